This is an optimization exercise on Yosys and OpenROAD, whose aim is small area, not a production implementation.
The RTL was checked by simulation tests, not by an equivalence proof against the original design.
The runs stand in the order in which they began. Some may have run side by side, so a run need not build on the results above it, and the first need not be the original design.
Some runs may be left out. An edit can pass the tests and still lose a function that they never use.
Power is estimated from default activity; no workload was simulated.

==> flow/design.v <==
module alu(
    input logic [4-1:0] alu_op,
    input logic [32-1:0] A, B,
    output logic [32-1:0] alu_out
);
    always_comb begin
        case (alu_op)
            0:   alu_out = A + B;
            1:   alu_out = A - B;
            2:   alu_out = A << B[4:0];
            3:   alu_out = $signed(A) < $signed(B);
            4:  alu_out = A < B;
            5:   alu_out = A ^ B;
            6:   alu_out = A >> B[4:0];
            7:   alu_out = A >>> B[4:0];
            9:   alu_out = A & B;
            8:    alu_out = A | B;
            10:     alu_out = A;
            11:     alu_out = B;
            12:  alu_out = (A + B) & ~(1'b1);
            default:        alu_out = '0;
        endcase
    end
endmodule
module branch_condition(
    input logic [3-1:0] br_op,
    input logic [32-1:0] a, b,
    output logic br_taken
);
    always_comb begin
        case (br_op)
            0:         br_taken = (a == b);
            1:         br_taken = (a != b);
            2:         br_taken = ($signed(a) < $signed(b));
            3:         br_taken = ($signed(a) >= $signed(b));
            4:        br_taken = (a < b);
            5:        br_taken = (a >= b);
            6:     br_taken = 1;
            default:            br_taken = 0;
        endcase
    end
endmodule
module controller(
    input clk, rst, valid,
    input logic [32-1:0] inst_de, inst_mw,
    output logic reg_wr, sel_a, sel_b, rd_en, wr_en, fwd_a, fwd_b, stall, csr_rd, csr_wr, is_mret,
    output logic [4-1:0] alu_op,
    output logic [4-1:0] rd_op, wr_op,
    output logic [3-1:0] br_op,
    output logic [1:0] wb_sel
);
    logic [6:0] opcode, funct7;
    logic [2:0] funct3;
    logic reg_wr_de, rd_en_de, wr_en_de, csr_rd_de, csr_wr_de, is_mret_de;
    logic [1:0] wb_sel_de;
    logic [4-1:0] rd_op_de, wr_op_de;
    assign opcode = inst_de[6:0];
    assign funct3 = inst_de[14:12];
    assign funct7 = inst_de[31:25];
    always_comb begin
        is_mret_de = 0;
        if (inst_de == 32'h30200073) begin
            is_mret_de = 1;
        end
        if (opcode == 7'b0110011) begin
            csr_rd_de = 0;
            csr_wr_de = 0;
            reg_wr_de = 1;
            sel_a = 0;
            sel_b = 0;
            rd_op_de = 8;
            rd_en_de = 0;
            wr_op_de = 8;
            wr_en_de = 0;
            wb_sel_de = 0;
            br_op = 7;
            case (funct3)
                3'b000: begin
                    case (funct7)
                        7'b0000000: alu_op = 0;
                        7'b0100000: alu_op = 1; 
                        default:    alu_op = 13;
                    endcase
                end
                3'b001: alu_op = 2;
                3'b010: alu_op = 3;
                3'b011: alu_op = 4;
                3'b100: alu_op = 5;
                3'b101: begin
                    case (funct7)
                        7'b0000000: alu_op = 6;
                        7'b0100000: alu_op = 7; 
                        default:    alu_op = 13;
                    endcase
                end
                3'b110: alu_op = 8;
                3'b111: alu_op = 9;
                default: alu_op = 13;
            endcase
        end else if (opcode == 7'b0010011) begin
            csr_rd_de = 0;
            csr_wr_de = 0;
            reg_wr_de = 1;
            sel_a = 0;
            sel_b = 1;
            rd_op_de = 8;
            rd_en_de = 0;
            wr_op_de = 8;
            wr_en_de = 0;
            wb_sel_de = 0;
            br_op = 7;
            case (funct3)
                3'b000: alu_op = 0;
                3'b001: alu_op = 2;
                3'b010: alu_op = 3;
                3'b011: alu_op = 4;
                3'b100: alu_op = 5;
                3'b101: begin
                    case (funct7)
                        7'b0000000: alu_op = 6;
                        7'b0100000: alu_op = 7; 
                        default:    alu_op = 13;
                    endcase
                end
                3'b110: alu_op = 8;
                3'b111: alu_op = 9;
                default: alu_op = 13;
            endcase
        end else if (opcode == 7'b0000011) begin 
            csr_rd_de = 0;
            csr_wr_de = 0;
            alu_op = 0;
            reg_wr_de = 1;
            sel_a = 0;
            sel_b = 1;
            rd_en_de = 1;
            wb_sel_de = 1;
            wr_op_de = 8;
            wr_en_de = 0;
            br_op = 7;
            case (funct3)
                3'b000: rd_op_de = 0;
                3'b001: rd_op_de = 2;
                3'b010: rd_op_de = 4;
                3'b100: rd_op_de = 1;
                3'b101: rd_op_de = 3; 
                default: rd_op_de = 8;
            endcase
        end else if (opcode == 7'b0100011) begin
            alu_op = 0;
            csr_rd_de = 0;
            csr_wr_de = 0;
            reg_wr_de = 0;
            sel_a = 0;
            sel_b = 1;
            rd_op_de = 8;
            rd_en_de = 0;
            wb_sel_de = 0;
            wr_en_de = 1;
            br_op = 7;
            case (funct3)
                3'b000: wr_op_de = 5;
                3'b001: wr_op_de = 6;
                3'b010: wr_op_de = 7;
                default: wr_op_de = 8;
            endcase
        end else if (opcode == 7'b0110111) begin
            csr_rd_de = 0;
            csr_wr_de = 0;
            alu_op = 11;
            reg_wr_de = 1;
            sel_a = 0;
            sel_b = 1;
            rd_op_de = 8;
            rd_en_de = 0;
            wb_sel_de = 0;
            wr_en_de = 0;
            wr_op_de = 8;
            br_op = 7;
        end else if (opcode == 7'b0010111) begin
            csr_rd_de = 0;
            csr_wr_de = 0;
            alu_op = 0;
            reg_wr_de = 1;
            sel_a = 1;
            sel_b = 1;
            rd_op_de = 8;
            rd_en_de = 0;
            wb_sel_de = 0;
            wr_en_de = 0;
            wr_op_de = 8;
            br_op = 7;
        end else if (opcode == 7'b1100011) begin
            csr_rd_de = 0;
            csr_wr_de = 0;
            alu_op = 0;
            reg_wr_de = 0;
            sel_a = 1;
            sel_b = 1;
            rd_op_de = 8;
            rd_en_de = 0;
            wb_sel_de = 0;
            wr_en_de = 0;
            wr_op_de = 8;
            case (funct3)
                3'b000: br_op = 0;
                3'b001: br_op = 1;
                3'b100: br_op = 2;
                3'b101: br_op = 3;
                3'b110: br_op = 4;
                3'b111: br_op = 5;
                default: br_op = 7;
            endcase
        end else if (opcode == 7'b1101111) begin
            csr_rd_de = 0;
            csr_wr_de = 0;
            alu_op = 0;
            reg_wr_de = 1;
            sel_a = 1;
            sel_b = 1;
            rd_op_de = 8;
            rd_en_de = 0;
            wr_op_de = 8;
            wr_en_de = 0;
            wb_sel_de = 2;
            br_op = 6;
        end else if (opcode == 7'b1100111) begin
            csr_rd_de = 0;
            csr_wr_de = 0;
            alu_op = 0;
            reg_wr_de = 1;
            sel_a = 0;
            sel_b = 1;
            rd_op_de = 8;
            rd_en_de = 0;
            wr_op_de = 8;
            wr_en_de = 0;
            wb_sel_de = 2;
            br_op = 6;
        end else if (opcode == 7'b1110011) begin
            csr_rd_de = 1;
            csr_wr_de = 1;
            alu_op = 0;
            reg_wr_de = 1;
            sel_a = 0;
            sel_b = 0;
            rd_op_de = 8;
            rd_en_de = 0;
            wr_op_de = 8;
            wr_en_de = 0;
            wb_sel_de = 3;
            br_op = 7;
        end else begin
            csr_rd_de = 0;
            csr_wr_de = 0;
            alu_op = 13;
            reg_wr_de = 0;
            sel_a = 0;
            sel_b = 0;
            rd_op_de = 8;
            rd_en_de = 0;
            wr_op_de = 8;
            wr_en_de = 0;
            wb_sel_de = 0;
            br_op = 7;
        end
    end
    de_mw_control_registers DE_MW_CTRL_REG(
        .clk(clk),
        .rst(rst),
        .reg_wr_in(reg_wr_de),
        .rd_en_in(rd_en_de),
        .wr_en_in(wr_en_de),
        .wb_sel_in(wb_sel_de),
        .rd_op_in(rd_op_de),
        .wr_op_in(wr_op_de),
        .reg_wr_out(reg_wr),
        .rd_en_out(rd_en),
        .wr_en_out(wr_en),
        .wb_sel_out(wb_sel),
        .rd_op_out(rd_op),
        .wr_op_out(wr_op),
        .csr_rd_in(csr_rd_de),
        .csr_wr_in(csr_wr_de),
        .csr_rd_out(csr_rd),
        .csr_wr_out(csr_wr),
        .is_mret_in(is_mret_de),
        .is_mret_out(is_mret)
    );
    forwarding_unit FWD_UNIT(
        .reg_wr(reg_wr),
        .valid(valid),
        .inst_de(inst_de),
        .inst_mw(inst_mw),
        .fwd_a(fwd_a),
        .fwd_b(fwd_b),
        .stall(stall)
    );
endmodule
module csr_encoder(
    input logic interrupt, exception,
    output logic [31:0] cause
);
    always_comb begin
        if (interrupt) cause = 32'h80000001;
        else cause = 32'h00000002;
    end
endmodule
module csr(
    input logic clk, rst, reg_rd, reg_wr, is_mret, interrupt, exception,
    input logic [32-1:0] addr, wdata, pc,
    output logic [32-1:0] rdata,
    output logic [32-1:0] epc_evec,
    output logic epc_taken
);
    logic [32-1:0] mie, mip, mstatus, mcause, mtvec, mepc, csr_mux_out, cause;
    always_comb begin
        rdata = 0;
        epc_taken = 0;
        if (((mip[7] == 1) & (mie[7]==1) & (mstatus[7] == 1)) | ((mip[11]==1) & (mie[11]==1) & (mstatus[11]==1)) | is_mret) epc_taken = 1;
        if (reg_rd) begin
            case (addr)
                12'h304:      rdata = mie;
                12'h344:      rdata = mip;
                12'h300:  rdata = mstatus;
                12'h342:   rdata = mcause;
                12'h305:    rdata = mtvec;
                12'h341:     rdata = mepc;
            endcase
        end
    end
    always_ff @(posedge clk) begin
        if (rst) begin
            mip <= 0; mie <= 0;
            mstatus <= 0;
            mtvec <= 0; mepc <= 16;
            mcause <= 0;
        end else begin
            if (interrupt | exception) mcause <= cause;
            mip[7] <= interrupt;
            mip[11] <= exception;
            if (epc_taken) begin
                mepc <= pc-4;
            end
            if (reg_wr) begin
                case (addr)
                    12'h304:      mie <= wdata;
                    12'h344:      mip <= wdata;
                    12'h300:  mstatus <= wdata;
                    12'h305:    mtvec <= wdata;
                    12'h341:     mepc <= wdata;
                endcase
            end
        end
    end
    csr_encoder CSR_ENC(
        .interrupt(interrupt),
        .exception(exception),
        .cause(cause)
    );
    mux2x1_32bit CSR_MUX(
        .ctrl(mtvec[0]),
        .a({mtvec[31:2], 2'b00}),
        .b({mtvec[31:2], 2'b00} + ((mcause[30:0])<<2)),
        .out(csr_mux_out)
    );
    mux2x1_32bit MRET_MUX(
        .ctrl(is_mret),
        .a(csr_mux_out),
        .b(mepc),
        .out(epc_evec)
    );
endmodule
module data_memory(
    input logic rd_en, wr_en,
    input logic [4-1:0] rd_op, wr_op,
    input logic [32-1:0] addr, wdata,
    output logic [32-1:0] rdata,
    output logic valid,
    output logic dmem_re, dmem_we,
    output logic [1:0] dmem_wsize,
    output logic [32-1:0] dmem_addr, dmem_wdata,
    input logic [32-1:0] dmem_rdata
);
    logic [32-1:0] read_data;
    assign dmem_re = rd_en;
    assign dmem_we = wr_en;
    assign dmem_addr = addr;
    assign dmem_wdata = wdata;
    always_comb begin
        case (wr_op)
            5: dmem_wsize = 2'd0;
            6: dmem_wsize = 2'd1;
            7: dmem_wsize = 2'd2;
            default:    dmem_wsize = 2'd3;
        endcase
    end
    always_comb begin
        valid = 0;
        rdata = '0;
        read_data = dmem_rdata;
        if (rd_en) begin
            valid = 1;
            case (rd_op)
                0:     rdata = {{24{read_data[7]}}, read_data[7:0]};
                1:    rdata = {24'b0, read_data[7:0]};
                2:     rdata = {{16{read_data[15]}}, read_data[15:0]};
                3:    rdata = {16'b0, read_data[15:0]};
                4:     rdata = read_data;
                default:        rdata = '0;
            endcase
        end
    end
endmodule
module de_mw_control_registers(
    input logic clk, rst, reg_wr_in, rd_en_in, wr_en_in, csr_rd_in, csr_wr_in, is_mret_in,
    input logic [1:0] wb_sel_in,
    input logic [4-1:0] rd_op_in, wr_op_in,
    output logic reg_wr_out, rd_en_out, wr_en_out, csr_rd_out, csr_wr_out, is_mret_out,
    output logic [1:0] wb_sel_out,
    output logic [4-1:0] rd_op_out, wr_op_out
);
    logic [31:0] cregs_out;
    register CTRL_REG(
        .clk(clk),
        .rst(rst),
        .stall(1'b0),
        .in({16'b0, is_mret_in, csr_rd_in, csr_wr_in, rd_op_in, wr_op_in, wb_sel_in, rd_en_in, wr_en_in, reg_wr_in}),
        .out(cregs_out)
    );
    assign reg_wr_out = cregs_out[0];
    assign wr_en_out = cregs_out[1];
    assign rd_en_out = cregs_out[2];
    assign wb_sel_out = cregs_out[4:3];
    assign wr_op_out = cregs_out[8:5];
    assign rd_op_out = cregs_out[12:9];
    assign csr_wr_out = cregs_out[13];
    assign csr_rd_out = cregs_out[14];
    assign is_mret_out = cregs_out[15];
endmodule
module de_mw_registers(
    input logic clk, rst, stall,
    input logic [31:0] pc_in, ir_in, alu_in, wd_in, csr_data_in, csr_addr_in,
    output logic [31:0] pc_out, ir_out, alu_out, wd_out, csr_data_out, csr_addr_out
);
    register PC_REG(
        .clk(clk),
        .rst(rst),
        .stall(stall),
        .in(pc_in),
        .out(pc_out)
    );
    register IR_REG(
        .clk(clk),
        .rst(rst),
        .stall(stall),
        .in(ir_in),
        .out(ir_out)
    );
    register ALU_REG(
        .clk(clk),
        .rst(rst),
        .stall(stall),
        .in(alu_in),
        .out(alu_out)
    );
    register WD_REG(
        .clk(clk),
        .rst(rst),
        .stall(stall),
        .in(wd_in),
        .out(wd_out)
    );
    register CSR_DATA_REG(
        .clk(clk),
        .rst(rst),
        .stall(stall),
        .in(csr_data_in),
        .out(csr_data_out)
    );
    register CSR_ADDR_REG(
        .clk(clk),
        .rst(rst),
        .stall(stall),
        .in(csr_addr_in),
        .out(csr_addr_out)
    );
endmodule
module f_de_registers(
    input logic clk, rst, stall,
    input logic [31:0] pc_in, ir_in,
    output logic [31:0] pc_out, ir_out
);
    register PC_REG(
        .clk(clk),
        .rst(rst),
        .stall(stall),
        .in(pc_in),
        .out(pc_out)
    );
    register IR_REG(
        .clk(clk),
        .rst(rst),
        .stall(stall),
        .in(ir_in),
        .out(ir_out)
    );
endmodule
module forwarding_unit(
    input logic reg_wr, valid,
    input logic [32-1:0] inst_de, inst_mw,
    output logic fwd_a, fwd_b, stall
);
    assign fwd_a = (inst_de[19:15] == inst_mw[11:7]) & (|inst_mw[11:7]) & reg_wr & (inst_mw[6:0] != 7'b0000011);
    assign fwd_b = (inst_de[24:20] == inst_mw[11:7]) & (|inst_mw[11:7]) & reg_wr & (inst_mw[6:0] != 7'b0000011);
    assign stall = (!valid) & (fwd_a | fwd_b) & (inst_mw[6:0] == 7'b0000011);
endmodule
module imm_generator(
    input logic [32-1:0] inst,
    output logic [32-1:0] imm
);
    logic [11:0] unextended_imm;
    logic [19:0] unextended_uimm;
    logic [6:0] opcode, funct7;
    logic [2:0] funct3;
    assign opcode = inst[6:0];
    assign funct3 = inst[14:12];
    assign funct7 = inst[31:25];
    always_comb begin
        unextended_imm = '0;
        unextended_uimm = '0;
        case (opcode)
            7'b0010011, 7'b0000011, 7'b1100111, 7'b1110011:
                unextended_imm = inst[31:20];
            7'b0100011:
                unextended_imm = {inst[31:25], inst[11:7]};
            7'b0110111, 7'b0010111:
                unextended_uimm = inst[31:12];
            7'b1100011:
                unextended_imm = {inst[31], inst[7], inst[30:25], inst[11:8]};
            7'b1101111:
                unextended_uimm = {inst[31], inst[19:12], inst[20], inst[30:21]};
        endcase
    end
    always_comb begin
        imm = '0;
        case (opcode)
            7'b0010011, 7'b1100111: begin
                if (funct3 == 3'b101 && funct7 == 7'b0100000) 
                    imm = {27'b0, unextended_imm[4:0]};
                else 
                    imm = {{20{unextended_imm[11]}}, unextended_imm};
            end
            7'b0000011, 7'b0100011: imm = {{20{unextended_imm[11]}}, unextended_imm};
            7'b0110111, 7'b0010111: imm = {unextended_uimm, 12'b0};
            7'b1100011: imm = {{19{unextended_imm[11]}}, unextended_imm, 1'b0};
            7'b1101111: imm = {{11{unextended_uimm[19]}}, unextended_uimm, 1'b0};
            7'b1110011: imm = {20'b0, unextended_imm};
        endcase
    end
endmodule
module mux2x1_32bit(
    input logic ctrl,
    input logic [31:0] a, b,
    output logic [31:0] out
);
    assign out = (ctrl)? b : a;
endmodule
module mux4x1_32bit(
    input logic [1:0] ctrl,
    input logic [31:0] a, b, c, d,
    output logic [31:0] out
);
    always_comb begin
        case (ctrl)
            2'b00: out = a;
            2'b01: out = b;
            2'b10: out = c;
            2'b11: out = d;
        endcase
    end
endmodule
module pc_increment(
    input logic [32-1:0] pci_i,
    output logic [32-1:0] pci_o
);
    assign pci_o = pci_i + 4;
endmodule
module register(
    input logic clk, rst, stall,
    input logic [31:0] in,
    output logic [31:0] out
);
    always_ff @(posedge clk) begin
        if (rst) out <= 0;
        else if (!stall) out <= in;
    end
endmodule
module register_file(
    input logic clk, rst, reg_wr,
    input logic [5-1:0] raddr1, raddr2, waddr,
    input logic [32-1:0] wdata,
    output logic [32-1:0] rdata1, rdata2
);
    logic [32-1:0] registers[32];
    always_ff @(posedge clk) begin
        if (reg_wr & ~(waddr == 0)) begin
            registers[waddr] <= wdata;
        end
    end
    assign rdata1 = (|raddr1)? registers[raddr1]: '0;
    assign rdata2 = (|raddr2)? registers[raddr2]: '0;
endmodule
module datapath(
    input logic clk, rst, reg_wr, sel_a, sel_b, rd_en, wr_en, fwd_a, fwd_b, stall, csr_rd, csr_wr, is_mret, interrupt, exception,
    input logic [4-1:0] alu_op,
    input logic [4-1:0] rd_op, wr_op,
    input logic [3-1:0] br_op,
    input logic [1:0] wb_sel,
    output logic [32-1:0] inst_de, inst_mw,
    output logic valid,
    output logic [32-1:0] imem_addr,
    input logic [32-1:0] imem_rdata,
    output logic dmem_re, dmem_we,
    output logic [1:0] dmem_wsize,
    output logic [32-1:0] dmem_addr, dmem_wdata,
    input logic [32-1:0] dmem_rdata
);
    logic [32-1:0] inst_f;
    logic [32-1:0] pc_f, pc_de, pc_mw, pci_o, pc_i, pci_o_wb, epc_evec, pc_br;
    logic [32-1:0] alu_out, alu_out_mw, rdata1, rdata2, imm, fwd_a_out, fwd_b_out;
    logic [32-1:0] alu_a, alu_b, wb_data, dm_rdata, csr_data, csr_addr, csr_rdata;
    logic [32-1:0] wdata_mw;
    logic br_taken, epc_taken, reg_wr_ie, wr_en_ie;
    always_comb begin
        if (interrupt) begin
            reg_wr_ie = 0; wr_en_ie = 0;
        end else if (exception) begin
            reg_wr_ie = 0; wr_en_ie = 0;
        end else begin
            reg_wr_ie = reg_wr; wr_en_ie = wr_en;
        end
    end
    assign imem_addr = pc_f;
    assign inst_f = imem_rdata;
    pc_increment PC_INC(
        .pci_i(pc_f),
        .pci_o(pci_o)
    );
    register PC(
        .clk(clk),
        .rst(rst),
        .stall(1'b0),
        .in(pc_i),
        .out(pc_f)
    );
    mux2x1_32bit PC_MUX(
        .ctrl(br_taken),
        .a(pci_o),
        .b(alu_out),
        .out(pc_br)
    );
    mux2x1_32bit CSR_PC_MUX(
        .ctrl(epc_taken),
        .a(pc_br),
        .b(epc_evec),
        .out(pc_i)
    );
    f_de_registers F_DE_REG(
        .clk(clk),
        .rst(rst|br_taken|epc_taken),
        .stall(stall),
        .pc_in(pc_f),
        .ir_in(inst_f),
        .pc_out(pc_de),
        .ir_out(inst_de)
    );
    register_file RF(
        .clk(clk),
        .rst(rst),
        .reg_wr(reg_wr_ie),
        .raddr1(inst_de[19:15]),
        .raddr2(inst_de[24:20]),
        .waddr(inst_mw[11:7]),
        .wdata(wb_data),
        .rdata1(rdata1),
        .rdata2(rdata2)
    );
    imm_generator IMM_GEN(
        .inst(inst_de),
        .imm(imm)
    );
    mux2x1_32bit FWD_A_MUX(
        .ctrl(fwd_a),
        .a(rdata1),
        .b(alu_out_mw),
        .out(fwd_a_out)
    );
    mux2x1_32bit FWD_B_MUX(
        .ctrl(fwd_b),
        .a(rdata2),
        .b(alu_out_mw),
        .out(fwd_b_out)
    );
    mux2x1_32bit IMM_MUX(
        .ctrl(sel_b),
        .a(fwd_b_out),
        .b(imm),
        .out(alu_b)
    );
    mux2x1_32bit SEL_A_MUX(
        .ctrl(sel_a),
        .a(fwd_a_out),
        .b(pc_de),
        .out(alu_a)
    );
    alu ALU(
        .alu_op(alu_op),
        .A(alu_a),
        .B(alu_b),
        .alu_out(alu_out)
    );
    branch_condition BR_COND(
        .br_op(br_op),
        .a(rdata1),
        .b(rdata2),
        .br_taken(br_taken)
    );
    de_mw_registers DE_MW_REG(
        .clk(clk),
        .rst(rst|epc_taken),
        .stall(stall),
        .pc_in(pc_de),
        .ir_in(inst_de),
        .alu_in(alu_out),
        .wd_in(rdata2),
        .csr_data_in(fwd_a_out),
        .csr_addr_in(imm),
        .pc_out(pc_mw),
        .ir_out(inst_mw),
        .alu_out(alu_out_mw),
        .wd_out(wdata_mw),
        .csr_data_out(csr_data),
        .csr_addr_out(csr_addr)
    );
    data_memory DM(
        .rd_en(rd_en),
        .wr_en(wr_en_ie),
        .rd_op(rd_op),
        .wr_op(wr_op),
        .addr(alu_out_mw),
        .wdata(wdata_mw),
        .rdata(dm_rdata),
        .valid(valid),
        .dmem_re(dmem_re),
        .dmem_we(dmem_we),
        .dmem_wsize(dmem_wsize),
        .dmem_addr(dmem_addr),
        .dmem_wdata(dmem_wdata),
        .dmem_rdata(dmem_rdata)
    );
    csr CSR(
        .clk(clk),
        .rst(rst),
        .pc(pc_mw),
        .interrupt(interrupt),
        .exception(exception),
        .reg_rd(csr_rd),
        .reg_wr(csr_wr),
        .addr(csr_addr),
        .wdata(csr_data),
        .rdata(csr_rdata),
        .is_mret(is_mret),
        .epc_evec(epc_evec),
        .epc_taken(epc_taken)
    );
    pc_increment PC_INC_WB(
        .pci_i(pc_mw),
        .pci_o(pci_o_wb)
    );
    mux4x1_32bit WB_MUX(
        .ctrl(wb_sel),
        .a(alu_out_mw),
        .b(dm_rdata),
        .c(pci_o_wb),
        .d(csr_rdata),
        .out(wb_data)
    );    
endmodule
module riscv(
    input logic rst, clk, interrupt, exception,
    output logic [32-1:0] imem_addr,
    input logic [32-1:0] imem_rdata,
    output logic dmem_re, dmem_we,
    output logic [1:0] dmem_wsize,
    output logic [32-1:0] dmem_addr, dmem_wdata,
    input logic [32-1:0] dmem_rdata
);
    logic reg_wr, sel_a, sel_b, rd_en, wr_en, fwd_a, fwd_b, stall, valid, csr_rd, csr_wr, is_mret;
    logic [4-1:0] alu_op;
    logic [4-1:0] rd_op, wr_op;
    logic [3-1:0] br_op;
    logic [32-1:0] inst_de, inst_mw;
    logic [1:0] wb_sel;
    datapath DATAPATH(
        .clk(clk),
        .rst(rst),
        .reg_wr(reg_wr),
        .sel_a(sel_a),
        .sel_b(sel_b),
        .rd_en(rd_en),
        .wr_en(wr_en),
        .fwd_a(fwd_a),
        .fwd_b(fwd_b),
        .stall(stall),
        .wb_sel(wb_sel),
        .alu_op(alu_op),
        .rd_op(rd_op),
        .wr_op(wr_op),
        .br_op(br_op),
        .inst_de(inst_de),
        .inst_mw(inst_mw),
        .valid(valid),
        .csr_rd(csr_rd),
        .csr_wr(csr_wr),
        .is_mret(is_mret),
        .interrupt(interrupt),
        .exception(exception),
        .imem_addr(imem_addr),
        .imem_rdata(imem_rdata),
        .dmem_re(dmem_re),
        .dmem_we(dmem_we),
        .dmem_wsize(dmem_wsize),
        .dmem_addr(dmem_addr),
        .dmem_wdata(dmem_wdata),
        .dmem_rdata(dmem_rdata)
    );
    controller CONTROLLER(
        .clk(clk),
        .rst(rst),
        .inst_de(inst_de),
        .inst_mw(inst_mw),
        .reg_wr(reg_wr),
        .valid(valid),
        .sel_a(sel_a),
        .sel_b(sel_b),
        .rd_en(rd_en),
        .wr_en(wr_en),
        .fwd_a(fwd_a),
        .fwd_b(fwd_b),
        .wb_sel(wb_sel),
        .alu_op(alu_op),
        .rd_op(rd_op),
        .wr_op(wr_op),
        .br_op(br_op),
        .stall(stall),
        .csr_rd(csr_rd),
        .csr_wr(csr_wr),
        .is_mret(is_mret)
    );
endmodule
==> flow/run.sh <==
#!/bin/bash
# synth_recipe.tcl (not shown) runs the flow's synth.tcl, then flattens the netlist and writes it again
# the make line also repeats each setting of config.mk as NAME=value (left out here)
make -C /OpenROAD-flow-scripts/flow DESIGN_CONFIG=/design/flow/config.mk WORK_HOME=/design/flow/orfs CLKGATE_MAP_FILE= SYNTH_SCRIPT=/design/flow/synth_recipe.tcl finish
==> flow/config.mk <==
export PLATFORM = sky130hd
export DESIGN_NAME = riscv
export DESIGN_NICKNAME = riscv
export VERILOG_FILES = /design/flow/design.v
export SDC_FILE = /design/flow/constraint.sdc
export NUM_CORES = 4
export LEC_CHECK = 0
export CAP_MARGIN = 20
export CORE_MARGIN = 2
export CORE_UTILIZATION = 40
export SLEW_MARGIN = 20
==> flow/constraint.sdc <==
create_clock -name core_clock -period 9.0 [get_ports {clk}]
set_input_delay 1.8000 -clock core_clock [delete_from_list [all_inputs] [get_ports {clk}]]
set_output_delay 1.8000 -clock core_clock [all_outputs]
set_load 0.01 [all_outputs]
==> notes.md, run 1 <==
* Estimated wirelength of the detail-placed design at 215 mm
* IO Count at 168
* Pwr Density at roughly 190 nW/um2
* Hold Path End: DATAPATH.CSR.mie[8]
* WL met2 at about 140 mm
* Yosys warns at 11
* Via count at 59200
* Area Growth Syn to Fin at 13.6%
* Total wire length at 316 mm
* Cts repair resizes at 0
* CTS root buffer: clkbuf_16
* Setup_tns at 0 ns
* Placer congestion estimate at 1.03
* Netlist cell types at around 100
* Final setup viols at 0
* Top-area cell type share of the netlist area at 0.398
* Worst slew margin at 0.180
* Leakage at 29.2 nW
* GRT Overall Usage at 0.314
* DR vias/cell at approximately 6.5
* Synthesized area per cell at 12.3 um2
* Die Area at 196000 um2
* Post-synth ARST share at 0
* Clock slew at reported path FFs at 0.06 ns
* Post-CTS Setup Bufs at 0
* Worst EP arrival at 8.80 ns
* Max-Cap Viols at 0
* Initial Utilization at 0.402
* F_max at 123 MHz
* DP Cell Count at 8764
* Die W at 443 um
* Hold Vio Cnt, Final at 0
* Synthesized flop and latch total at about 1500
* Iteration-0 DRC Markers at 8254
* Number of flip-flops in the largest register at 1024
* Commonest cells in the netlist: edfxtp_1, nand2_1, mux4_2
* Top sig layer: met5
* Top FF cell, synth: edfxtp_1
* Number of synthesized flops with an enable pin at 1024
* RSZ-0062 raised after global routing: no
* CP endpoint kind: flip-flop
* Run status: finished clean
* Antenna viol nets, final at 0
* Mapped Cells at 6261
* Worst hold path class: reg -> reg
* Clock period minus worst slack at 8.12 ns
* Hold-fix buffers, CTS at 0
* Drt first pass iters at 8
* Final Non-Filler Cells at 9060
* Core area at 192000 um2
* Critical Path Source Type: flip-flop
* Top cells by area, synth: edfxtp_1, mux4_2, dfxtp_1, mux2i_1, nand2_1
* Pin count of the biggest net entering global routing at 100
* Max-slew violations at 0
* Seq/Total Area, Yosys at 0.517
* Post-synth top area cell: edfxtp_1
* Top reg by flops: DATAPATH.RF.registers
* CP Class: reg -> reg
* Fin crit share at 0.902
* Worst Hold Launch: DATAPATH.CSR.mie[8]
* Vias in the first global route at 57000
* Post-Syn Area at 77200 um2
* Hold depth at 2
* # port buffers at 167
* WP data required at 9.68 ns
* Avg WL per Cell at approximately 35 um
* Nets at 6602
* Initial antenna violation count at 26
* Ratio of cells with drive above 1 in the final layout at 0.182
* Std cell rows at between 150 and 200
* First-pass GRT wire length at 439 mm
* Grt total ovfl at 0
* Worst-skew pair later-pin latency at 0.82 ns
* Least-Margin Pin Slew at between 1 and 1.5 ns
* Met1 wire length at 118 mm
* R2R Setup Slk at about 0.88 ns
* Most common cell in the netlist: edfxtp_1
* Power, Total at 16.7 mW
* Metal3 WL at 34.8 mm
* Reg2reg end: DATAPATH.DE_MW_REG.ALU_REG.out[31]
* CP Max Fanout at 48
* CTS max path bufs at 3
* Max H-tree Level at 4
* Remaining DRCs at 0
* Peak supply drop at around 190 uV
* Die Ht at 443 um
* CTS tree: yes
* Sink Count at 1479
* Number of buffers created by CTS at 157
* Reg2reg path depth at 20
* Clk_skew at 0.0460 ns
## layer usage
layer | track usage | vias to the layer above
li1 | - | 24500
met1 | 0.402 | 30000
met2 | 0.476 | 3838
met3 | 0.0827 | 903
met4 | 0.195 | 14
met5 | 0 | -
## cells in the final DEF (no fill, tap or decap), drive strengths merged, types with 22 or more instances in the layout
master and n:
conb 32, a21o 34, a211oi 57, mux4 473, xnor2 84, o22ai 74
buf 247, nand4 58, o21a 23, o211ai 43, and3 107, mux2i 353
clkbuf 205, inv 127, clkinv 60, mux2 91, and2 102, a31oi 27
a221o 24, nand3 136, dfxtp 455, or3 26, nor2b 53, nor4 31
clkdlybuf4s50 166, nand2 597, xor2 49, nand2b 32, a221oi 51, a22oi 214
ha 134, nor2 404, or2 22, edfxtp 1024, a21oi 396, o21ai 169
nor3 82
## worst max path at each step
stage | startpoint | endpoint | slack, ns | depth (start not counted)
detailed placement | flip-flop | DATAPATH.DE_MW_REG.ALU_REG.out[31] | 1.42 | 19
finish | flip-flop | DATAPATH.DE_MW_REG.ALU_REG.out[31] | 0.88 | 20
floorplan | flip-flop | DATAPATH.PC.out[0] | 2.19 | 27
CTS | flip-flop | DATAPATH.DE_MW_REG.ALU_REG.out[31] | 1.36 | 19
global placement | flip-flop | DATAPATH.DE_MW_REG.ALU_REG.out[31] | 1.47 | 19
global route | flip-flop | DATAPATH.DE_MW_REG.ALU_REG.out[31] | 0.76 | 20
## stage by stage
stage | util | hold slack, ns | area, um2 | setup WS [ns]
global placement | 0.430 | 0.438 | 82600 | 1.47
floorplan | - | 0.433 | 77300 | 2.19
detailed placement | 0.430 | 0.445 | 82600 | 1.42
global route | 0.456 | 0.471 | 87700 | 0.758
finish | 0.456 | 0.451 | 87700 | 0.880
CTS | 0.456 | 0.454 | 87600 | 1.36
## area by class of cell
class	instances	area [um2]
fill	17400	104000
sequential	1479	39900
multi-input combinational	4224	35500
clock buffer	205	4270
timing repair buffer	413	3680
tap	2526	3160
clock inverter	78	722
inverter	122	465
antenna	13	32.5
## cell families after synthesis
family                     Yosys count  synth area share
adders and majority gates          137            0.0225
muxes                              917             0.197
DFF                               1479             0.517
and+or+nand+nor                   1718             0.106
xor gates and xnor gates           133            0.0151
other                                1         0.0000486
AOI/OAI and AO/OA                 1287             0.111
buffers and inverters              589            0.0323
## where the power goes
group	switching, mW	internal, mW
Sequential	0.123	7.30
Combinational	1.91	0.995
Clock	2.81	3.59
Total	4.84	11.9
## worst max-delay path: stages, from the launching register on
cell	delay [ns]
dfxtp_4	0.87
buf_12	0.37
mux4_2	0.36
mux4_2	0.50
mux2i_1	0.24
or2_2	0.34
nor2_1	0.08
a21oi_1	0.76
o21ai_0	0.44
inv_1	0.21
ha_1	0.39
nand2_1	0.17
nor3b_1	0.42
and4_1	0.35
o2111ai_1	0.23
a2111oi_0	0.78
o31ai_1	0.19
mux2i_1	0.15
a31oi_1	0.41
o221ai_1	0.22
o31a_1	0.33
==> inputs of run 2 (changes only) <==
==> flow/design.v (replaced) <==
module riscv(
    input logic rst, clk, interrupt, exception,
    output logic [31:0] imem_addr,
    input logic [31:0] imem_rdata,
    output logic dmem_re, dmem_we,
    output logic [1:0] dmem_wsize,
    output logic [31:0] dmem_addr, dmem_wdata,
    input logic [31:0] dmem_rdata
);
    logic [31:0] pc_f, ir;
    logic        v_de;                      
    logic        fwa, fwb;                  
    logic [31:0] pc4_mw, alu_mw, wd_mw;     
    logic [4:0]  rd_mw;                     
    logic [1:0]  wb_mw;                     
    logic [2:0]  sub_mw;                    
    logic        epc_taken;
    logic        re_mw, we_mw, mret_mw;
    logic [1:0]  ws_mw;
    logic [31:0] regs [1:31];
    logic [31:1] sel1, sel2;                
    logic [31:0] mie, mip, mstatus, mtvec, mepc;
    logic [31:0] mip_r;                     
    logic        mip7, mip11;
    assign mip = {mip_r[31:12], mip11, mip_r[10:8], mip7, mip_r[6:0]};
    logic        mc31, mc1;                 
    logic [6:0] op;
    logic [2:0] f3;
    logic [6:0] f7;
    logic [4:0] rs1, rs2, rd;
    assign op  = ir[6:0];
    assign f3  = ir[14:12];
    assign f7  = ir[31:25];
    assign rs1 = ir[19:15];
    assign rs2 = ir[24:20];
    assign rd  = ir[11:7];
    logic op_r, op_i, op_ld, op_st, op_lui, op_auipc, op_br, op_jal, op_jalr, op_sys;
    assign op_r     = v_de & (op == 7'b0110011);
    assign op_i     = v_de & (op == 7'b0010011);
    assign op_ld    = v_de & (op == 7'b0000011);
    assign op_st    = v_de & (op == 7'b0100011);
    assign op_lui   = v_de & (op == 7'b0110111);
    assign op_auipc = v_de & (op == 7'b0010111);
    assign op_br    = v_de & (op == 7'b1100011);
    assign op_jal   = v_de & (op == 7'b1101111);
    assign op_jalr  = v_de & (op == 7'b1100111);
    assign op_sys   = v_de & (op == 7'b1110011);
    logic reg_wr_de;
    assign reg_wr_de = op_r | op_i | op_ld | op_lui | op_auipc | op_jal | op_jalr | op_sys;
    logic f7_sra;
    assign f7_sra = f7 == 7'b0100000;
    logic [31:0] imm;
    always_comb begin
        imm = {{20{ir[31]}}, ir[31:20]};
        if (op_st)               imm = {{20{ir[31]}}, ir[31:25], ir[11:7]};
        if (op_lui | op_auipc)   imm = {ir[31:12], 12'b0};
        if (op_br)               imm = {{19{ir[31]}}, ir[31], ir[7], ir[30:25], ir[11:8], 1'b0};
        if (op_jal)              imm = {{11{ir[31]}}, ir[31], ir[19:12], ir[20], ir[30:21], 1'b0};
        if (op_jalr & (f3 == 3'b101) & f7_sra) imm = {27'b0, ir[24:20]};
    end
    logic [31:0] rdata1, rdata2;
    always_comb begin
        rdata1 = {32{fwa}} & alu_mw;
        rdata2 = {32{fwb}} & alu_mw;
        for (int i = 1; i < 32; i++) begin
            rdata1 = rdata1 | ({32{sel1[i]}} & regs[i]);
            rdata2 = rdata2 | ({32{sel2[i]}} & regs[i]);
        end
    end
    logic [31:0] fa, fb, pc_de;
    assign fa = rdata1;
    assign fb = rdata2;
    assign pc_de = pc_f - 32'd4;
    logic sel_a, sel_b;
    assign sel_a = op_auipc | op_br | op_jal;
    assign sel_b = ~(op_r | op_sys);
    logic [31:0] A, B;
    assign A = sel_a ? pc_de : fa;
    assign B = sel_b ? imm : fb;
    logic ri, f7_bad, is_sub, is_cmp;
    assign ri       = op_r | op_i;
    assign f7_bad   = (f7 != 7'b0000000) & ~f7_sra;
    assign is_cmp   = ri & (f3[2:1] == 2'b01);
    assign is_sub   = (op_r & (f3 == 3'b000) & f7_sra) | is_cmp;
    logic [33:0] sum_w;
    logic [31:0] sum;
    assign sum_w = {1'b0, A, 1'b1} + {1'b0, B ^ {32{is_sub}}, is_sub};
    assign sum = sum_w[32:1];
    logic ltu, lts;
    assign ltu = ~sum_w[33];
    assign lts = (A[31] ^ B[31]) ? A[31] : sum[31];
    logic shl;
    assign shl = ~f3[2];
    logic [31:0] sh_in, sh_out;
    always_comb for (int i = 0; i < 32; i++) sh_in[i] = shl ? A[31-i] : A[i];
    assign sh_out = sh_in >> B[4:0];
    logic kill;
    assign kill = rst | epc_taken;
    logic s_add, s_sll, s_srl, s_logic, s_cmp;
    assign s_add   = ~kill & ~op_lui & ~(ri & (f3 != 3'b000)) & ~(op_r & (f3 == 3'b000) & f7_bad);
    assign s_sll   = ~kill & ri & (f3 == 3'b001);
    assign s_srl   = ~kill & ri & (f3 == 3'b101) & ~f7_bad;
    assign s_logic = ~kill & (op_lui | (ri & f3[2] & (f3[1:0] != 2'b01)));
    assign s_cmp   = ~kill & is_cmp;
    logic [3:0] tt;
    always_comb begin
        if (op_lui) tt = 4'b1010;
        else case (f3[1:0])
            2'b00:   tt = 4'b0110;
            2'b10:   tt = 4'b1110;
            default: tt = 4'b1000;
        endcase
    end
    logic [31:0] alu_out;
    always_comb begin
        for (int i = 0; i < 32; i++)
            alu_out[i] = (s_add & sum[i]) | (s_sll & sh_out[31-i]) | (s_srl & sh_out[i])
                       | (s_logic & tt[{A[i], B[i]}]);
        alu_out[0] = alu_out[0] | (s_cmp & (f3[0] ? ltu : lts));
    end
    logic br_eq, br_lt, br_ltu, br_cond, br_taken;
    logic br_sgn;
    assign br_sgn = ~f3[1];
    assign br_eq  = rdata1 == rdata2;
    assign br_ltu = {rdata1[31] ^ br_sgn, rdata1[30:0]} < {rdata2[31] ^ br_sgn, rdata2[30:0]};
    assign br_lt  = br_ltu;
    always_comb begin
        case (f3)
            3'b000: br_cond = br_eq;
            3'b001: br_cond = ~br_eq;
            3'b100: br_cond = br_lt;
            3'b101: br_cond = ~br_lt;
            3'b110: br_cond = br_ltu;
            3'b111: br_cond = ~br_ltu;
            default: br_cond = 1'b0;
        endcase
    end
    assign br_taken = (op_br & br_cond) | op_jal | op_jalr;
    logic [2:0] csr_sel;
    always_comb begin
        case (ir[31:20])
            12'h300: csr_sel = 3'd1;
            12'h304: csr_sel = 3'd2;
            12'h305: csr_sel = 3'd3;
            12'h341: csr_sel = 3'd4;
            12'h342: csr_sel = 3'd5;
            12'h344: csr_sel = 3'd6;
            default: csr_sel = 3'd0;
        endcase
    end
    logic trap;
    assign trap = (mip[7] & mie[7] & mstatus[7]) | (mip[11] & mie[11] & mstatus[11]);
    assign epc_taken = trap | mret_mw;
    logic block;
    assign block = interrupt | exception;
    assign dmem_re    = re_mw;
    assign dmem_we    = we_mw & ~block;
    assign dmem_wsize = ws_mw;
    assign dmem_addr  = alu_mw;
    assign dmem_wdata = wd_mw;
    logic [31:0] ld_data;
    always_comb begin
        case (sub_mw)
            3'b000: ld_data = {{24{dmem_rdata[7]}}, dmem_rdata[7:0]};
            3'b001: ld_data = {{16{dmem_rdata[15]}}, dmem_rdata[15:0]};
            3'b010: ld_data = dmem_rdata;
            3'b100: ld_data = {24'b0, dmem_rdata[7:0]};
            3'b101: ld_data = {16'b0, dmem_rdata[15:0]};
            default: ld_data = 32'd0;
        endcase
    end
    logic is_csr;
    assign is_csr = wb_mw == 2'd3;
    logic [31:0] wb_data;
    assign wb_data = ({32{wb_mw == 2'd0}} & alu_mw)
                   | ({32{wb_mw == 2'd1}} & ld_data)
                   | ({32{wb_mw == 2'd2}} & pc4_mw)
                   | ({32{is_csr & (sub_mw == 3'd1)}} & mstatus)
                   | ({32{is_csr & (sub_mw == 3'd2)}} & mie)
                   | ({32{is_csr & (sub_mw == 3'd3)}} & mtvec)
                   | ({32{is_csr & (sub_mw == 3'd4)}} & mepc)
                   | ({32{is_csr & (sub_mw == 3'd5)}} & {mc31, 29'b0, mc1, mc31})
                   | ({32{is_csr & (sub_mw == 3'd6)}} & mip);
    logic csr_we;
    assign csr_we = wb_mw == 2'd3;
    logic [31:0] tvec, epc_evec;
    assign tvec = {mtvec[31:2] + (mtvec[0] ? {28'b0, mc1, mc31} : 30'd0), 2'b00};
    assign epc_evec = mret_mw ? mepc : tvec;
    assign imem_addr = pc_f;
    always_ff @(posedge clk) begin
        if (rst) pc_f <= 32'd0;
        else if (epc_taken) pc_f <= epc_evec;
        else if (br_taken) pc_f <= alu_out;
        else pc_f <= pc_f + 32'd4;
    end
    logic [6:0] op_f;
    logic fw_rd, nfa, nfb;
    assign op_f  = imem_rdata[6:0];
    assign fw_rd = ~kill & reg_wr_de & ~op_ld & (rd != 5'd0);
    assign nfa   = fw_rd & (imem_rdata[19:15] == rd) & (op_f != 7'b1100011);
    assign nfb   = fw_rd & (imem_rdata[24:20] == rd) & ((op_f == 7'b0110011) | (op_f == 7'b1110011));
    always_ff @(posedge clk) begin
        if (rst | br_taken | epc_taken) begin
            v_de <= 1'b0;
        end else begin
            v_de <= 1'b1;
        end
    end
    always_ff @(posedge clk) begin
        ir <= imem_rdata;
        fwa <= nfa;
        fwb <= nfb;
        for (int i = 1; i < 32; i++) begin
            sel1[i] <= (imem_rdata[19:15] == i) & ~nfa;
            sel2[i] <= (imem_rdata[24:20] == i) & ~nfb;
        end
    end
    always_ff @(posedge clk) begin
        alu_mw <= alu_out;
        wd_mw <= ({32{~kill & op_sys}} & fa) | ({32{~kill & op_st}} & rdata2);
        if (kill) begin
            pc4_mw <= 32'd4;
            rd_mw <= 5'd0;
            wb_mw <= 2'd0;
        end else begin
            pc4_mw <= v_de ? pc_f : 32'd4;      
            rd_mw <= reg_wr_de ? rd : 5'd0;
            wb_mw <= op_ld ? 2'd1 : (op_jal | op_jalr) ? 2'd2 : op_sys ? 2'd3 : 2'd0;
        end
    end
    always_ff @(posedge clk) begin
        sub_mw <= op_sys ? csr_sel : f3;
    end
    always_ff @(posedge clk) begin
        if (rst) begin
            re_mw <= 1'b0;
            we_mw <= 1'b0;
            ws_mw <= 2'd0;
            mret_mw <= 1'b0;
        end else begin
            re_mw <= op_ld;
            we_mw <= op_st;
            ws_mw <= (f3[2] | (f3[1:0] == 2'b11)) ? 2'd3 : f3[1:0];
            mret_mw <= v_de & (ir == 32'h30200073);
        end
    end
    always_ff @(posedge clk) begin
        if ((rd_mw != 5'd0) & ~block) regs[rd_mw] <= wb_data;
    end
    logic [31:0] csr_d, mepc_d;
    logic en_mstatus, en_mie, en_mtvec, en_mepc, en_mip, wr_mepc;
    assign csr_d      = wd_mw & {32{~rst}};
    assign en_mstatus = rst | (csr_we & (sub_mw == 3'd1));
    assign en_mie     = rst | (csr_we & (sub_mw == 3'd2));
    assign en_mtvec   = rst | (csr_we & (sub_mw == 3'd3));
    assign wr_mepc    = csr_we & (sub_mw == 3'd4);
    assign en_mepc    = rst | wr_mepc | epc_taken;
    assign en_mip     = rst | (csr_we & (sub_mw == 3'd6));
    assign mepc_d     = rst ? 32'd16 : wr_mepc ? wd_mw : pc4_mw - 32'd8;
    always_ff @(posedge clk) begin
        if (en_mstatus) mstatus <= csr_d;
        if (en_mie) mie <= csr_d;
        if (en_mtvec) mtvec <= csr_d;
        if (en_mepc) mepc <= mepc_d;
        if (en_mip) mip_r <= csr_d;
    end
    always_ff @(posedge clk) begin
        if (rst) begin
            mip7 <= 1'b0;
            mip11 <= 1'b0;
            mc31 <= 1'b0;
            mc1 <= 1'b0;
        end else begin
            if (block) begin
                mc31 <= interrupt;
                mc1 <= ~interrupt;
            end
            mip7 <= (csr_we & (sub_mw == 3'd6)) ? wd_mw[7] : interrupt;
            mip11 <= (csr_we & (sub_mw == 3'd6)) ? wd_mw[11] : exception;
        end
    end
endmodule
==> flow/flow/run.sh (new file) <==
#!/bin/bash
# Layout flow: the standard synthesis unchanged, then the standard ORFS layout with
# a lighter clock tree (clkbuf_8 buffers, no dummy loads) and small port buffers.
# Each step's full output goes to a log in the work folder.
set -euo pipefail
bash standard.sh synth > flow_synth.log 2>&1
bash standard.sh \
  "CTS_ARGS=-sink_clustering_enable -repair_clock_nets -buf_list sky130_fd_sc_hd__clkbuf_8 -dont_use_dummy_load" \
  "BUFFER_PORTS_ARGS=-buffer_cell sky130_fd_sc_hd__buf_1" \
  finish > flow_layout.log 2>&1
==> flow/standard.sh (new file) <==
#!/bin/bash
# synth_recipe.tcl (not shown) runs the flow's synth.tcl, then flattens the netlist and writes it again
# the make line also repeats each setting of config.mk as NAME=value (left out here)
make -C /OpenROAD-flow-scripts/flow DESIGN_CONFIG=/design/flow/config.mk WORK_HOME=/design/flow/orfs CLKGATE_MAP_FILE= SYNTH_SCRIPT=/design/flow/synth_recipe.tcl "${@:-finish}"
--- a/flow/config.mk
+++ b/flow/config.mk
@@ -8,2 +8,4 @@
 export CAP_MARGIN = 20
+export CELL_PAD_IN_SITES_DETAIL_PLACEMENT = 1
+export CELL_PAD_IN_SITES_GLOBAL_PLACEMENT = 1
 export CORE_MARGIN = 2
removed: flow/run.sh
==> run 2 against run 1 <==
  * Largest power group unchanged
  * Clock power decreased by 27%
  * Power down 9.7%
  * Clock skew increased by 0.082 ns
  * Largest cell class unchanged
  * Setup slack better by 0.54 ns
  * Die area fell by 14%
  * Register-to-register slack better by 0.54 ns
  * Via count grew 2.6%
  * Hold slack improved by 0.11 ns
  * Highest routed layer unchanged
==> notes.md, run 2 <==
* Yosys warns at 1 (-10)
* Post-route cell area at 73800 um2 (-16%)
* Top reg by flops: regs
* Ratio of cells with drive above 1 in the final layout at 0.126 (-0.0559)
* Initial Utilization at 0.402 (about the same)
* Clock slew at reported path FFs at 0.06 ns (about the same)
* GRT Overall Usage at 0.460 (+0.146)
* Most common cell after layout, fill and taps aside: edfxtp_1
* First-pass GRT wire length at 523 mm (+19%)
* Top cells by area, synth: edfxtp_1, a22oi_1, dfxtp_1, nand4_1, clkbuf_1
* Least-Margin Pin Slew at 1.29 ns (+0.0577 ns)
* WP depth at 21 (+5.0%)
* Hold-fix buffers, CTS at 0 (unchanged)
* Iteration-0 DRC Markers at 10500 (+27%)
* RSZ-0062 raised after global routing: no
* Reg2reg path depth at 21 (+5.0%)
* Via count at 60800 (+2.6%)
* CP Class: reg -> reg
* IO Count at 168 (unchanged)
* Commonest non-fill, non-tap cells in the layout: edfxtp_1, a22oi_1, nand2_1
* Leakage at 24.4 nW (-17%)
* Initial antenna violation count at 26 (unchanged)
* Synthesized flop and latch total at 1394 (-5.7%)
* Final setup viols at 0 (unchanged)
* Clock period minus worst slack at 7.58 ns (-0.542 ns)
* Reg2reg end: pc_f[24]
* Drt first pass iters at 9 (+1)
* Number of synthesized flops with an enable pin at 1150 (+12%)
* Post-CTS Setup Bufs at 0 (unchanged)
* Crit path to: pc_f[24]
* Netlist cell types at 104 (+2.0%)
* DR vias/cell at 7.59 (+16%)
* F_max at 132 MHz (+7.2%)
* CP Max Fanout at 22 (-54%)
* Remaining DRCs at 0 (unchanged)
* WP data required at 9.86 ns (+0.18 ns)
* Run status: finished clean
* Max H-tree Level at 4 (unchanged)
* DP Area at 70500 um2 (-15%)
* CP Cell Sequence: buf_4 -> a22oi_1 -> nand4_1 -> nor2_1 -> a21oi_1 -> nor2_2 -> buf_4 -> xnor2_1 -> ha_1 -> nand4_1 -> o211ai_1 -> nand4_1 -> a2111oi_0 -> buf_4 -> o21ai_0 -> nor2b_1 -> and3_1 -> o21ai_0 -> nand4_1 -> a211o_1 -> a221o_1
* Std cell rows at 149 (-7.5%)
* Hold Vio Cnt, Final at 0 (unchanged)
* Critical Path Source Type: flip-flop
* Number of flip-flops in the largest register at 992 (-3.1%)
* Bufs and invs on worst path at 3 (+1)
* Post-Syn Area at 66100 um2 (-14%)
* Worst-skew pair later-pin latency at 1.09 ns (+0.27 ns)
* CP endpoint kind: flip-flop
* Pwr Density at 205 nW/um2 (+7.3%)
* Commonest cells in the netlist: edfxtp_1, a22oi_1, clkbuf_1
* # port buffers at 167 (unchanged)
* Die Area at 168000 um2 (-14%)
* Number of buffers created by CTS at 232 (+48%)
* Total wire length at 397 mm (+26%)
* Worst hold path class: reg -> reg
* Die W at 410 um (-7.4%)
* Avg WL per Cell at 49.6 um (+42%)
* R2R Setup Slk at 1.42 ns (+0.54 ns)
* Worst slew margin at 0.142 (-0.0385)
* Cts repair resizes at 0 (unchanged)
* Peak supply drop at 169 uV (-8.9%)
* Placer congestion estimate at 0.993 (-3.4%)
* Seq/Total Area, Yosys at 0.597 (+0.0801)
* Sink Count at 1394 (-5.7%)
* CTS max path bufs at 3 (unchanged)
* Worst EP arrival at 8.43 ns (-0.37 ns)
* Estimated wirelength of the detail-placed design at 253 mm (+18%)
* Most common cell in the netlist: edfxtp_1
* Die Ht at 410 um (-7.4%)
* Area Growth Syn to Fin at 11.7%
* CTS tree: yes
* CP Launch Point: sel2[26]
* Clk_skew at 0.128 ns (+0.0820 ns)
* Pin count of the biggest net entering global routing at 62 (-38%)
* Vias in the first global route at 58500 (+2.5%)
* Top-area cell type share of the netlist area at 0.523 (+0.124)
* CP max-delay cell: dfxtp_2
* Grt total ovfl at 0 (unchanged)
* Max-Cap Viols at 0 (unchanged)
* Post-synth ARST share at 0 (unchanged)
* Core area at 164000 um2 (-14%)
* Synthesized area per cell at 11.9 um2 (-3.4%)
* Antenna viol nets, final at 0 (unchanged)
* Top FF cell, synth: edfxtp_1
* CTS root buffer: clkbuf_8
* Setup_tns at 0 ns (unchanged)
* Crit path largest cell delay at 0.97 ns (+0.10 ns)
* Fin crit share at 0.842 (-0.0603)
* Worst r2r src: sel2[26]
* Mapped Cells at 5552 (-11%)
* CP most frequent cell: nand4_1
* Nets at 5932 (-10%)
* Max-slew violations at 0 (unchanged)
* Post-synth top area cell: edfxtp_1
* Top delay family on crit path: compound AO/OA/AOI/OAI gates
run 2: cell count changes in the layout (fill, tap and decap cells not counted), sizes merged, moves of 172 or more:
cell and change:
buf +172, nand2 -301, dfxtp -211, mux4 -452
a22oi +791, nand4 +208, mux2i -286, a21oi -229
run 2: final cells by class:
type | instances | area [um2]
Timing Repair Buffer | 420 | 2620
Fill cell | 17200 | 90700
Multi-Input combinational cell | 3646 | 25300
Tap cell | 2189 | 2740
Sequential cell | 1394 | 39500
Antenna cell | 22 | 55.1
Inverter | 105 | 394
Clock buffer | 232 | 3190
run 2: routing by layer:
metal,share of wire,vias to the layer above,track usage
met5,0.00016,-,0
li1,-,22800,-
met2,0.43,5496,0.683
met1,0.35,30800,0.556
met4,0.090,10,0.341
met3,0.13,1696,0.150
run 2: metrics by stage:
stage / setup slack [ns] / cells / util / hold WS, ns / power, mW
after floorplan: 3.74 / 5552 / - / 0.465 / 8.85
after global placement: 1.67 / 7752 / 0.429 / 0.530 / 10.4
after detailed placement: 1.73 / 7752 / 0.429 / 0.552 / 10.4
after CTS: 1.77 / 7984 / 0.448 / 0.563 / 15.0
after global routing: 1.22 / 7991 / 0.448 / 0.588 / 15.4
final: 1.42 / 8008 / 0.449 / 0.562 / 15.1
run 2: report_power, final:
| group | switching [mW] | internal [mW] |
|---|---|---|
| Clock | 2.43 | 2.24 |
| Sequential | 0.334 | 7.39 |
| Combinational | 2.01 | 0.695 |
run 2: cells by family (layout without fill, tap and decap cells):
| family | Yosys count | count (layout) | synth area share |
|---|---|---|---|
| AND/OR/NAND/NOR | 1467 | 1467 | 0.114 |
| multiplexers | 110 | 110 | 0.0219 |
| flip-flops | 1394 | 1394 | 0.597 |
| buffers and inverters | 512 | 757 | 0.0298 |
| XOR/XNOR | 169 | 169 | 0.0224 |
| adder cells (fa/ha/maj) | 66 | 66 | 0.0126 |
| AO/OA/AOI/OAI | 1834 | 1834 | 0.202 |
| other | 0 | 22 | 0 |
run 2: worst register-to-register path: stages, from the launching register on:
cell and delay [ns]:
dfxtp_2 0.97, buf_4 0.60, a22oi_1 0.18, nand4_1 0.18, nor2_1 0.17, a21oi_1 0.62, nor2_2 0.09, buf_4 0.27
xnor2_1 0.18, ha_1 0.55, nand4_1 0.43, o211ai_1 0.38, nand4_1 0.30, a2111oi_0 0.68, buf_4 0.22, o21ai_0 0.15
nor2b_1 0.21, and3_1 0.18, o21ai_0 0.18, nand4_1 0.14, a211o_1 0.40, a221o_1 0.34
run 2: worst min-delay path by stage:
stage / from / to / slack (ns) / cells after the start
6_report: mc31 / mc31 / 0.56 / 2
5_1_grt: mc1 / mc1 / 0.59 / 2
4_1_cts: mc31 / mc31 / 0.56 / 2
3_5_place_dp: mc31 / mc31 / 0.55 / 2
3_3_place_gp: mc1 / mc1 / 0.53 / 2
2_1_floorplan: mc31 / mc31 / 0.46 / 2
==> inputs of run 3 (changes only) <==
==> flow/run.sh (new file) <==
#!/bin/bash
# synth_recipe.tcl (not shown) runs the flow's synth.tcl, then flattens the netlist and writes it again
# the make line also repeats each setting of config.mk as NAME=value (left out here)
make -C /OpenROAD-flow-scripts/flow DESIGN_CONFIG=/design/flow/config.mk WORK_HOME=/design/flow/orfs CLKGATE_MAP_FILE= SYNTH_SCRIPT=/design/flow/synth_recipe.tcl finish
--- a/flow/config.mk
+++ b/flow/config.mk
@@ -12,2 +12,3 @@
 export CORE_UTILIZATION = 40
+export CTS_BUF_LIST = sky130_fd_sc_hd__clkbuf_8
 export SLEW_MARGIN = 20
removed: flow/flow/run.sh
removed: flow/standard.sh
==> run 3 against run 2 <==
  * Still clean
  * Sequential cell count did not move
  * Wire length is 0.72% lower
  * Cell area is 3.4% higher
  * Count of clock-buffer cells in the layout increased by 18
  * Global-route usage is 0.46 points lower
  * Non-clock buffer count rose by 18
  * Combinational power grew 6%
  * Fmax grew 6.3%
  * Setup slack gained 0.45 ns
  * Critical path depth down 3
  * Utilization grew 1.5 points
  * Largest power group unchanged
==> notes.md, run 3 <==
* Run status: finished clean
* Critical Path Source Type: flip-flop
* Top reg by flops: regs
* Ratio of cells with drive above 1 in the final layout at 0.137 (+0.0108)
* Die Area at 168000 um2 (unchanged)
* Worst EP arrival at 8.07 ns (-0.36 ns)
* CTS tree: yes
* Initial antenna violation count at 33 (+27%)
* Number of synthesized flops with an enable pin at 1150 (unchanged)
* Max H-tree Level at 4 (unchanged)
* CP Max Fanout at 33 (+50%)
* Top-area cell type share of the netlist area at 0.523 (unchanged)
* Top cells by area, synth: edfxtp_1, a22oi_1, dfxtp_1, nand4_1, clkbuf_1
* Post-synth top area cell: edfxtp_1
* Final Non-Filler Cells at 8223 (+2.7%)
* Remaining DRCs at 0 (unchanged)
* Synthesized area per cell at 11.9 um2 (unchanged)
* Leakage at 25.8 nW (+5.7%)
* CTS root buffer: clkbuf_8
* CP Class: reg -> reg
* Max-slew violations at 0 (unchanged)
* Worst slew margin at 0.145 (+0.00367)
* Seq/Total Area, Yosys at 0.597 (unchanged)
* Final setup viols at 0 (unchanged)
* Total wire length at 395 mm (-0.72%)
* Post-synth ARST share at 0 (unchanged)
* Post-CTS Setup Bufs at 0 (unchanged)
* CP endpoint kind: flip-flop
* Yosys warns at 1 (unchanged)
* First-pass GRT wire length at 520 mm (-0.74%)
* Clk_skew at 0.0849 ns (-0.0431 ns)
* Least-Margin Pin Slew at 1.25 ns (-0.0378 ns)
* Grt total ovfl at 0 (unchanged)
* Most common cell after layout, fill and taps aside: edfxtp_1
* Post-Syn Area at 66100 um2 (unchanged)
* Mapped Cells at 5552 (unchanged)
* Vias in the first global route at 58600 (+0.24%)
* Pin count of the biggest net entering global routing at 62 (unchanged)
* IO Count at 168 (unchanged)
* WP data required at 9.94 ns (+0.08 ns)
* Placer congestion estimate at 1.01 (+1.7%)
* Antenna viol nets, final at 0 (unchanged)
* Die W at 410 um (unchanged)
* Drt first pass iters at 10 (+1)
* Netlist cell types at 104 (unchanged)
* Worst-skew pair later-pin latency at 1.05 ns (-0.04 ns)
* # port buffers at 167 (unchanged)
* WHS at 0.543 ns (-0.0191 ns)
* Core area at 164000 um2 (unchanged)
* Hold-fix buffers, CTS at 0 (unchanged)
* Cts repair resizes at 0 (unchanged)
* GRT Overall Usage at 0.455 (-0.00463)
* Synthesized flop and latch total at 1394 (unchanged)
* DR vias/cell at 7.54 (-0.62%)
* Max-Cap Viols at 0 (unchanged)
* Initial Utilization at 0.402 (unchanged)
* Std cell rows at 149 (unchanged)
* Commonest non-fill, non-tap cells in the layout: edfxtp_1, a22oi_1, nand2_1
* Area Growth Syn to Fin at 15.4%
* Via count at 62000 (+2.1%)
* Fin crit share at 0.792 (-0.0496)
* Avg WL per Cell at 48.0 um (-3.3%)
* Setup_tns at 0 ns (unchanged)
* Nets at 5949 (+0.29%)
* Peak supply drop at 166 uV (-1.8%)
* Hold Vio Cnt, Final at 0 (unchanged)
* Pwr Density at 211 nW/um2 (+3.0%)
* Estimated wirelength of the detail-placed design at 251 mm (-1.1%)
* Worst hold path class: reg -> reg
* DP Cell Count at 7772 (+0.26%)
* Commonest cells in the netlist: edfxtp_1, a22oi_1, clkbuf_1
* RSZ-0062 raised after global routing: no
* Iteration-0 DRC Markers at 12100 (+15%)
* Sink Count at 1394 (unchanged)
* Most common cell in the netlist: edfxtp_1
* Top FF cell, synth: edfxtp_1
* Clock period minus worst slack at 7.13 ns (-0.447 ns)
* F_max at 140 MHz (+6.3%)
* Number of buffers created by CTS at 231 (-0.43%)
* Clock slew at reported path FFs at 0.07 ns (about the same)
* Number of flip-flops in the largest register at 992 (unchanged)
* Die Ht at 410 um (unchanged)
* CTS max path bufs at 3 (unchanged)
## run 3: cell counts after synthesis
Identical to the previous run, type by type.
## run 3: logic make-up after synthesis
logic type	share of synthesized area
adder cells (fa/ha/maj)	0.0126
AND/OR/NAND/NOR	0.114
XOR/XNOR	0.0224
multiplexers	0.0219
flip-flops	0.597
AO/OA/AOI/OAI	0.202
buffers and inverters	0.0298
## run 3: layer usage
metal	vias up	share of wire	GRT usage
li1	23000	-	-
met1	31000	0.35	0.550
met2	6122	0.42	0.653
met3	1854	0.15	0.177
met4	20	0.091	0.340
met5	-	0.0013	0.0178
## run 3: worst paths after layout
check         start        to  slack [ns]  cells after the start
min            mc31      mc31        0.54                      2
max          ir[14]  pc_f[29]        1.87                     18
max reg2reg  ir[14]  pc_f[29]        1.87                     18
min reg2reg    mc31      mc31        0.54                      2
## run 3: report_power, final
group,switching (mW),internal (mW)
combinational,2.08,0.778
clock,2.81,2.75
sequential,0.269,7.38
## run 3: through the flow
step	area, um2	total power, mW	setup slack (ns)	utilization
final	76300	16.1	1.87	0.464
after global routing	76200	16.4	1.45	0.463
after CTS	76200	15.9	1.95	0.463
after detailed placement	71700	10.4	2.03	0.436
after global placement	71600	10.4	2.16	0.435
after floorplan	66100	8.85	3.74	-
## run 3: cell type report
type | instances | area (um2)
Fill cell | 17100 | 88200
Sequential cell | 1394 | 39500
Multi-Input combinational cell | 3646 | 25300
Timing Repair Buffer | 438 | 3850
Clock buffer | 250 | 3440
Tap cell | 2189 | 2740
Clock inverter | 172 | 1010
Inverter | 105 | 394
Antenna cell | 29 | 72.6
## run 3: worst max-delay path, cell delays in order (launching register included)
cell and delay [ns]:
dfxtp_2 0.31, buf_4 0.28, nor3_1 0.92, a41oi_1 0.34, nand2b_1 0.48, inv_2 0.69
xnor2_1 0.16, ha_1 0.45, and4_1 0.31, a221oi_1 0.13, nand2b_1 0.16, a211oi_1 0.59
a21oi_1 0.21, a31oi_1 0.48, a31oi_1 0.22, o41ai_1 0.42, xor2_1 0.50, nand2_1 0.16
o221ai_1 0.21
==> inputs of run 4 (changes only) <==
==> flow/flow/run.sh (new file) <==
#!/bin/bash
# Layout flow: the standard synthesis unchanged, then the standard ORFS layout with
# a lighter clock tree (clkbuf_8 buffers in sink clusters of up to 12, no dummy loads) and small port buffers.
# Each step's full output goes to a log in the work folder.
set -euo pipefail
bash standard.sh synth > flow_synth.log 2>&1
bash standard.sh \
  "CTS_ARGS=-sink_clustering_enable -repair_clock_nets -buf_list sky130_fd_sc_hd__clkbuf_8 -sink_clustering_size 12 -sink_clustering_max_diameter 45 -dont_use_dummy_load" \
  "BUFFER_PORTS_ARGS=-buffer_cell sky130_fd_sc_hd__buf_1" \
  finish > flow_layout.log 2>&1
==> flow/standard.sh (new file) <==
#!/bin/bash
# synth_recipe.tcl (not shown) runs the flow's synth.tcl, then flattens the netlist and writes it again
# the make line also repeats each setting of config.mk as NAME=value (left out here)
make -C /OpenROAD-flow-scripts/flow DESIGN_CONFIG=/design/flow/config.mk WORK_HOME=/design/flow/orfs CLKGATE_MAP_FILE= SYNTH_SCRIPT=/design/flow/synth_recipe.tcl "${@:-finish}"
--- a/flow/config.mk
+++ b/flow/config.mk
@@ -12,3 +12,2 @@
 export CORE_UTILIZATION = 40
-export CTS_BUF_LIST = sky130_fd_sc_hd__clkbuf_8
 export SLEW_MARGIN = 20
removed: flow/run.sh
==> run 4 against run 3 <==
  * Sequential share of layout area grew 2.3 points
  * Sequential cell count unchanged
  * Sequential power rose by 0.8%
  * Fmax fell by 5.7%
  * Global-route usage grew 0.42 points
  * Synthesized cell count unchanged
  * Clock skew grew 0.032 ns
  * Non-clock buffer count decreased by 17
  * Wire length rose by 0.65%
  * Count of clock-buffer cells in the layout decreased by 70
  * Highest routed layer unchanged
==> notes.md, run 4 <==
* DP Cell Count at 7752 (-0.26%)
* Synthesized area per cell at 11.9 um2 (unchanged)
* Clock period minus worst slack at 7.56 ns (+0.428 ns)
* Vias in the first global route at 58000 (-1.0%)
* Main combinational cell family by area after synthesis: compound AO/OA/AOI/OAI gates
* Top cells by area, synth: edfxtp_1, a22oi_1, dfxtp_1, nand4_1, clkbuf_1
* XOR/XNOR Fraction of Synth Area at 0.0224 (unchanged)
* Worst hold path class: reg -> reg
* Hold Vio Cnt, Final at 0 (unchanged)
* Ratio of cells with drive above 1 in the final layout at 0.118 (-0.0185)
* CP Class: reg -> reg
* Peak supply drop at 172 uV (+3.3%)
* Max-Cap Viols at 0 (unchanged)
* Final Non-Filler Cells at 7956 (-3.2%)
* Via count at 60600 (-2.3%)
* Pin count of the biggest net entering global routing at 62 (unchanged)
* Netlist cell types at 104 (unchanged)
* GRT Overall Usage at 0.459 (+0.00417)
* Estimated wirelength of the detail-placed design at 253 mm (+1.1%)
* Post-synth ARST share at 0 (unchanged)
* Initial Utilization at 0.402 (unchanged)
* Seq/Total Area, Yosys at 0.597 (unchanged)
* Cts repair resizes at 0 (unchanged)
* Leakage at 24.0 nW (-6.8%)
* R2R Setup Slk at 1.44 ns (-0.43 ns)
* Worst EP arrival at 8.42 ns (+0.35 ns)
* Synthesized flop and latch total at 1394 (unchanged)
* Run status: finished clean
* Clk_skew at 0.116 ns (+0.0316 ns)
* Sink Count at 1394 (unchanged)
* Pwr Density at 198 nW/um2 (-5.9%)
* Nets at 5881 (-1.1%)
* Hold-fix buffers, CTS at 0 (unchanged)
* Max H-tree Level at 4 (unchanged)
* Post-CTS Setup Bufs at 0 (unchanged)
* Compound-cell area share of the yosys netlist at 0.202 (unchanged)
* Antenna viol nets, final at 0 (unchanged)
* CTS max path bufs at 3 (unchanged)
* IO Count at 168 (unchanged)
* Fin crit share at 0.840 (+0.0475)
* Number of flip-flops in the largest register at 992 (unchanged)
* Die W at 410 um (unchanged)
* Final Util at 0.444 (-0.0194)
* DP Area at 70500 um2 (-1.8%)
* Remaining DRCs at 0 (unchanged)
* Std cell rows at 149 (unchanged)
* Most common cell after layout, fill and taps aside: edfxtp_1
* Top FF cell, synth: edfxtp_1
* Die Ht at 410 um (unchanged)
* Most common cell in the netlist: edfxtp_1
* Initial antenna violation count at 27 (-18%)
* Final setup viols at 0 (unchanged)
* WP data required at 9.86 ns (-0.08 ns)
* Mux cell area share after synthesis at 0.0219 (unchanged)
* Drt first pass iters at 7 (-3)
* Worst slew margin at 0.121 (-0.0245)
* Least-Margin Pin Slew at 1.32 ns (+0.0673 ns)
* Simple logic cell fraction of the synthesized area at 0.114 (unchanged)
* Area Growth Syn to Fin at 10.6%
* DR vias/cell at 7.62 (+1.0%)
* Post-synthesis adder-cell area fraction at 0.0126 (unchanged)
* Power, Total at 14.5 mW (-9.8%)
* Commonest non-fill, non-tap cells in the layout: edfxtp_1, a22oi_1, nand2_1
* Number of buffers created by CTS at 180 (-22%)
* Post-route cell area at 73100 um2 (-4.2%)
* Setup_tns at 0 ns (unchanged)
* Total wire length at 397 mm (+0.65%)
* Die Area at 168000 um2 (unchanged)
* Yosys warns at 1 (unchanged)
* Top reg by flops: regs
* Avg WL per Cell at 49.9 um (+4.0%)
* Clock slew at reported path FFs at 0.08 ns (about the same)
* CP Max Fanout at 22 (-33%)
* Top-area cell type share of the netlist area at 0.523 (unchanged)
* Grt total ovfl at 0 (unchanged)
* Number of synthesized flops with an enable pin at 1150 (unchanged)
* Critical Path Source Type: flip-flop
* Post-synth top area cell: edfxtp_1
* Core area at 164000 um2 (unchanged)
* Placer congestion estimate at 0.993 (-1.6%)
* CTS tree: yes
* Commonest cells in the netlist: edfxtp_1, a22oi_1, clkbuf_1
* Post-Syn Area at 66100 um2 (unchanged)
* # port buffers at 167 (unchanged)
* Max-slew violations at 0 (unchanged)
* Worst-skew pair later-pin latency at 1.05 ns (about the same)
* CTS root buffer: clkbuf_8
* RSZ-0062 raised after global routing: no
* First-pass GRT wire length at 522 mm (+0.49%)
* Mapped Cells at 5552 (unchanged)
* Iteration-0 DRC Markers at 10600 (-12%)
* CP endpoint kind: flip-flop
* F_max at 132 MHz (-5.7%)
run 4: changes by cell type in the layout (fill, tap and decap cells not counted), moves of 35 or more:
cell	before	now
buf_1	0	166
clkdlybuf4s50_1	166	0
inv_1	174	102
clkinv_1	42	0
clkbuf_8	250	180
clkinv_2	35	0
run 4: final timing paths:
path                 start        to  cells past startpoint
setup reg to reg  sel2[26]  pc_f[24]                     21
hold / removal        mc31      mc31                      2
hold reg to reg       mc31      mc31                      2
setup / recovery  sel2[26]  pc_f[24]                     21
run 4: logic make-up after synthesis:
kind of cell    Yosys count
simple gates           1467
xor+xnor                169
flops                  1394
fa+ha+maj                66
buf+inv                 512
mux                     110
compound gates         1834
run 4: cell type report:
cell class / instances / area, um2
fillers: 17200 / 91400
flip-flops and latches: 1394 / 39500
multi-input cells: 3646 / 25300
well taps: 2189 / 2740
repair buffers: 421 / 2640
clock buffers: 180 / 2480
inverters: 105 / 394
diodes: 21 / 52.6
run 4: metal layers:
| layer | vias to the layer above | share of wire | GRT usage |
|---|---|---|---|
| li1 | 22700 | - | - |
| met3 | 1660 | 0.13 | 0.150 |
| met2 | 5455 | 0.43 | 0.681 |
| met4 | 10 | 0.090 | 0.341 |
| met1 | 30800 | 0.35 | 0.558 |
| met5 | - | 0.00017 | 0 |
run 4: power breakdown:
| group | leakage (nW) | switching [mW] | internal [mW] |
|---|---|---|---|
| clock network | 1.29 | 2.32 | 1.76 |
| registers | 12.7 | 0.336 | 7.38 |
| logic | 10.0 | 2.01 | 0.696 |
run 4: per-stage QoR:
stage	hold slack, ns	setup WS [ns]
after floorplan	0.465	3.74
final	0.563	1.44
after global placement	0.530	1.67
after CTS	0.563	1.78
after detailed placement	0.552	1.73
after global routing	0.587	1.25
run 4: critical path, cell delays in order (launching register included):
cell,delay [ns]
dfxtp_2,1.01
buf_4,0.58
a22oi_1,0.17
nand4_1,0.18
nor2_1,0.18
a21oi_1,0.61
nor2_2,0.08
buf_4,0.26
xnor2_1,0.17
ha_1,0.56
nand4_1,0.43
o211ai_1,0.38
nand4_1,0.30
a2111oi_0,0.62
buf_4,0.21
o21ai_0,0.15
nor2b_1,0.21
and3_1,0.18
o21ai_0,0.19
nand4_1,0.13
a211o_1,0.40
a221o_1,0.34
==> inputs of run 5 (changes only) <==
==> flow/flow/run.sh (replaced) <==
#!/bin/bash
# Layout flow: the standard synthesis unchanged, then the standard ORFS layout with
# a lighter clock tree (clkbuf_8 buffers in sink clusters of up to 16, no dummy loads) and small port buffers.
# Each step's full output goes to a log in the work folder.
set -euo pipefail
bash standard.sh synth > flow_synth.log 2>&1
bash standard.sh \
  "CTS_ARGS=-sink_clustering_enable -repair_clock_nets -buf_list sky130_fd_sc_hd__clkbuf_8 -sink_clustering_size 16 -sink_clustering_max_diameter 55 -dont_use_dummy_load" \
  "BUFFER_PORTS_ARGS=-buffer_cell sky130_fd_sc_hd__buf_1" \
  finish > flow_layout.log 2>&1
==> run 5 against run 4 <==
  * Cell count is 0.55% lower
  * Sequential share of layout area rose by 0.41 points
  * Synthesized cell count stayed put
  * Count of clock-buffer cells in the layout shrank 36
  * Sequential power about the same
  * Non-clock buffer count decreased by 2
  * Cell area fell by 0.74%
  * Sequential cell count unchanged
  * Clock skew increased by 0.011 ns
  * Clock power down 11%
==> notes.md, run 5 <==
* Vias in the first global route at 57700 (-0.50%)
* GRT Overall Usage at 0.458 (-0.00134)
* Most common cell in the netlist: edfxtp_1
* Cts repair resizes at 0 (unchanged)
* Commonest non-fill, non-tap cells in the layout: edfxtp_1, a22oi_1, nand2_1
* CTS root buffer: clkbuf_8
* CTS max path bufs at 3 (unchanged)
* Post-Syn Area at 66100 um2 (unchanged)
* Power, Total at 14.0 mW (-3.1%)
* Std cell rows at 149 (unchanged)
* Initial Utilization at 0.402 (unchanged)
* # port buffers at 167 (unchanged)
* CP Cell Sequence: buf_4 -> a22oi_1 -> nand4_1 -> nor2_1 -> a21oi_1 -> nor2_2 -> buf_4 -> xnor2_1 -> ha_1 -> nand4_1 -> o211ai_1 -> nand4_1 -> a2111oi_0 -> buf_4 -> o21ai_0 -> nor2b_1 -> and3_1 -> o21ai_0 -> nand4_1 -> a211o_1 -> a221o_1
* CP endpoint kind: flip-flop
* Clock slew at reported path FFs at 0.10 ns (+0.02 ns)
* CP max-delay cell: dfxtp_2
* Total wire length at 396 mm (-0.34%)
* Pwr Density at 194 nW/um2 (-2.3%)
* Grt total ovfl at 0 (unchanged)
* Setup_tns at 0 ns (unchanged)
* Core area at 164000 um2 (unchanged)
* Worst-skew pair later-pin latency at 0.99 ns (-0.06 ns)
* WP data required at 9.81 ns (-0.05 ns)
* CP Max Fanout at 22 (unchanged)
* Hold-fix buffers, CTS at 0 (unchanged)
* Fillers at 17200 (+0.046%)
* Fin crit share at 0.834 (-0.00607)
* IO Count at 168 (unchanged)
* DP Cell Count at 7752 (unchanged)
* Antenna viol nets, final at 0 (unchanged)
* Via count at 60400 (-0.28%)
* Number of flip-flops in the largest register at 992 (unchanged)
* Crit path largest cell delay at 0.97 ns (-0.04 ns)
* Iteration-0 DRC Markers at 10400 (-2.2%)
* Top-area cell type share of the netlist area at 0.523 (unchanged)
* Sink Count at 1394 (unchanged)
* Clk_skew at 0.128 ns (+0.0115 ns)
* Least-Margin Pin Slew at 1.29 ns (-0.0265 ns)
* Nets at 5843 (-0.65%)
* Worst slew margin at 0.140 (+0.0189)
* Die Ht at 410 um (unchanged)
* Netlist cell types at 104 (unchanged)
* Area Growth Syn to Fin at 9.78%
* Synthesized flop and latch total at 1394 (unchanged)
* First-pass GRT wire length at 521 mm (-0.29%)
* Yosys warns at 1 (unchanged)
* Drt first pass iters at 8 (+1)
* Run status: finished clean
* Die W at 410 um (unchanged)
* CP Class: reg -> reg
* Avg WL per Cell at 50.0 um (+0.21%)
* Peak supply drop at 165 uV (-4.0%)
* Reg2reg path depth at 21 (unchanged)
* Worst hold path class: reg -> reg
* DR vias/cell at 7.64 (+0.27%)
* Number of buffers created by CTS at 144 (-20%)
* Critical Path Source Type: flip-flop
* Die Area at 168000 um2 (unchanged)
* Remaining DRCs at 0 (unchanged)
* CP most frequent cell: nand4_1
* Seq/Total Area, Yosys at 0.597 (unchanged)
* Top cells by area, synth: edfxtp_1, a22oi_1, dfxtp_1, nand4_1, clkbuf_1
* Post-CTS Setup Bufs at 0 (unchanged)
* Number of synthesized flops with an enable pin at 1150 (unchanged)
* Pin count of the biggest net entering global routing at 62 (unchanged)
* Leakage at 23.7 nW (-1.1%)
* F_max at 133 MHz (+0.73%)
* Ratio of cells with drive above 1 in the final layout at 0.113 (-0.00569)
* Worst EP arrival at 8.31 ns (-0.11 ns)
* Most common cell after layout, fill and taps aside: edfxtp_1
* Placer congestion estimate at 0.993 (unchanged)
* Final setup viols at 0 (unchanged)
* Max-Cap Viols at 0 (unchanged)
* Max H-tree Level at 4 (unchanged)
* Final Non-Filler Cells at 7912 (-0.55%)
* Top reg by flops: regs
* RSZ-0062 raised after global routing: no
* Hold Vio Cnt, Final at 0 (unchanged)
* Commonest cells in the netlist: edfxtp_1, a22oi_1, clkbuf_1
* Clock period minus worst slack at 7.50 ns (-0.0546 ns)
* Hold depth at 2 (unchanged)
* Estimated wirelength of the detail-placed design at 253 mm (unchanged)
* Max-slew violations at 0 (unchanged)
* Post-synth top area cell: edfxtp_1
* Post-synth ARST share at 0 (unchanged)
* Synthesized area per cell at 11.9 um2 (unchanged)
* Initial antenna violation count at 28 (+3.7%)
* Mapped Cells at 5552 (unchanged)
* WHS at 0.564 ns (+0.000758 ns)
* Top FF cell, synth: edfxtp_1
* CTS tree: yes
-- run 5: cell counts after synthesis --
No cell type changed its count.
-- run 5: worst paths after layout --
path	from	end	slack, ns
max	sel2[26]	pc_f[24]	1.50
min reg2reg	mc31	mc31	0.56
min	mc31	mc31	0.56
max reg2reg	sel2[26]	pc_f[24]	1.50
-- run 5: routing by layer --
layer  share of wire  vias to the layer above  track usage  wire, um
li1                -                    22600            -         -
met1            0.35                    30800        0.554    140000
met2            0.43                     5401        0.680    170000
met3            0.13                     1608        0.151     50600
met4           0.090                       14        0.338     35700
met5         0.00048                        -      0.00172       191
-- run 5: power breakdown --
part           internal [mW]  total, mW  switching (mW)
sequential              7.37       7.71           0.334
combinational          0.691       2.69            2.00
clock                   1.42       3.64            2.22
-- run 5: area by class of cell --
| cell class | instances | area [um2] | area share |
|---|---|---|---|
| multi-input combinational | 3646 | 25300 | 0.348 |
| tap | 2189 | 2740 | 0.0378 |
| antenna | 15 | 37.5 | 0.000518 |
| clock buffer | 144 | 1980 | 0.0273 |
| inverter | 105 | 394 | 0.00543 |
| timing repair buffer | 419 | 2600 | 0.0358 |
| sequential | 1394 | 39500 | 0.545 |
-- run 5: logic make-up (layout without fill, tap and decap cells) --
group,count (synthesis),count (layout),share of synthesized area
compound gates,1834,1834,0.202
simple gates,1467,1467,0.114
flops,1394,1394,0.597
buf+inv,512,668,0.0298
xor+xnor,169,169,0.0224
mux,110,110,0.0219
fa+ha+maj,66,66,0.0126
other cells,0,15,0
-- run 5: worst max-delay path: cells and delay by family, from the launching register on --
kind | cells | cell delay, ns
AND/OR/NAND/NOR | 8 | 1.72
XOR/XNOR | 1 | 0.17
adder cells (fa/ha/maj) | 1 | 0.57
buffers and inverters | 3 | 1.05
AO/OA/AOI/OAI | 8 | 2.82
flip-flops | 1 | 0.97
-- run 5: through the flow --
stage	setup WS (ns)	util	instance area, um2
6_report	1.50	0.441	72500
3_5_place_dp	1.73	0.429	70500
2_1_floorplan	3.74	-	66100
3_3_place_gp	1.67	0.429	70500
5_1_grt	1.18	0.441	72500
4_1_cts	1.74	0.441	72400

[afterwards: timing with drivers on the ports]
Ports are ideal in the flow. The routed layouts listed here were re-timed in OpenROAD.
Step 1, drivers: a clkbuf_16 drives clk and a buf_2 each remaining input, both assumed.
Step 2, shift: input delay + t, output delay - t, t = (earliest + latest rising clock arrival at the registers) / 2. This alone moves slack from input paths to output paths.
Three values: no drivers, after step 1, after step 2; two values: the first two.
run	shift t [ns]	slack for setup (ns)	latest minus earliest clock arrival (ns)	worst register clock-pin slew, ns	pins driven straight from the clock port
run 1	0.884	0.880 / 0.880 / 0.880	0.046 / 0.046	0.07 / 0.07	1
run 2	1.076	1.423 / 1.423 / 1.423	0.184 / 0.184	0.07 / 0.07	1
run 3	1.097	1.869 / 1.869 / 1.869	0.104 / 0.104	0.08 / 0.08	1
run 4	1.042	1.442 / 1.442 / 1.442	0.169 / 0.169	0.09 / 0.09	1
run 5	1.015	1.497 / 1.497 / 1.497	0.128 / 0.128	0.11 / 0.11	1
After both steps setup and hold are still met in every run listed.
